This is an optimization exercise on Yosys and OpenROAD, whose aim is small area, a short achievable clock period and few clock cycles per item, not a production implementation.
At most, simulation tests tie the RTL to the original design; equivalence was not proved.
Order is by start time. A run may have started before the one above it ended, and the first run may already hold edits.
Some runs may be left out. An edit can pass the tests and still lose a function that they never use.
No functional check of the RTL was part of runs 2 to 4.
Power and IR drop assume default switching activity.

[flow/run.sh]
#!/bin/bash
# synth_recipe.tcl (not shown) runs the flow's synth.tcl, then flattens the netlist and writes it again
# the make line also repeats each setting of config.mk as NAME=value (left out here)
make -C /OpenROAD-flow-scripts/flow DESIGN_CONFIG=/design/flow/config.mk WORK_HOME=/design/flow/orfs CLKGATE_MAP_FILE= SYNTH_SCRIPT=/design/flow/synth_recipe.tcl finish
[flow/design.v]
module sbox(
   input wire [4:0] in,
   output wire [4:0] out
);
reg [4:0] i_out;
always @* begin
   case (in)
      5'b00000: i_out = 5'b00000;
      5'b00001: i_out = 5'b00100;
      5'b00010: i_out = 5'b01110;
      5'b00011: i_out = 5'b01001;
      5'b00100: i_out = 5'b01101;
      5'b00101: i_out = 5'b01011;
      5'b00110: i_out = 5'b11110;
      5'b00111: i_out = 5'b11011;
      5'b01000: i_out = 5'b11100;
      5'b01001: i_out = 5'b10100;
      5'b01010: i_out = 5'b10011;
      5'b01011: i_out = 5'b11000;
      5'b01100: i_out = 5'b10111;
      5'b01101: i_out = 5'b11101;
      5'b01110: i_out = 5'b00101;
      5'b01111: i_out = 5'b01100;
      5'b10000: i_out = 5'b01111;
      5'b10001: i_out = 5'b10001;
      5'b10010: i_out = 5'b01000;
      5'b10011: i_out = 5'b10101;
      5'b10100: i_out = 5'b00011;
      5'b10101: i_out = 5'b11111;
      5'b10110: i_out = 5'b11001;
      5'b10111: i_out = 5'b00110;
      5'b11000: i_out = 5'b10000;
      5'b11001: i_out = 5'b00010;
      5'b11010: i_out = 5'b10110;
      5'b11011: i_out = 5'b00111;
      5'b11100: i_out = 5'b11010;
      5'b11101: i_out = 5'b01010;
      5'b11110: i_out = 5'b00001;
      5'b11111: i_out = 5'b10010;
      default: i_out = 5'b00000;
   endcase
end
assign out = i_out;
endmodule
module perm#(
   parameter integer PERM_SIZE = 40
) (
   input wire [PERM_SIZE-1:0] in,
   output wire [PERM_SIZE-1:0] out
);
generate
   if (PERM_SIZE == 30) begin
      assign out = {
         in[29-6]  ^ in[29-22],
         in[29-16] ^ in[29-8],
         in[29-0]  ^ in[29-18],
         in[29-15],
         in[29-1],
         in[29-7]  ^ in[29-27],
         in[29-20] ^ in[29-13],
         in[29-2]  ^ in[29-23],
         in[29-21],
         in[29-11],
         in[29-12] ^ in[29-17],
         in[29-26] ^ in[29-3],
         in[29-10] ^ in[29-28],
         in[29-25],
         in[29-5],
         in[29-2]  ^ in[29-27],
         in[29-21] ^ in[29-9],
         in[29-11] ^ in[29-24],
         in[29-16],
         in[29-0],
         in[29-7]  ^ in[29-17],
         in[29-15] ^ in[29-14],
         in[29-1]  ^ in[29-29],
         in[29-20],
         in[29-10],
         in[29-12] ^ in[29-25],
         in[29-22] ^ in[29-4],
         in[29-5]  ^ in[29-19],
         in[29-26],
         in[29-6]
      };
   end
   if (PERM_SIZE == 40) begin
      assign out = {
         in[39-22] ^ in[39-2],
         in[39-35] ^ in[39-8],
         in[39-16] ^ in[39-28],
         in[39-10],
         in[39-31],
         in[39-20] ^ in[39-7],
         in[39-27] ^ in[39-13],
         in[39-1]  ^ in[39-33],
         in[39-15],
         in[39-36],
         in[39-25] ^ in[39-12],
         in[39-32] ^ in[39-18],
         in[39-6]  ^ in[39-38],
         in[39-0],
         in[39-21],
         in[39-37] ^ in[39-17],
         in[39-26] ^ in[39-3],
         in[39-11] ^ in[39-23],
         in[39-5],
         in[39-30],
         in[39-27] ^ in[39-17],
         in[39-30] ^ in[39-9],
         in[39-0]  ^ in[39-24],
         in[39-11],
         in[39-35],
         in[39-32] ^ in[39-2],
         in[39-36] ^ in[39-14],
         in[39-5]  ^ in[39-29],
         in[39-16],
         in[39-20],
         in[39-37] ^ in[39-7],
         in[39-21] ^ in[39-19],
         in[39-10] ^ in[39-34],
         in[39-1],
         in[39-25],
         in[39-22] ^ in[39-12],
         in[39-31] ^ in[39-4],
         in[39-15] ^ in[39-39],
         in[39-6],
         in[39-26]
      };
   end
endgenerate
endmodule
module mix_groups#(
   parameter integer SIZE_STATE = 160
) (
   input wire [SIZE_STATE-1:0] in,
   output wire [SIZE_STATE-1:0] out
);
localparam integer GROUP_SIZE = SIZE_STATE/8;
assign out = {
   in[8*GROUP_SIZE-1:7*GROUP_SIZE],
   in[4*GROUP_SIZE-1:3*GROUP_SIZE],
   in[7*GROUP_SIZE-1:6*GROUP_SIZE],
   in[3*GROUP_SIZE-1:2*GROUP_SIZE],
   in[6*GROUP_SIZE-1:5*GROUP_SIZE],
   in[2*GROUP_SIZE-1:1*GROUP_SIZE],
   in[5*GROUP_SIZE-1:4*GROUP_SIZE],
   in[1*GROUP_SIZE-1:0*GROUP_SIZE]
};
endmodule
module round#(
   parameter integer SIZE_STATE = 160,
   parameter integer PERM_SIZE = 40
) (
   input wire [3:0] rnd_const,
   input wire [SIZE_STATE-1:0] in,
   output wire [SIZE_STATE-1:0] out
);
localparam integer N_GRPS_SBOX = SIZE_STATE/5;
localparam integer N_GRPS_PERM = SIZE_STATE/PERM_SIZE;
wire [SIZE_STATE-1:0] i_state [4:0];
assign i_state[0] = in;
wire [SIZE_STATE-1:0] rnd_const_ext = {N_GRPS_SBOX{1'b0, rnd_const}};
assign i_state[1] = i_state[0] ^ rnd_const_ext;
genvar I_SBOX;
generate
   for (I_SBOX=0; I_SBOX<N_GRPS_SBOX; I_SBOX=I_SBOX+1) begin: sbox
      sbox inst (
         .in (i_state[1][(I_SBOX+1)*5-1:I_SBOX*5]),
         .out(i_state[2][(I_SBOX+1)*5-1:I_SBOX*5])
      );
   end
endgenerate
genvar I_PERM;
generate
   for (I_PERM=0; I_PERM<N_GRPS_PERM; I_PERM=I_PERM+1) begin: perm
      perm #(
         .PERM_SIZE(PERM_SIZE)
      ) inst (
         .in (i_state[2][(I_PERM+1)*PERM_SIZE-1:I_PERM*PERM_SIZE]),
         .out(i_state[3][(I_PERM+1)*PERM_SIZE-1:I_PERM*PERM_SIZE])
      );
   end
endgenerate
mix_groups #(
   .SIZE_STATE(SIZE_STATE)
) inst (
   .in(i_state[3]),
   .out(i_state[4])
);
assign out = i_state[4];
endmodule
module key_ext#(
   parameter integer SIZE_STATE = 160,
   parameter integer SIZE_KEY = 128
) (
   input wire [SIZE_KEY-1:0] key,
   input wire [3:0] rnd_cnt,
   output wire [SIZE_STATE-1:0] key_ext
);
reg [SIZE_STATE-1:0] i_key_ext;
always @* begin
   if (rnd_cnt == 0) begin
      i_key_ext = {
         key[127:126], 3'd0,
         key[125:124], 3'd0,
         key[123:122], 3'd0,
         key[121:120], 3'd0,
         key[119:118], 3'd0,
         key[117:116], 3'd0,
         key[115:114], 3'd0,
         key[113:112], 3'd0,
         key[111:110], 3'd0,
         key[109:108], 3'd0,
         key[107:106], 3'd0,
         key[105:104], 3'd0,
         key[103:102], 3'd0,
         key[101:100], 3'd0,
         key[99:98], 3'd0,
         key[97:96], 3'd0,
         key[95:94], 3'd0,
         key[93:92], 3'd0,
         key[91:90], 3'd0,
         key[89:88], 3'd0,
         key[87:86], 3'd0,
         key[85:84], 3'd0,
         key[83:82], 3'd0,
         key[81:80], 3'd0,
         key[79:78], 3'd0,
         key[77:76], 3'd0,
         key[75:74], 3'd0,
         key[73:72], 3'd0,
         key[71:70], 3'd0,
         key[69:68], 3'd0,
         key[67:66], 3'd0,
         key[65:64], 3'd0
      };
   end else if (rnd_cnt == 1) begin
      i_key_ext = {
         key[63:62], 3'd0,
         key[61:60], 3'd0,
         key[59:58], 3'd0,
         key[57:56], 3'd0,
         key[55:54], 3'd0,
         key[53:52], 3'd0,
         key[51:50], 3'd0,
         key[49:48], 3'd0,
         key[47:46], 3'd0,
         key[45:44], 3'd0,
         key[43:42], 3'd0,
         key[41:40], 3'd0,
         key[39:38], 3'd0,
         key[37:36], 3'd0,
         key[35:34], 3'd0,
         key[33:32], 3'd0,
         key[31:30], 3'd0,
         key[29:28], 3'd0,
         key[27:26], 3'd0,
         key[25:24], 3'd0,
         key[23:22], 3'd0,
         key[21:20], 3'd0,
         key[19:18], 3'd0,
         key[17:16], 3'd0,
         key[15:14], 3'd0,
         key[13:12], 3'd0,
         key[11:10], 3'd0,
         key[9:8], 3'd0,
         key[7:6], 3'd0,
         key[5:4], 3'd0,
         key[3:2], 3'd0,
         key[1:0], 3'd0
      };
   end else begin
      i_key_ext = 0;
   end
end
assign key_ext = i_key_ext;
endmodule
module rounds_1#(
   parameter integer SIZE_STATE = 160,
   parameter integer SIZE_KEY = 128,
   parameter integer PERM_SIZE = 40
) (
   input wire clk,
   input wire load,
   input wire next,
   input wire [SIZE_KEY-1:0] key,  
   output wire busy,
   output wire [SIZE_STATE-1:0] state_out
);
reg [SIZE_STATE-1:0] state;
reg [3:0] rnd_const_lfsr;
wire final_round;
reg [3:0] rnd_cnt;
reg i_busy;
reg [3:0] rnd_const;
wire [SIZE_STATE-1:0] rnd_in_xor_value;
wire [SIZE_STATE-1:0] rnd_in;
wire [SIZE_STATE-1:0] rnd_out;
key_ext #(
   .SIZE_STATE(SIZE_STATE),
   .SIZE_KEY(SIZE_KEY)
) key_ext_inst (
   .key(key),
   .rnd_cnt(rnd_cnt),
   .key_ext(rnd_in_xor_value)
);
assign rnd_in = (load ? 0 : state) ^ rnd_in_xor_value;
always @(posedge clk) begin
   if (load || next || i_busy) begin
      rnd_const_lfsr <= {
         rnd_const_lfsr[2:0],
         rnd_const_lfsr[3]^rnd_const_lfsr[0]
      };
   end else begin
      rnd_const_lfsr <= 4'b1000;
   end
end
round #(
   .SIZE_STATE(SIZE_STATE),
   .PERM_SIZE(PERM_SIZE)
) rnd_inst (
   .rnd_const(rnd_const_lfsr),
   .in(rnd_in),
   .out(rnd_out)
);
always @(posedge clk) begin
   if (load || next) begin
      state <= rnd_out;
      rnd_cnt <= 1;
      i_busy <= 1;
   end else if (i_busy) begin
      state <= rnd_out;
      if (final_round) begin
         rnd_cnt <= 0;
         i_busy <= 0;
      end else begin
         rnd_cnt <= rnd_cnt + 1;
      end
   end else begin
      rnd_cnt <= 0;
   end
end
assign final_round = (rnd_cnt == 4'he);
assign busy = i_busy;
assign state_out = state;
endmodule
[flow/constraint.sdc]
create_clock -name core_clock -period 6.0 [get_ports {clk}]
set_input_delay 1.2000 -clock core_clock [delete_from_list [all_inputs] [get_ports {clk}]]
set_output_delay 1.2000 -clock core_clock [all_outputs]
set_load 0.01 [all_outputs]
[flow/config.mk]
export PLATFORM = sky130hd
export DESIGN_NAME = rounds_1
export DESIGN_NICKNAME = rounds_1
export VERILOG_FILES = /design/flow/design.v
export SDC_FILE = /design/flow/constraint.sdc
export NUM_CORES = 4
export LEC_CHECK = 0
export CAP_MARGIN = 20
export CORE_MARGIN = 2
export CORE_UTILIZATION = 40
export SLEW_MARGIN = 20
==> results of run 1 <==
[cells in the final DEF (no fill, tap or decap), drive strengths merged, types with 37 or more instances in the layout]
cell,count
xor2,86
a21oi,178
o211ai,45
nand3,58
edfxtp,160
nand2,225
nor3,51
clkdlybuf4s50,290
nor2,127
inv,107
nor2b,62
a211oi,37
nand2b,118
xnor2,344
mux2i,85
ha,164
nand3b,68
o21ai,116
a31oi,40
[layer usage]
layer  up-vias  track usage
li1       8749            -
met1      8840       0.3882
met2       673       0.4014
met3        72      0.03026
met4         0      0.07258
met5         -            0
[synth_stat cells, types with 8 or more instances]
| cell type | number |
|---|---|
| ha_1 | 164 |
| mux2i_1 | 84 |
| nor2b_1 | 62 |
| mux2_2 | 11 |
| nand2_1 | 225 |
| o31ai_1 | 16 |
| xor2_1 | 77 |
| a21oi_1 | 142 |
| o311ai_0 | 10 |
| buf_2 | 75 |
| o21ai_0 | 94 |
| nand3_1 | 58 |
| dfxtp_1 | 9 |
| buf_4 | 15 |
| nand2b_1 | 116 |
| inv_1 | 105 |
| clkbuf_1 | 18 |
| and2_1 | 8 |
| o211ai_1 | 42 |
| a21boi_0 | 8 |
| xor2_2 | 8 |
| and3_1 | 8 |
| edfxtp_1 | 160 |
| a21oi_2 | 30 |
| a211o_1 | 10 |
| a31oi_1 | 39 |
| nand3b_1 | 68 |
| a211oi_1 | 36 |
| o21ai_1 | 22 |
| xnor2_2 | 29 |
| nor2_1 | 127 |
| xnor2_1 | 315 |
| or3_1 | 16 |
| buf_6 | 10 |
| o22ai_1 | 11 |
| nor3_1 | 51 |
[worst max-delay path by stage]
stage               slack (ns)         to        from  cells after the start
CTS                       1.98  state[82]  rnd_cnt[1]                     10
global route              1.66  state[43]  rnd_cnt[0]                      9
detailed placement        1.47  state[29]        load                      9
finish                    1.94  state[82]  rnd_cnt[1]                     10
floorplan                 0.56   state[0]        load                      4
global placement          1.55  state[67]        load                     10
[through the flow]
step | hold WS (ns) | std cells | cell area (um2)
2_1_floorplan | 0.4863 | 2378 | 20530
3_3_place_gp | 0.5245 | 3264 | 23920
3_5_place_dp | 0.5230 | 3264 | 23920
4_1_cts | 0.5389 | 3296 | 24480
5_1_grt | 0.5540 | 3296 | 24560
6_report | 0.5353 | 3296 | 24560
[registers in the layout (all words and copies together), names as in the netlist]
signal and count:
rnd_const_lfsr 4, rnd_cnt 4, i_busy 1, state 160
[critical path, delay by kind of cell (launching register included)]
| family | cells | cell delay (ns) |
|---|---|---|
| buffers and inverters | 2 | 0.61 |
| XOR/XNOR | 3 | 0.76 |
| adder cells (fa/ha/maj) | 1 | 0.75 |
| flip-flops | 1 | 0.34 |
| AO/OA/AOI/OAI | 3 | 1.09 |
| AND/OR/NAND/NOR | 1 | 0.20 |
[kinds of logic (layout without fill, tap and decap cells)]
| logic type | count (synthesis) | count (layout) | share of synthesized area |
|---|---|---|---|
| compound gates | 538 | 538 | 0.1734 |
| flops | 169 | 169 | 0.2428 |
| mux | 96 | 96 | 0.04767 |
| simple gates | 757 | 757 | 0.1863 |
| buf+inv | 224 | 462 | 0.05193 |
| xor+xnor | 430 | 430 | 0.1979 |
| fa+ha+maj | 164 | 164 | 0.09996 |
[final cells by class]
| type | instances | area, um2 |
|---|---|---|
| well taps | 680 | 850.8 |
| inverters | 106 | 402.9 |
| multi-input cells | 1985 | 14580 |
| fillers | 4874 | 26430 |
| clock inverters | 14 | 131.4 |
| repair buffers | 324 | 3171 |
| clock buffers | 18 | 429.2 |
| flip-flops and latches | 169 | 4992 |
==> impl_results.md, run 1 <==
- Startpoint Class: register
- RSZ-0062 raised after global routing: false
- First-pass GRT wire length: about 110 mm
- M1 WL: about 34 mm
- Critical hold path startpoint: rnd_cnt[0]
- Number of hold buffers added after CTS: 0
- CTS tree: yes
- Site row count: 83
- Clock-pin slew on the worst setup and hold paths: 0.07 ns
- Critical path type: register to register
- Setup TNS: 0 ns
- Register area share after synthesis: 0.2428
- DR vias/cell: between 5 and 6
- Ranking of synthesized cells by area: edfxtp_1 23%, xnor2_1 13%, ha_1 10%, nand2_1 4.1%, mux2i_1 4.1%
- Fin util: 0.4817
- Max incr delay on CP: 0.75 ns
- Cell count after synthesis: 2378
- Nets: 2898
- Clock Path Buffers: 2
- I/O Buffers: 291
- H-tree levels: 4
- CTS buffer count: 17
- Iter 0 DRT Violations: 1588
- Tcrit/Tclk final: 0.6775
- Largest net degree at the start of global routing: 86
- Reg2reg end: state[82]
- Initial core utilization: 0.4026
- N_diodes: 0
- Slew Limit Headroom: 0.2457
- Syn nets: 2673
- Final setup skew: 0.01261 ns
- Worst R2R Start: rnd_cnt[1]
- Gr ovfl total: 0
- Die W: approximately 230 um
- Dpl ws: 1.467 ns
- Number of global-route vias before repair: 16995
- Setup slack after layout: 1.935 ns
- Top-area cell type share of the netlist area: 0.2341
- Reg2reg path depth: 10
- Critical Path AT: 4.24 ns
- Syn Area/Cell: approximately 8.6 um2
- Req. time, crit path: 6.17 ns
- Fmax: 246.0 MHz
- Ys flop type: edfxtp_1
- DRC: 0
- Share of cells above drive strength 1: 0.06995
- CTS root buffer: clkbuf_16
- Post-CTS resize count: 0
- Highest routed layer: met4
- Hold path depth: 1
- Number of flops mapped to enable cells by yosys: between 150 and 200
- IO Pins: 292
- Mapped cell area: 20530 um2
- Critical Path Slowest Stage Cell: ha_2
- Register bit count reported by yosys: 169
- Routed wire length: ~70 mm
- Post-synth top area cell: edfxtp_1
- Vias: between 15000 and 20000
- Post-DR wirelength/cell: 21.79 um
- Die area: 53150 um2
- Initial antenna violation count: 1
- Hold-critical path endpoint: rnd_cnt[0]
- CP Cell Sequence: inv_1 -> ha_2 -> buf_4 -> nand3b_1 -> a21oi_4 -> xor2_2 -> xnor2_1 -> a211oi_1 -> a21oi_1 -> xor2_1
- Core area: between 50000 and 60000 um2
- Async set-reset flop share out of synthesis: 0
- Routed length on met2: between 30 and 40 mm
- RePlAce Congestion: approximately 0.9
- R2R Setup Slk: 1.94 ns
- # setup viols final: 0
- Min-Delay Path Class: register to register
- Crit path max fanout: 33
- Clock Latency Late Sink: roughly 0.47 ns
- Slew Limit Fails: 0
- TritonRoute pass-1 iters: 5
- Gr usage total: 0.2626
- Post-DP HPWL: 55.01 mm
- Min cycle time layout: 4.065 ns
- Synthesis Warnings: 4
- CP Capture Type: register
- Setup Fix Bufs, Post-CTS: 0
- CTS Sinks: 169
- Status: finished clean
- Post-route ant nets: 0
- Tightest Pin Transition: around 1.1 ns
- Fin. Hold Viols: 0
- Area growth, synth to finish: 19.65%
- Die Y: 230.5 um
- Yosys cell types: 70
- Met3 wire length: ~4.6 mm
- Max-cap violations: 0
Testbench counts, summed over its fixed seeds: cycles 61,440, items 4,096.
Power of run 1 is left out: the tool's default activity adds up to more than one toggle a clock period on the data nets, which glitch-free logic cannot reach.
==> run 2: changes to the inputs <==
--- a/flow/design.v
+++ b/flow/design.v
@@ -4,41 +4,8 @@
 );
-reg [4:0] i_out;
-always @* begin
-   case (in)
-      5'b00000: i_out = 5'b00000;
-      5'b00001: i_out = 5'b00100;
-      5'b00010: i_out = 5'b01110;
-      5'b00011: i_out = 5'b01001;
-      5'b00100: i_out = 5'b01101;
-      5'b00101: i_out = 5'b01011;
-      5'b00110: i_out = 5'b11110;
-      5'b00111: i_out = 5'b11011;
-      5'b01000: i_out = 5'b11100;
-      5'b01001: i_out = 5'b10100;
-      5'b01010: i_out = 5'b10011;
-      5'b01011: i_out = 5'b11000;
-      5'b01100: i_out = 5'b10111;
-      5'b01101: i_out = 5'b11101;
-      5'b01110: i_out = 5'b00101;
-      5'b01111: i_out = 5'b01100;
-      5'b10000: i_out = 5'b01111;
-      5'b10001: i_out = 5'b10001;
-      5'b10010: i_out = 5'b01000;
-      5'b10011: i_out = 5'b10101;
-      5'b10100: i_out = 5'b00011;
-      5'b10101: i_out = 5'b11111;
-      5'b10110: i_out = 5'b11001;
-      5'b10111: i_out = 5'b00110;
-      5'b11000: i_out = 5'b10000;
-      5'b11001: i_out = 5'b00010;
-      5'b11010: i_out = 5'b10110;
-      5'b11011: i_out = 5'b00111;
-      5'b11100: i_out = 5'b11010;
-      5'b11101: i_out = 5'b01010;
-      5'b11110: i_out = 5'b00001;
-      5'b11111: i_out = 5'b10010;
-      default: i_out = 5'b00000;
-   endcase
-end
-assign out = i_out;
+wire x0 = in[0], x1 = in[1], x2 = in[2], x3 = in[3], x4 = in[4];
+assign out[0] = (x1 & (x0^x2^x3^x4)) ^ (x4 & ~(x2^x3)) ^ x2;
+assign out[1] = (x0 & (x1^x2^x4)) ^ (x3 & (x2^x4)) ^ x1 ^ x4;
+assign out[2] = (x1&x2) ^ (x3 & (x0^x2)) ^ x0^x1^x2^x3^x4;
+assign out[3] = (x1 & (x2^x4)) ^ (x0 & (x3^x4)) ^ x1^x2^x3^x4;
+assign out[4] = (x1&x2) ^ x3 ^ (x0&x4);
 endmodule
@@ -289,56 +256,66 @@
 );
+localparam integer K = 1;
+localparam integer NCYC = 15 / K;
+function [3:0] rc_of(input integer r);
+   integer i;
+   reg [3:0] c;
+   begin
+      c = 4'b1000;
+      for (i = 1; i < r; i = i + 1) c = {c[2:0], c[3] ^ c[0]};
+      rc_of = c;
+   end
+endfunction
+function [SIZE_STATE-1:0] kext(input [63:0] h);
+   integer i;
+   begin
+      kext = 0;
+      for (i = 0; i < 32; i = i + 1) begin
+         kext[159 - 5*i] = h[63 - 2*i];
+         kext[158 - 5*i] = h[62 - 2*i];
+      end
+   end
+endfunction
 reg [SIZE_STATE-1:0] state;
-reg [3:0] rnd_const_lfsr;
-wire final_round;
-reg [3:0] rnd_cnt;
 reg i_busy;
-reg [3:0] rnd_const;
-wire [SIZE_STATE-1:0] rnd_in_xor_value;
-wire [SIZE_STATE-1:0] rnd_in;
-wire [SIZE_STATE-1:0] rnd_out;
-key_ext #(
-   .SIZE_STATE(SIZE_STATE),
-   .SIZE_KEY(SIZE_KEY)
-) key_ext_inst (
-   .key(key),
-   .rnd_cnt(rnd_cnt),
-   .key_ext(rnd_in_xor_value)
-);
-assign rnd_in = (load ? 0 : state) ^ rnd_in_xor_value;
-always @(posedge clk) begin
-   if (load || next || i_busy) begin
-      rnd_const_lfsr <= {
-         rnd_const_lfsr[2:0],
-         rnd_const_lfsr[3]^rnd_const_lfsr[0]
-      };
-   end else begin
-      rnd_const_lfsr <= 4'b1000;
+reg [3:0] cyc;    
+wire start = load | next;
+wire [3:0] c = start ? 4'd0 : cyc;
+wire [SIZE_STATE-1:0] st_in [0:K];
+genvar J;
+generate
+   for (J = 0; J < K; J = J + 1) begin: stg
+      reg [3:0] rc;
+      reg [SIZE_STATE-1:0] kx;
+      integer q;
+      always @* begin
+         rc = 4'b0;
+         for (q = 0; q < NCYC; q = q + 1)
+            if (c == q) rc = rc_of(q*K + J + 1);
+      end
+      always @* begin
+         kx = 0;
+         if (J == 0) begin
+            if (start) kx = kext(key[127:64]);
+            if (K == 1 && !start && cyc == 1) kx = kext(key[63:0]);
+         end
+         if (J == 1 && start) kx = kext(key[63:0]);
+      end
+      round #(.SIZE_STATE(SIZE_STATE), .PERM_SIZE(PERM_SIZE)) rnd (
+         .rnd_const(rc),
+         .in(st_in[J] ^ kx),
+         .out(st_in[J+1])
+      );
    end
-end
-round #(
-   .SIZE_STATE(SIZE_STATE),
-   .PERM_SIZE(PERM_SIZE)
-) rnd_inst (
-   .rnd_const(rnd_const_lfsr),
-   .in(rnd_in),
-   .out(rnd_out)
-);
+endgenerate
+assign st_in[0] = load ? {SIZE_STATE{1'b0}} : state;
 always @(posedge clk) begin
-   if (load || next) begin
-      state <= rnd_out;
-      rnd_cnt <= 1;
-      i_busy <= 1;
+   if (start || i_busy) state <= st_in[K];
+   if (start) begin
+      i_busy <= (NCYC > 1);
+      cyc <= 1;
    end else if (i_busy) begin
-      state <= rnd_out;
-      if (final_round) begin
-         rnd_cnt <= 0;
-         i_busy <= 0;
-      end else begin
-         rnd_cnt <= rnd_cnt + 1;
-      end
-   end else begin
-      rnd_cnt <= 0;
+      if (cyc == NCYC - 1) i_busy <= 0;
+      cyc <= cyc + 1;
    end
 end
-assign final_round = (rnd_cnt == 4'he);
 assign busy = i_busy;
==> run 2 against run 1 <==
Net effect: still clean; first-iteration DRC count up 42%; fmax down 16%; critical path depth up 2; area after synthesis up 2.0%; synthesized cell count up 4.7%.
==> impl_results.md, run 2 <==
- Status: finished clean (unchanged)
- Slew Limit Headroom: 0.2558 (was 0.2457)
- Leakage: 9.417 nW
- Post-synth top area cell: edfxtp_1 (unchanged)
- RePlAce Congestion: 0.9348 (was 0.8990)
- Hold-critical path endpoint: i_busy (was rnd_cnt[0])
- Most frequent cell after synthesis: xnor2_1 (unchanged)
- Final setup skew: 0.008084 ns (was 0.01261 ns)
- Slew Limit Fails: 0 (unchanged)
- Largest register by flop count: state (unchanged)
- Clock-pin slew on the worst setup and hold paths: 0.07 ns (about the same)
- Syn Area/Cell: 8.416 um2 (was 8.632 um2)
- Most common cell after layout, fill and taps aside: xnor2_1 (unchanged)
- Max-cap violations: 0 (unchanged)
- Die W: 232.8 um (was 230.5 um)
- Initial core utilization: 0.4067 (was 0.4026)
- Setup Fix Bufs, Post-CTS: 0 (unchanged)
- Ranking of synthesized cells by area: edfxtp_1 23%, xnor2_1 16%, xor2_1 4.6%, ha_1 4.0%, a21oi_1 3.8% (was edfxtp_1 23%, xnor2_1 13%, ha_1 10%, nand2_1 4.1%, mux2i_1 4.1%)
- Worst R2R Start: cyc[2] (was rnd_cnt[1])
- Number of hold buffers added after CTS: 0 (unchanged)
- Nets: 2916 (was 2898)
- Vias: 20575 (was 18334)
- Cell count after synthesis: 2489 (was 2378)
- Min cycle time layout: 4.843 ns (was 4.065 ns)
- CTS buffer count: 17 (unchanged)
- Gr usage total: 0.3105 (was 0.2626)
- Max rail drop VDD: between 0.0002 and 0.0003 V
- Area of the multi-input gates: 15030 um2 (was 14580 um2)
- Critical path type: register to register (unchanged)
- Largest register FFs: 160 (unchanged)
- R2R Setup Slk: 1.16 ns (was 1.94 ns)
- Post-CTS resize count: 0 (unchanged)
- Startpoint Class: register (unchanged)
- Reg2reg end: state[128] (was state[82])
- Share of cells above drive strength 1: 0.07397 (was 0.06995)
- Post-route ant nets: 0 (unchanged)
- Commonest cells after routing, fill and taps aside: 371 x xnor2_1, 289 x clkdlybuf4s50_1, 199 x nand2_1, 195 x nor2_1, 160 x edfxtp_1 (was 303 x xnor2_1, 290 x clkdlybuf4s50_1, 225 x nand2_1, 162 x ha_1, 160 x edfxtp_1)
- DRC: 0 (unchanged)
- Setup TNS: 0 ns (unchanged)
- Clock Path Buffers: 2 (unchanged)
- RSZ-0062 raised after global routing: false (unchanged)
- First-pass GRT wire length: 123.1 mm (was 106.0 mm)
- Async set-reset flop share out of synthesis: 0 (unchanged)
- Number of global-route vias before repair: 18588 (was 16995)
- Tightest Pin Transition: 1.108 ns (was 1.123 ns)
- Req. time, crit path: 6.24 ns (was 6.17 ns)
- Fillers: 4911 (was 4874)
- Hold path depth: 2 (was 1)
- Die Y: 232.8 um (was 230.5 um)
- Storage cell area: 4905 um2 (was 4992 um2)
- Fin util: 0.4886 (was 0.4817)
- H-tree levels: 4 (unchanged)
- PwrDens: between 600 and 700 nW/um2
- Overall power: around 0.016 W
- Synthesis Warnings: 2 (was 4)
- Number of flops mapped to enable cells by yosys: 160 (unchanged)
- CTS Sinks: 165 (was 169)
- Site row count: 83 (unchanged)
- Clock Latency Late Sink: 0.50 ns (was 0.47 ns)
- I/O Buffers: 291 (unchanged)
- CTS root buffer: clkbuf_16 (unchanged)
- Yosys cell types: 97 (was 70)
- Register bit count reported by yosys: 165 (was 169)
- Crit path max fanout: 14 (was 33)
- Critical hold path startpoint: i_busy (was rnd_cnt[0])
- Register area share after synthesis: 0.2341 (was 0.2428)
- Fmax: 206.5 MHz (was 246.0 MHz)
- Iter 0 DRT Violations: 2255 (was 1588)
- Initial antenna violation count: 0 (was 1)
- Core area: 51510 um2 (was 50990 um2)
- # setup viols final: 0 (unchanged)
- Top-area cell type share of the netlist area: 0.2294 (was 0.2341)
- Post-DP HPWL: 66.38 mm (was 55.01 mm)
- Fin. Hold Viols: 0 (unchanged)
- Tcrit/Tclk final: 0.8072 (was 0.6775)
- Ys flop type: edfxtp_1 (unchanged)
- Syn nets: 2687 (was 2673)
- Post-synth top cells: 372 x xnor2_1, 199 x nand2_1, 196 x nor2_1, 160 x edfxtp_1, 157 x a21oi_1 (was 315 x xnor2_1, 225 x nand2_1, 164 x ha_1, 160 x edfxtp_1, 142 x a21oi_1)
- Area growth, synth to finish: 20.15% (was 19.65%)
- IO Pins: 292 (unchanged)
- Gr ovfl total: 0 (unchanged)
- TritonRoute pass-1 iters: 6 (was 5)
- CTS tree: yes (unchanged)
- Min-Delay Path Class: register to register (unchanged)
- DR vias/cell: 6.030 (was 5.563)
- Critical Path AT: 5.09 ns (was 4.24 ns)
- Largest net degree at the start of global routing: 94 (was 86)
- Routed wire length: 86.14 mm (was 71.81 mm)
- Largest regs: state: 160 flops, cyc: 4 flops, i_busy: 1 flops (was state: 160 flops, rnd_cnt: 4 flops, rnd_const_lfsr: 4 flops)
- Post-DR wirelength/cell: 25.25 um (was 21.79 um)
- Die area: 54210 um2 (was 53150 um2)
- CP Capture Type: register (unchanged)
- Reg2reg path depth: 12 (was 10)
- Mapped cell area: 20950 um2 (was 20530 um2)
## run 2: cell count changes after synthesis, moves of 29 or more
cell	delta
xor2_1	+34
xnor2_1	+57
clkbuf_1	+36
inv_1	-35
nand2b_1	-65
mux2i_1	-57
nand3b_1	-62
ha_1	-97
nor2_1	+69
nor2b_1	+35
a21oi_2	-29
## run 2: cell families after synthesis
kind of cell / after synthesis / synth area share
AOI/OAI and AO/OA: 629 / 0.2105
muxes: 38 / 0.01899
and+or+nand+nor: 844 / 0.2108
adders and majority gates: 67 / 0.04002
buffers and inverters: 227 / 0.05035
DFF: 165 / 0.2341
xor gates and xnor gates: 519 / 0.2352
## run 2: final cells by class
| class | instances | share of cell area |
|---|---|---|
| diodes | 1 | 0.00009942 |
| clock buffers | 18 | 0.01705 |
| clock inverters | 14 | 0.007258 |
| inverters | 80 | 0.01193 |
| multi-input cells | 2097 | 0.5970 |
| flip-flops and latches | 165 | 0.1949 |
| well taps | 680 | 0.03380 |
| repair buffers | 357 | 0.1380 |
## run 2: worst max-delay path by stage
stage	from	endpoint	slack, ns	cells after the start
after global routing	cyc[2]	state[128]	1.0	12
after detailed placement	next	state[28]	0.81	12
after global placement	next	state[28]	0.92	12
after CTS	cyc[2]	state[49]	1.34	10
final	cyc[2]	state[128]	1.16	12
after floorplan	load	state[0]	0.92	8
## run 2: through the flow
stage          cells  area [um2]  hold slack [ns]  worst slack, ns
2_1_floorplan   2489       20950           0.5465           0.9177
3_3_place_gp    3379       24550           0.6218           0.9151
3_5_place_dp    3379       24550           0.6240           0.8122
4_1_cts         3411       25160           0.6340            1.344
5_1_grt         3411       25170           0.6866           0.9959
6_report        3412       25170           0.6441            1.157
## run 2: power by group
part	internal [W]	switching (W)	leakage [nW]	total [W]
registers	0.00254	0.00105	1.74	0.00358
clock network	0.000692	0.000553	0.293	0.00125
logic	0.00490	0.00596	7.39	0.0109
## run 2: routing by layer
layer / vias to the layer above / track usage / share of wire
met5: - / 0 / 0
met4: 0 / 0.1125 / 0.034
met3: 119 / 0.04645 / 0.078
met2: 1027 / 0.4856 / 0.45
met1: 9982 / 0.4324 / 0.44
li1: 9447 / - / -
## run 2: critical path, cell delays in order (launching register included)
cell and delay, ns:
dfxtp_1 0.79, buf_4 0.33, nor4b_1 0.51, a211o_1 0.49, buf_4 0.31, mux2i_1 0.59, inv_1 0.21, ha_1 0.25
xnor2_1 0.31, xnor2_1 0.14, xnor2_1 0.35, xnor2_1 0.19, xnor2_1 0.10
==> run 3: changes to the inputs <==
--- a/flow/design.v
+++ b/flow/design.v
@@ -256,64 +256,37 @@
 );
-localparam integer K = 1;
-localparam integer NCYC = 15 / K;
-function [3:0] rc_of(input integer r);
-   integer i;
-   reg [3:0] c;
-   begin
-      c = 4'b1000;
-      for (i = 1; i < r; i = i + 1) c = {c[2:0], c[3] ^ c[0]};
-      rc_of = c;
-   end
-endfunction
-function [SIZE_STATE-1:0] kext(input [63:0] h);
-   integer i;
-   begin
-      kext = 0;
-      for (i = 0; i < 32; i = i + 1) begin
-         kext[159 - 5*i] = h[63 - 2*i];
-         kext[158 - 5*i] = h[62 - 2*i];
-      end
-   end
-endfunction
 reg [SIZE_STATE-1:0] state;
+reg [3:0] rc;       
 reg i_busy;
-reg [3:0] cyc;    
+reg rnd2;           
 wire start = load | next;
-wire [3:0] c = start ? 4'd0 : cyc;
-wire [SIZE_STATE-1:0] st_in [0:K];
-genvar J;
+wire last = (rc == 4'b0100) | (rc == 4'b0000);
+wire [63:0] kh = !i_busy ? key[127:64] : (rnd2 ? key[63:0] : 64'd0);
+wire [SIZE_STATE-1:0] kx;
+genvar I;
 generate
-   for (J = 0; J < K; J = J + 1) begin: stg
-      reg [3:0] rc;
-      reg [SIZE_STATE-1:0] kx;
-      integer q;
-      always @* begin
-         rc = 4'b0;
-         for (q = 0; q < NCYC; q = q + 1)
-            if (c == q) rc = rc_of(q*K + J + 1);
-      end
-      always @* begin
-         kx = 0;
-         if (J == 0) begin
-            if (start) kx = kext(key[127:64]);
-            if (K == 1 && !start && cyc == 1) kx = kext(key[63:0]);
-         end
-         if (J == 1 && start) kx = kext(key[63:0]);
-      end
-      round #(.SIZE_STATE(SIZE_STATE), .PERM_SIZE(PERM_SIZE)) rnd (
-         .rnd_const(rc),
-         .in(st_in[J] ^ kx),
-         .out(st_in[J+1])
-      );
+   for (I = 0; I < 32; I = I + 1) begin: kext
+      assign kx[159-5*I -: 5] = {kh[63-2*I], kh[62-2*I], 3'b000};
    end
 endgenerate
-assign st_in[0] = load ? {SIZE_STATE{1'b0}} : state;
+wire [SIZE_STATE-1:0] rnd_in = (load ? {SIZE_STATE{1'b0}} : state) ^ kx;
+wire [SIZE_STATE-1:0] rnd_out;
+round #(
+   .SIZE_STATE(SIZE_STATE),
+   .PERM_SIZE(PERM_SIZE)
+) rnd_inst (
+   .rnd_const(rc),
+   .in(rnd_in),
+   .out(rnd_out)
+);
 always @(posedge clk) begin
-   if (start || i_busy) state <= st_in[K];
+   if (start || i_busy) state <= rnd_out;
+   rnd2 <= start;
    if (start) begin
-      i_busy <= (NCYC > 1);
-      cyc <= 1;
-   end else if (i_busy) begin
-      if (cyc == NCYC - 1) i_busy <= 0;
-      cyc <= cyc + 1;
+      i_busy <= 1'b1;
+      rc <= {rc[2:0], rc[3] ^ rc[0]};
+   end else if (i_busy && !last) begin
+      rc <= {rc[2:0], rc[3] ^ rc[0]};
+   end else begin
+      i_busy <= 1'b0;
+      rc <= 4'b1000;
    end
==> run 3 against run 2 <==
Net effect: still clean on timing, DRC and antenna; via count decreased by 20%; synthesized cell count decreased by 15%; first-iteration DRC count decreased by 27%; area after synthesis decreased by 10%; sequential share of layout area increased by 2.1 points; register-to-register slack improved by 1.1 ns; critical path depth decreased by 2; clock-buffer cell count decreased by 1; cell count decreased by 12%; clock skew increased by 0.012 ns; core utilization increased by 0.20 points; sequential cell count increased by 1; critical path type is now input pin to register; largest cell class unchanged.
==> impl_results.md, run 3 <==
- Async set-reset flop share out of synthesis: 0 (unchanged)
- Clock Path Buffers: 2 (unchanged)
- Largest register by flop count: state (unchanged)
- Clock-pin slew on the worst setup and hold paths: 0.08 ns (was 0.07 ns)
- CTS buffer count: 17 (unchanged)
- Iter 0 DRT Violations: 1645 (was 2255)
- Dpl ws: 1.355 ns (was 0.8122 ns)
- Post-synth top area cell: edfxtp_1 (unchanged)
- Storage cell area: 4933 um2 (was 4905 um2)
- Number of hold buffers added after CTS: 0 (unchanged)
- First-pass GRT wire length: 96.08 mm (was 123.1 mm)
- Min cycle time layout: 4.191 ns (was 4.843 ns)
- Post-synth top cells: 420 x xnor2_1, 167 x nor2_1, 163 x a21oi_1, 160 x edfxtp_1, 157 x nand2_1 (was 372 x xnor2_1, 199 x nand2_1, 196 x nor2_1, 160 x edfxtp_1, 157 x a21oi_1)
- Clock Latency Late Sink: 0.48 ns (was 0.50 ns)
- Die W: 221.1 um (was 232.8 um)
- Post-DR wirelength/cell: 21.60 um (was 25.25 um)
- Max-cap violations: 0 (unchanged)
- Vias: 16525 (was 20575)
- Number of global-route vias before repair: 15527 (was 18588)
- Syn Area/Cell: 8.878 um2 (was 8.416 um2)
- Min-Delay Path Class: register to register (unchanged)
- Req. time, crit path: 6.22 ns (was 6.24 ns)
- CP Cell Sequence: buf_4 -> inv_2 -> buf_4 -> nand2_1 -> xnor2_1 -> ha_1 -> a22o_1 -> a222oi_1 -> xor2_1 -> xnor2_1 (was buf_4 -> nor4b_1 -> a211o_1 -> buf_4 -> mux2i_1 -> inv_1 -> ha_1 -> xnor2_1 -> xnor2_1 -> xnor2_1 -> xnor2_1 -> xnor2_1)
- Slew Limit Headroom: 0.3273 (was 0.2558)
- Ys flop type: edfxtp_1 (unchanged)
- Post-DP HPWL: 49.53 mm (was 66.38 mm)
- Setup slack after layout: 1.809 ns (was 1.157 ns)
- Setup TNS: 0 ns (unchanged)
- Yosys cell types: 82 (was 97)
- Number of flops mapped to enable cells by yosys: 160 (unchanged)
- Most frequent cell after synthesis: xnor2_1 (unchanged)
- TritonRoute pass-1 iters: 6 (unchanged)
- Mapped cell area: 18850 um2 (was 20950 um2)
- Die Y: 221.1 um (was 232.8 um)
- Tightest Pin Transition: 1.009 ns (was 1.108 ns)
- Routed wire length: 64.83 mm (was 86.14 mm)
- CTS root buffer: clkbuf_16 (unchanged)
- Register area share after synthesis: 0.2613 (was 0.2341)
- Post-CTS resize count: 0 (unchanged)
- Final setup skew: 0.02042 ns (was 0.008084 ns)
- CTS tree: yes (unchanged)
- Startpoint Class: input pin (was register)
- DR vias/cell: 5.506 (was 6.030)
- Largest net degree at the start of global routing: 73 (was 94)
- Setup Fix Bufs, Post-CTS: 0 (unchanged)
- Fin. Hold Viols: 0 (unchanged)
- RePlAce Congestion: 0.9249 (was 0.9348)
- # setup viols final: 0 (unchanged)
- Syn nets: 2318 (was 2687)
- Register bit count reported by yosys: 166 (was 165)
- Largest regs: state: 160 flops, rc: 4 flops (was state: 160 flops, cyc: 4 flops, i_busy: 1 flops)
- Initial core utilization: 0.4048 (was 0.4067)
- Gr ovfl total: 0 (unchanged)
- Largest register FFs: 160 (unchanged)
- Nets: 2575 (was 2916)
- Top-area cell type share of the netlist area: 0.2549 (was 0.2294)
- Cell count after synthesis: 2123 (was 2489)
- Synthesis Warnings: 2 (unchanged)
- Critical Path Slowest Stage Cell: inv_2 (was dfxtp_1)
- Crit path max fanout: 42 (was 14)
- Area of the multi-input gates: 13190 um2 (was 15030 um2)
- Post-route ant nets: 0 (unchanged)
- RSZ-0062 raised after global routing: false (unchanged)
- Worst R2R Start: rc[2] (was cyc[2])
- Share of cells above drive strength 1: 0.07898 (was 0.07397)
- I/O Buffers: 291 (unchanged)
- Slew Limit Fails: 0 (unchanged)
- Fillers: 4385 (was 4911)
- Critical Path Source: load (was cyc[2])
- H-tree levels: 4 (unchanged)
- Tcrit/Tclk final: 0.6985 (was 0.8072)
- Ranking of synthesized cells by area: edfxtp_1 25%, xnor2_1 20%, xor2_1 5.2%, nor2b_1 4.9%, xnor2_2 4.5% (was edfxtp_1 23%, xnor2_1 16%, xor2_1 4.6%, ha_1 4.0%, a21oi_1 3.8%)
- Max incr delay on CP: 0.64 ns (was 0.79 ns)
- Area growth, synth to finish: 21.19% (was 20.15%)
- Status: finished clean (unchanged)
- Site row count: 79 (was 83)
- Commonest cells after routing, fill and taps aside: 420 x xnor2_1, 290 x clkdlybuf4s50_1, 167 x nor2_1, 163 x a21oi_1, 160 x edfxtp_1 (was 371 x xnor2_1, 289 x clkdlybuf4s50_1, 199 x nand2_1, 195 x nor2_1, 160 x edfxtp_1)
- Initial antenna violation count: 0 (unchanged)
- Core area: 46560 um2 (was 51510 um2)
- DRC: 0 (unchanged)
- CP Capture Type: register (unchanged)
- Fmax: 238.6 MHz (was 206.5 MHz)
- Most common cell after layout, fill and taps aside: xnor2_1 (unchanged)
- WP buf/inv: 3 (unchanged)
- Critical Path AT: 4.41 ns (was 5.09 ns)
- Critical path type: input pin to register (was register to register)
- Critical hold path startpoint: rc[0] (was i_busy)
- Die area: 48870 um2 (was 54210 um2)
- Hold WS: 0.7115 ns (was 0.6441 ns)
- IO Pins: 292 (unchanged)
- Gr usage total: 0.2583 (was 0.3105)
- CTS Sinks: 166 (was 165)
- Family with the most delay on the worst path: buffers and inverters (was XOR/XNOR gates)
## run 3: cell types whose count changed after synthesis, moves of 29 or more
cell	before	now
clkbuf_1	54	4
nor3_1	60	28
xnor2_2	14	52
xnor2_1	372	420
nor2b_1	97	149
nand2_1	199	157
nor2_1	196	167
## run 3: through the flow
stage / utilization / cell area [um2] / cells
after global routing: 0.4906 / 22840 / 3000
final: 0.4906 / 22840 / 3001
after floorplan: - / 18850 / 2123
after global placement: 0.4775 / 22230 / 2968
after detailed placement: 0.4775 / 22230 / 2968
after CTS: 0.4906 / 22840 / 3000
## run 3: worst paths after layout
check / slack (ns) / endpoint / cells after the start
setup / recovery: 1.81 / state[127] / 10
hold / removal: 0.71 / rc[1] / 1
setup reg to reg: 2.21 / state[68] / 10
hold reg to reg: 0.71 / rc[1] / 1
## run 3: cells by family after synthesis
| family | after synthesis | synth area share |
|---|---|---|
| and+or+nand+nor | 647 | 0.1701 |
| xor gates and xnor gates | 608 | 0.3166 |
| AOI/OAI and AO/OA | 479 | 0.1618 |
| DFF | 166 | 0.2613 |
| buffers and inverters | 143 | 0.03897 |
| adders and majority gates | 64 | 0.04249 |
| muxes | 16 | 0.008630 |
## run 3: cell type report
cell class / instances / share of cell area
Antenna cell: 1 / 0.0001096
Clock buffer: 17 / 0.01862
Clock inverter: 15 / 0.008052
Inverter: 72 / 0.01205
Multi-Input combinational cell: 1814 / 0.5775
Sequential cell: 166 / 0.2160
Tap cell: 607 / 0.03325
Timing Repair Buffer: 309 / 0.1344
## run 3: metal layers
layer / track usage / share of wire
met1: 0.3444 / 0.44
met2: 0.4270 / 0.47
met3: 0.03227 / 0.059
met4: 0.09829 / 0.034
met5: 0 / 0
Power of run 3 is left out: the tool's default activity adds up to more than one toggle a clock period on the data nets, which glitch-free logic cannot reach.
==> run 4: changes to the inputs <==
--- a/flow/config.mk
+++ b/flow/config.mk
@@ -10,2 +10,3 @@
 export CORE_UTILIZATION = 40
+export SETUP_SLACK_MARGIN = 3.6
 export SLEW_MARGIN = 20
==> run 4 against run 3 <==
Net effect: still clean on timing, DRC and antenna; critical path depth up 2; via count up 29%; sequential cell count unchanged; register-to-register slack better by 0.74 ns; die area unchanged; design area up 66%; cell count up 24%; area after synthesis unchanged; core utilization up 32 points; critical endpoint is now state[157].
==> impl_results.md, run 4 <==
- Hold path depth: 1 (unchanged)
- Worst R2R Start: rc[2] (unchanged)
- Largest net degree at the start of global routing: 29 (was 73)
- Clock-pin slew on the worst setup and hold paths: 0.07 ns (was 0.08 ns)
- Status: finished clean (unchanged)
- Share of cells above drive strength 1: 0.5966 (was 0.07898)
- Storage cell area: 4943 um2 (was 4933 um2)
- Iter 0 DRT Violations: 2069 (was 1645)
- Hold-critical path endpoint: rc[3] (was rc[1])
- Post-synth top cells: 420 x xnor2_1, 167 x nor2_1, 163 x a21oi_1, 160 x edfxtp_1, 157 x nand2_1 (unchanged)
- CTS root buffer: clkbuf_16 (unchanged)
- Vias: 21315 (was 16525)
- Largest regs: state: 160 flops, rc: 4 flops (unchanged)
- Slew Limit Headroom: 0.4400 (was 0.3273)
- Min-Delay Path Class: register to register (unchanged)
- Number of flops mapped to enable cells by yosys: 160 (unchanged)
- Die Y: 221.1 um (unchanged)
- Fin. Hold Viols: 0 (unchanged)
- Post-DP HPWL: 51.07 mm (was 49.53 mm)
- Critical Path AT: 3.36 ns (was 4.41 ns)
- Async set-reset flop share out of synthesis: 0 (unchanged)
- Die W: 221.1 um (unchanged)
- CP Capture Type: register (unchanged)
- IO Pins: 292 (unchanged)
- Clock Path Buffers: 2 (unchanged)
- First-pass GRT wire length: 125.3 mm (was 96.08 mm)
- Synthesis Warnings: 2 (unchanged)
- Setup TNS: 0 ns (unchanged)
- Commonest cells after routing, fill and taps aside: 462 x buf_4, 175 x xnor2_2, 169 x buf_6, 160 x xnor2_1, 160 x edfxtp_1 (was 420 x xnor2_1, 290 x clkdlybuf4s50_1, 167 x nor2_1, 163 x a21oi_1, 160 x edfxtp_1)
- Gr usage total: 0.3420 (was 0.2583)
- Core area: 46560 um2 (unchanged)
- CTS tree: yes (unchanged)
- Post-DR wirelength/cell: 25.57 um (was 21.60 um)
- Critical Path Source: load (unchanged)
- Final setup skew: 0.01715 ns (was 0.02042 ns)
- CTS Sinks: 166 (unchanged)
- Reg2reg path depth: 12 (was 10)
- Reg2reg end: state[148] (was state[68])
- Initial core utilization: 0.4048 (unchanged)
- Grt met3 use: 0.05072 (was 0.03227)
- Critical Path Slowest Stage Cell: o221ai_1 (was inv_2)
- Routed wire length: 94.82 mm (was 64.83 mm)
- Most common cell after layout, fill and taps aside: buf_4 (was xnor2_1)
- Area of the multi-input gates: 21330 um2 (was 13190 um2)
- Syn nets: 2318 (unchanged)
- Max incr delay on CP: 0.32 ns (was 0.64 ns)
- Crit path max fanout: 10 (was 42)
- Register bit count reported by yosys: 166 (unchanged)
- TritonRoute pass-1 iters: 9 (was 6)
- Clock Latency Late Sink: 0.48 ns (about the same)
- Startpoint Class: input pin (unchanged)
- RSZ-0062 raised after global routing: true (was false)
- Area growth, synth to finish: 101.4% (was 21.19%)
- Gr ovfl total: 0 (unchanged)
- Gr busiest metal: met2 (unchanged)
- Tightest Pin Transition: 0.8400 ns (was 1.009 ns)
- Initial antenna violation count: 1 (was 0)
- Family with the most delay on the worst path: buffers and inverters (unchanged)
- H-tree levels: 4 (unchanged)
- Worst path depth: 12 (was 10)
- WP buf/inv: 4 (was 3)
- Post-route ant nets: 0 (unchanged)
- Number of global-route vias before repair: 19739 (was 15527)
- Worst path most repeated cell: xnor2_1
- Post-synth top area cell: edfxtp_1 (unchanged)
- CP Cell Sequence: clkbuf_16 -> buf_12 -> buf_16 -> nand2b_4 -> xnor2_4 -> buf_4 -> nor2_2 -> nand2_1 -> o221ai_1 -> a21oi_1 -> xnor2_1 -> xnor2_1 (was buf_4 -> inv_2 -> buf_4 -> nand2_1 -> xnor2_1 -> ha_1 -> a22o_1 -> a222oi_1 -> xor2_1 -> xnor2_1)
- R2R Setup Slk: 2.95 ns (was 2.21 ns)
- Register area share after synthesis: 0.2613 (unchanged)
- Most frequent cell after synthesis: xnor2_1 (unchanged)
- Tcrit/Tclk final: 0.5224 (was 0.6985)
- CTS buffer count: 17 (unchanged)
- Ys flop type: edfxtp_1 (unchanged)
- Ranking of synthesized cells by area: edfxtp_1 25%, xnor2_1 20%, xor2_1 5.2%, nor2b_1 4.9%, xnor2_2 4.5% (unchanged)
- Max-cap violations: 0 (unchanged)
- Fillers: 2566 (was 4385)
- Largest register FFs: 160 (unchanged)
- Fmax: 319.0 MHz (was 238.6 MHz)
- Syn Area/Cell: 8.878 um2 (unchanged)
- M1 GR Usage: 0.4466 (was 0.3444)
- Cell count after synthesis: 2123 (unchanged)
- Top-area cell type share of the netlist area: 0.2549 (unchanged)
- Nets: 3284 (was 2575)
- Slew Limit Fails: 0 (unchanged)
- Site row count: 79 (unchanged)
- Largest register by flop count: state (unchanged)
- I/O Buffers: 291 (unchanged)
- N_diodes: 0 (was 1)
- Req. time, crit path: 6.22 ns (about the same)
- Min cycle time layout: 3.134 ns (was 4.191 ns)
- DR vias/cell: 5.748 (was 5.506)
- Critical hold path startpoint: rc[2] (was rc[0])
- RePlAce Congestion: 0.8967 (was 0.9249)
- Die area: 48870 um2 (unchanged)
- DRC: 0 (unchanged)
- GR Layer Usage met2: 0.5604 (was 0.4270)
- Mapped cell area: 18850 um2 (unchanged)
- # setup viols final: 0 (unchanged)
- Critical path type: input pin to register (unchanged)
- Yosys cell types: 82 (unchanged)
[run 4: layout make-up]
class	instances	area share
Multi-Input combinational cell	1817	0.5618
Timing Repair Buffer	1009	0.2610
Timing Repair inverter	6	0.003625
Clock buffer	21	0.01160
Tap cell	607	0.02000
Inverter	72	0.008271
Sequential cell	166	0.1302
Clock inverter	10	0.003460
[run 4: worst max-delay path by stage]
stage	endpoint	slack [ns]
2_1_floorplan	state[0]	1.16
3_3_place_gp	state[68]	1.45
3_5_place_dp	state[68]	1.42
4_1_cts	state[104]	2.91
5_1_grt	state[128]	2.78
6_report	state[157]	2.87
[run 4: metal layers]
metal,vias up,routed length [um]
li1,9301,-
met1,10472,36450
met2,1244,44370
met3,298,8005
met4,0,5993
met5,-,0
[run 4: cells by family after synthesis]
family	Yosys count	share of synthesized area
adder cells (fa/ha/maj)	64	0.04249
flip-flops	166	0.2613
multiplexers	16	0.008630
XOR/XNOR	608	0.3166
AO/OA/AOI/OAI	479	0.1618
AND/OR/NAND/NOR	647	0.1701
buffers and inverters	143	0.03897
[run 4: worst register-to-register path, stage by stage (launching register included)]
cell and delay [ns]:
dfxtp_4 0.53, buf_8 0.47, xor2_4 0.26, inv_4 0.07, xnor2_4 0.14, ha_4 0.18
xor2_2 0.18, xnor2_2 0.15, xnor2_1 0.14, xnor2_1 0.24, xnor2_2 0.18, xnor2_1 0.18
xnor2_1 0.09
[run 4: timing repair]
action                                  4_1_cts  5_1_grt
pin swaps                                   340      353
setup buffers                               494      172
cloned                                       31        9
gates resized for setup                    1138      513
endpoints found under the setup margin      481      355
hold endpoints to repair                      0        0
hold buffers                                  0        0
[run 4: per-stage QoR]
stage	cells	worst slack, ns	util	cell area (um2)	hold slack (ns)
floorplan	2123	1.158	-	21970	0.9007
global placement	2971	1.453	0.5403	25150	0.6223
detailed placement	2971	1.424	0.5403	25150	0.6244
CTS	3527	2.911	0.7303	34000	0.6433
global route	3708	2.783	0.8156	37970	0.6757
finish	3708	2.866	0.8156	37970	0.6532
Power of run 4 is left out for the same reason.
==> run 5: changes to the inputs <==
--- a/flow/design.v
+++ b/flow/design.v
@@ -5,6 +5,6 @@
 wire x0 = in[0], x1 = in[1], x2 = in[2], x3 = in[3], x4 = in[4];
-assign out[0] = (x1 & (x0^x2^x3^x4)) ^ (x4 & ~(x2^x3)) ^ x2;
-assign out[1] = (x0 & (x1^x2^x4)) ^ (x3 & (x2^x4)) ^ x1 ^ x4;
-assign out[2] = (x1&x2) ^ (x3 & (x0^x2)) ^ x0^x1^x2^x3^x4;
-assign out[3] = (x1 & (x2^x4)) ^ (x0 & (x3^x4)) ^ x1^x2^x3^x4;
+assign out[0] = (x0&x1) ^ x2 ^ (x1&x2) ^ (x1&x3) ^ x4 ^ (x1&x4) ^ (x2&x4) ^ (x3&x4);
+assign out[1] = x1 ^ (x0&x1) ^ (x0&x2) ^ (x2&x3) ^ x4 ^ (x0&x4) ^ (x3&x4);
+assign out[2] = x0 ^ x1 ^ x2 ^ (x1&x2) ^ x3 ^ (x0&x3) ^ (x2&x3) ^ x4;
+assign out[3] = x1 ^ x2 ^ (x1&x2) ^ x3 ^ (x0&x3) ^ x4 ^ (x0&x4) ^ (x1&x4);
 assign out[4] = (x1&x2) ^ x3 ^ (x0&x4);
--- a/flow/config.mk
+++ b/flow/config.mk
@@ -10,3 +10,2 @@
 export CORE_UTILIZATION = 40
-export SETUP_SLACK_MARGIN = 3.6
 export SLEW_MARGIN = 20
==> run 5 against run 4 <==
Net effect: still clean on timing, DRC and antenna; via count decreased by 30%; register-to-register slack got worse by 0.69 ns; critical path depth decreased by 3; sequential cell count unchanged; cell count decreased by 29%; area after synthesis decreased by 9.0%; non-clock buffer count decreased by 699; sequential share of layout area increased by 11 points; critical path type unchanged; critical endpoint is now state[18].
==> impl_results.md, run 5 <==
- Status: finished clean (unchanged)
- Final setup skew: 0.01363 ns (was 0.01715 ns)
- Share of cells above drive strength 1: 0.08230 (was 0.5966)
- CTS root buffer: clkbuf_16 (unchanged)
- Ys flop type: edfxtp_1 (unchanged)
- Most frequent cell after synthesis: xnor2_1 (unchanged)
- Iter 0 DRT Violations: 1388 (was 2069)
- Cell count after synthesis: 1855 (was 2123)
- Slew Limit Fails: 0 (unchanged)
- Setup slack after layout: 1.931 ns (was 2.866 ns)
- CP Cell Sequence: buf_4 -> buf_12 -> nor2b_1 -> xnor2_1 -> xnor2_1 -> nor2_1 -> or3_1 -> a31oi_1 -> xor2_1 (was clkbuf_16 -> buf_12 -> buf_16 -> nand2b_4 -> xnor2_4 -> buf_4 -> nor2_2 -> nand2_1 -> o221ai_1 -> a21oi_1 -> xnor2_1 -> xnor2_1)
- R2R Setup Slk: 2.26 ns (was 2.95 ns)
- Fin. Hold Viols: 0 (unchanged)
- Site row count: 75 (was 79)
- Clock Path Buffers: 2 (unchanged)
- Reg2reg end: state[18] (was state[148])
- Die W: 211.1 um (was 221.1 um)
- Reg2reg path depth: 8 (was 12)
- Largest net degree at the start of global routing: 88 (was 29)
- Syn nets: 1986 (was 2318)
- Startpoint Class: input pin (unchanged)
- DRC: 0 (unchanged)
- Commonest cells after routing, fill and taps aside: 323 x xnor2_1, 290 x clkdlybuf4s50_1, 160 x edfxtp_1, 141 x nor2_1, 130 x xor2_1 (was 462 x buf_4, 175 x xnor2_2, 169 x buf_6, 160 x xnor2_1, 160 x edfxtp_1)
- Setup Fix Bufs, Post-CTS: 0 (was 494)
- CTS buffer count: 17 (unchanged)
- Worst R2R Start: i_busy (was rc[2])
- Ranking of synthesized cells by area: edfxtp_1 28%, xnor2_1 16%, xor2_1 6.6%, mux2i_1 3.8%, xnor2_2 3.5% (was edfxtp_1 25%, xnor2_1 20%, xor2_1 5.2%, nor2b_1 4.9%, xnor2_2 4.5%)
- Tightest Pin Transition: 1.090 ns (was 0.8400 ns)
- Register area share after synthesis: 0.2871 (was 0.2613)
- RePlAce Congestion: 0.9144 (was 0.8967)
- Post-route ant nets: 0 (unchanged)
- Slew Limit Headroom: 0.2683 (was 0.4400)
- Req. time, crit path: 6.19 ns (was 6.22 ns)
- RSZ-0062 raised after global routing: false (was true)
- Crit path to: state[18] (was state[157])
- N_diodes: 0 (unchanged)
- Most common cell after layout, fill and taps aside: xnor2_1 (was buf_4)
- # setup viols final: 0 (unchanged)
- Worst path most repeated cell: xnor2_1 (unchanged)
- Post-DP HPWL: 44.14 mm (was 51.07 mm)
- Core area: 42130 um2 (was 46560 um2)
- Routed wire length: 58.21 mm (was 94.82 mm)
- Non-Filler Instances: 2641 (was 3708)
- I/O Buffers: 291 (unchanged)
- Dpl ws: 1.534 ns (was 1.424 ns)
- Gr usage total: 0.2562 (was 0.3420)
- Die area: 44550 um2 (was 48870 um2)
- Number of global-route vias before repair: 13458 (was 19739)
- Area growth, synth to finish: 21.63% (was 101.4%)
- Largest register by flop count: state (unchanged)
- Async set-reset flop share out of synthesis: 0 (unchanged)
- Mapped cell area: 17150 um2 (was 18850 um2)
- Synthesis Warnings: 2 (unchanged)
- Post-DR wirelength/cell: 22.04 um (was 25.57 um)
- Post-CTS resize count: 0 (was 1138)
- CTS Sinks: 166 (unchanged)
- Critical Path AT: 4.26 ns (was 3.36 ns)
- IO Pins: 292 (unchanged)
- Clock-pin slew on the worst setup and hold paths: 0.07 ns (about the same)
- Min-Delay Path Class: register to register (unchanged)
- Min cycle time layout: 4.069 ns (was 3.134 ns)
- Critical Path Source: load (unchanged)
- Initial antenna violation count: 2 (was 1)
- Gr ovfl total: 0 (unchanged)
- Vias: 14949 (was 21315)
- Register bit count reported by yosys: 166 (unchanged)
- Die Y: 211.1 um (was 221.1 um)
- Largest register FFs: 160 (unchanged)
- Top-area cell type share of the netlist area: 0.2801 (was 0.2549)
- Fmax: 245.8 MHz (was 319.0 MHz)
- Critical path type: input pin to register (unchanged)
- Initial core utilization: 0.4071 (was 0.4048)
- H-tree levels: 4 (unchanged)
- DR vias/cell: 5.660 (was 5.748)
- Placed cells: 2607 (was 2971)
- Yosys cell types: 76 (was 82)
- CTS tree: yes (unchanged)
- Number of hold buffers added after CTS: 0 (unchanged)
- First-pass GRT wire length: 84.91 mm (was 125.3 mm)
- TritonRoute pass-1 iters: 5 (was 9)
- Tcrit/Tclk final: 0.6782 (was 0.5224)
- Largest regs: state: 160 flops, rc: 4 flops (unchanged)
- Syn Area/Cell: 9.246 um2 (was 8.878 um2)
- Clock Latency Late Sink: 0.46 ns (was 0.48 ns)
- CP Capture Type: register (unchanged)
- Setup TNS: 0 ns (unchanged)
- Post-synth top area cell: edfxtp_1 (unchanged)
- Post-synth top cells: 323 x xnor2_1, 160 x edfxtp_1, 141 x nor2_1, 130 x xor2_1, 111 x nand2_1 (was 420 x xnor2_1, 167 x nor2_1, 163 x a21oi_1, 160 x edfxtp_1, 157 x nand2_1)
- Critical Path Slowest Stage Cell: xnor2_1 (was o221ai_1)
- Number of flops mapped to enable cells by yosys: 160 (unchanged)
- Crit path max fanout: 86 (was 10)
- Max incr delay on CP: 0.81 ns (was 0.32 ns)
- Max-cap violations: 0 (unchanged)
- Nets: 2220 (was 3284)
==> run 5: changes by cell type after synthesis, sizes merged, moves of 51 or more <==
cell   change
nor2b     -57
a21oi    -113
xnor2    -113
mux2i     +51
ha        -64
a22oi     +65
inv       -52
==> run 5: logic make-up after synthesis <==
logic type                after synthesis  synth area share
AOI/OAI and AO/OA                     398            0.1692
muxes                                  83           0.05106
xor gates and xnor gates              502            0.2791
DFF                                   166            0.2871
buffers and inverters                 113           0.03852
and+or+nand+nor                       593            0.1749
==> run 5: how the worst min path moves through the flow <==
| stage | startpoint | endpoint | slack (ns) | cells past startpoint |
|---|---|---|---|---|
| 2_1_floorplan | i_busy | rc[0] | 0.67 | 2 |
| 3_3_place_gp | i_busy | rc[0] | 0.75 | 2 |
| 3_5_place_dp | i_busy | rc[0] | 0.78 | 2 |
| 4_1_cts | i_busy | rc[1] | 0.79 | 2 |
| 5_1_grt | i_busy | rc[0] | 0.86 | 2 |
| 6_report | i_busy | rc[2] | 0.79 | 2 |
==> run 5: critical path, delay by kind of cell <==
family	cells	cell delay [ns]
buffers and inverters	2	1.02
and+or+nand+nor	3	0.68
AOI/OAI and AO/OA	1	0.24
xor gates and xnor gates	3	1.04
==> run 5: layer usage <==
| metal | track usage | part of all wire | vias to the layer above | wire length [um] |
|---|---|---|---|---|
| met5 | 0 | 0 | - | 0 |
| met4 | 0.07188 | 0.023 | 0 | 1317 |
| met3 | 0.04490 | 0.073 | 68 | 4234 |
| met2 | 0.3854 | 0.44 | 562 | 25710 |
| met1 | 0.3754 | 0.46 | 7254 | 26960 |
| li1 | - | - | 7065 | - |
==> run 5: area by class of cell <==
| class | count | area (um2) |
|---|---|---|
| sequential | 166 | 4932 |
| tap | 539 | 674.4 |
| fill | 3927 | 21270 |
| clock buffer | 17 | 425.4 |
| timing repair buffer | 310 | 3060 |
| clock inverter | 15 | 128.9 |
| multi-input combinational | 1576 | 11570 |
| inverter | 18 | 73.82 |
==> run 5: metrics by stage <==
stage                       util  hold slack (ns)  cell area, um2
final                     0.4951           0.7901           20860
after global placement    0.4817           0.7473           20300
after CTS                 0.4949           0.7899           20850
after detailed placement  0.4817           0.7826           20300
after floorplan                -           0.6673           17150
after global routing      0.4951           0.8559           20860
Testbench counts for the RTL of run 5, summed over its fixed seeds: cycles 61,440, items 4,096.
Power of run 5 is left out for the same reason.
==> run 6: changes to the inputs <==
--- a/flow/config.mk
+++ b/flow/config.mk
@@ -10,2 +10,3 @@
 export CORE_UTILIZATION = 40
+export SETUP_SLACK_MARGIN = 3.3
 export SLEW_MARGIN = 20
==> run 6 against run 5 <==
Net effect: global-route usage is 6.2 points higher; first-iteration DRC count rose by 18%; cell count grew 15%; area after synthesis unchanged; clock-buffer cell count up 2; sequential cell count unchanged; fmax increased by 42%; via count grew 18%; core utilization up 22 points; wire length grew 29%; register-to-register slack gained 1.1 ns; critical path type unchanged; largest cell class unchanged.
==> impl_results.md, run 6 <==
- Cell count after synthesis: 1855 (unchanged)
- Max-cap violations: 0 (unchanged)
- Share of cells above drive strength 1: 0.4568 (was 0.08230)
- Max incr delay on CP: 0.44 ns (was 0.81 ns)
- Syn nets: 1986 (unchanged)
- Number of flops mapped to enable cells by yosys: 160 (unchanged)
- CTS root buffer: clkbuf_16 (unchanged)
- Top-area cell type share of the netlist area: 0.2801 (unchanged)
- Number of hold buffers added after CTS: 0 (unchanged)
- Hold-critical path endpoint: rc[2] (unchanged)
- WP buf/inv: 1 (was 2)
- Slew Limit Headroom: 0.5981 (was 0.2683)
- Die W: 211.1 um (unchanged)
- Core area: 42130 um2 (unchanged)
- RSZ-0062 raised after global routing: true (was false)
- CTS Sinks: 166 (unchanged)
- Gr ovfl total: 0 (unchanged)
- Most common cell after layout, fill and taps aside: buf_4 (was xnor2_1)
- Nets: 2627 (was 2220)
- Routed wire length: 75.00 mm (was 58.21 mm)
- Die Y: 211.1 um (unchanged)
- Min-Delay Path Class: register to register (unchanged)
- Number of global-route vias before repair: 16291 (was 13458)
- Syn Area/Cell: 9.246 um2 (unchanged)
- Hold WS: 0.7452 ns (was 0.7901 ns)
- Status: finished clean (unchanged)
- Mapped cell area: 17150 um2 (unchanged)
- Crit path max fanout: 4 (was 86)
- Dpl ws: 1.532 ns (was 1.534 ns)
- H-tree levels: 4 (unchanged)
- DRC: 0 (unchanged)
- I/O Buffers: 291 (unchanged)
- Post-DP HPWL: 45.59 mm (was 44.14 mm)
- Critical path type: input pin to register (unchanged)
- Critical Path Slowest Stage Cell: clkdlybuf4s50_1 (was xnor2_1)
- CTS tree: yes (unchanged)
- CP Capture Type: register (unchanged)
- Setup slack after layout: 3.136 ns (was 1.931 ns)
- Register bit count reported by yosys: 166 (unchanged)
- Reg2reg end: state[57] (was state[18])
- Hold path depth: 3 (was 2)
- Fin util: 0.7116 (was 0.4951)
- Critical hold path startpoint: i_busy (unchanged)
- Tcrit/Tclk final: 0.4774 (was 0.6782)
- Clock Path Buffers: 2 (unchanged)
- Initial core utilization: 0.4071 (unchanged)
- Family with the most delay on the worst path: compound AO/OA/AOI/OAI gates (was XOR/XNOR gates)
- Clock Latency Late Sink: 0.47 ns (was 0.46 ns)
- Area growth, synth to finish: 74.81% (was 21.63%)
- TritonRoute pass-1 iters: 5 (unchanged)
- Site row count: 75 (unchanged)
- Clock-pin slew on the worst setup and hold paths: 0.07 ns (about the same)
- Reg2reg path depth: 9 (was 8)
- Most frequent cell after synthesis: xnor2_1 (unchanged)
- Async set-reset flop share out of synthesis: 0 (unchanged)
- Gr usage total: 0.3186 (was 0.2562)
- Commonest cells after routing, fill and taps aside: 328 x buf_4, 194 x clkdlybuf4s50_1, 160 x edfxtp_1, 143 x xnor2_1, 135 x xnor2_2 (was 323 x xnor2_1, 290 x clkdlybuf4s50_1, 160 x edfxtp_1, 141 x nor2_1, 130 x xor2_1)
- IO Pins: 292 (unchanged)
- Final setup skew: 0.01250 ns (was 0.01363 ns)
- Yosys cell types: 76 (unchanged)
- Post-DR wirelength/cell: 24.60 um (was 22.04 um)
- Slew Limit Fails: 0 (unchanged)
- Tightest Pin Transition: 0.5986 ns (was 1.090 ns)
- Synthesis Warnings: 2 (unchanged)
- Iter 0 DRT Violations: 1643 (was 1388)
- Largest register by flop count: state (unchanged)
- CTS buffer count: 17 (unchanged)
- Min cycle time layout: 2.864 ns (was 4.069 ns)
- Die area: 44550 um2 (unchanged)
- Startpoint Class: input pin (unchanged)
- Post-route ant nets: 0 (unchanged)
- Critical Path AT: 3.07 ns (was 4.26 ns)
- Ys flop type: edfxtp_1 (unchanged)
- Post-synth top cells: 323 x xnor2_1, 160 x edfxtp_1, 141 x nor2_1, 130 x xor2_1, 111 x nand2_1 (unchanged)
- Ranking of synthesized cells by area: edfxtp_1 28%, xnor2_1 16%, xor2_1 6.6%, mux2i_1 3.8%, xnor2_2 3.5% (unchanged)
- First-pass GRT wire length: 104.2 mm (was 84.91 mm)
- Area of the multi-input gates: 16850 um2 (was 11570 um2)
- CP Cell Sequence: clkdlybuf4s50_1 -> a22oi_2 -> xor2_2 -> nor2_1 -> o32ai_1 -> a311o_1 -> xor2_1 (was buf_4 -> buf_12 -> nor2b_1 -> xnor2_1 -> xnor2_1 -> nor2_1 -> or3_1 -> a31oi_1 -> xor2_1)
- Vias: 17616 (was 14949)
- Fin. Hold Viols: 0 (unchanged)
- Post-synth top area cell: edfxtp_1 (unchanged)
- R2R Setup Slk: 3.34 ns (was 2.26 ns)
- RePlAce Congestion: 0.8829 (was 0.9144)
- Worst R2R Start: i_busy (unchanged)
- Setup TNS: 0 ns (unchanged)
- Fillers: 2908 (was 3927)
- Largest net degree at the start of global routing: 50 (was 88)
- N_diodes: 0 (unchanged)
- Largest regs: state: 160 flops, rc: 4 flops (unchanged)
- Storage cell area: 4945 um2 (was 4932 um2)
- Largest register FFs: 160 (unchanged)
- # setup viols final: 0 (unchanged)
- Initial antenna violation count: 1 (was 2)
- Req. time, crit path: 6.21 ns (was 6.19 ns)
- Fmax: 349.1 MHz (was 245.8 MHz)
- Register area share after synthesis: 0.2871 (unchanged)
- DR vias/cell: 5.780 (was 5.660)
[run 6: cell counts after synthesis]
No cell type changed its count.
[run 6: timing repair]
item,in CTS,in global routing
cloned,19,2
pin swaps,164,175
resized for setup,369,264
setup endpoints to repair,373,123
buffers inserted,264,118
[run 6: worst max path at each step]
stage / startpoint / end / depth (start not counted)
6_report: key[91] / state[122] / 7
5_1_grt: load / state[47] / 10
4_1_cts: load / state[122] / 7
3_5_place_dp: load / state[119] / 9
3_3_place_gp: load / state[153] / 9
2_1_floorplan: load / state[0] / 5
[run 6: area by class of cell]
type,count,share of cell area
repair inverters,2,0.0005425
clock buffers,19,0.01444
flip-flops and latches,166,0.1649
repair buffers,707,0.2264
inverters,18,0.003255
multi-input cells,1584,0.5620
clock inverters,13,0.005968
well taps,539,0.02249
[run 6: cell families after synthesis]
| group | after synthesis | share of synthesized area |
|---|---|---|
| buffers and inverters | 113 | 0.03852 |
| AOI/OAI and AO/OA | 398 | 0.1692 |
| xor gates and xnor gates | 502 | 0.2791 |
| and+or+nand+nor | 593 | 0.1749 |
| muxes | 83 | 0.05106 |
| DFF | 166 | 0.2871 |
[run 6: tightest hold or removal path: cells and delay by family, from the launching register on]
kind / cells / cell delay (ns)
AND/OR/NAND/NOR: 2 / 0.17
buffers and inverters: 1 / 0.15
flip-flops: 1 / 0.40
[run 6: routing by layer]
layer	vias to the layer above	global-route usage	share of wire
li1	7889	-	-
met1	8729	0.4326	0.41
met2	841	0.5082	0.47
met3	155	0.05843	0.080
met4	2	0.1151	0.040
met5	-	0	0.00019
[run 6: metrics by stage]
step	cells	instance area, um2
3_3_place_gp	2613	22480
2_1_floorplan	1855	19540
5_1_grt	3048	29980
3_5_place_dp	2613	22480
4_1_cts	2928	27510
6_report	3048	29980
Power of run 6 is left out for the same reason.
==> run 7: changes to the inputs <==
--- a/flow/config.mk
+++ b/flow/config.mk
@@ -10,3 +10,3 @@
 export CORE_UTILIZATION = 40
-export SETUP_SLACK_MARGIN = 3.3
+export SETUP_SLACK_MARGIN = 3.7
 export SLEW_MARGIN = 20
==> run 7 against run 6 <==
Net effect: still clean; die area unchanged; first-iteration DRC count is 40% higher; via count is 15% higher; worst setup slack got worse by 0.084 ns; clock-buffer cell count fell by 2; sequential cell count is the same; critical path type unchanged.
==> impl_results.md, run 7 <==
- Status: finished clean (unchanged)
- Post-DR wirelength/cell: 27.22 um (was 24.60 um)
- Largest net degree at the start of global routing: 31 (was 50)
- Number of hold buffers added after CTS: 0 (unchanged)
- Worst path most repeated cell: xnor2_4
- Routed wire length: 91.47 mm (was 75.00 mm)
- Core area: 42130 um2 (unchanged)
- Fmax: 339.1 MHz (was 349.1 MHz)
- Final setup skew: 0.01923 ns (was 0.01250 ns)
- Vias: 20209 (was 17616)
- Fin. Hold Viols: 0 (unchanged)
- Nets: 2939 (was 2627)
- Syn nets: 1986 (unchanged)
- Min cycle time layout: 2.949 ns (was 2.864 ns)
- Synthesis Warnings: 2 (unchanged)
- Fin util: 0.8315 (was 0.7116)
- Max-cap violations: 0 (unchanged)
- Post-synth top cells: 323 x xnor2_1, 160 x edfxtp_1, 141 x nor2_1, 130 x xor2_1, 111 x nand2_1 (unchanged)
- Critical Path Slowest Stage Cell: a311o_2 (was clkdlybuf4s50_1)
- Crit path max fanout: 10 (was 4)
- Share of cells above drive strength 1: 0.6515 (was 0.4568)
- # setup viols final: 0 (unchanged)
- Largest register FFs: 160 (unchanged)
- Min-Delay Path Class: register to register (unchanged)
- Slew Limit Fails: 0 (unchanged)
- Async set-reset flop share out of synthesis: 0 (unchanged)
- Post-route ant nets: 0 (unchanged)
- Tcrit/Tclk final: 0.4914 (was 0.4774)
- Clock Path Buffers: 2 (unchanged)
- Number of flops mapped to enable cells by yosys: 160 (unchanged)
- Area growth, synth to finish: 104.3% (was 74.81%)
- Family with the most delay on the worst path: XOR/XNOR gates (was compound AO/OA/AOI/OAI gates)
- Initial core utilization: 0.4071 (unchanged)
- CTS tree: yes (unchanged)
- CTS buffer count: 17 (unchanged)
- Top-area cell type share of the netlist area: 0.2801 (unchanged)
- CP Cell Sequence: clkbuf_16 -> buf_16 -> nor2b_4 -> xnor2_4 -> xnor2_4 -> mux2i_1 -> o22ai_1 -> a311o_2 -> xnor2_1 (was clkdlybuf4s50_1 -> a22oi_2 -> xor2_2 -> nor2_1 -> o32ai_1 -> a311o_1 -> xor2_1)
- Max incr delay on CP: 0.39 ns (was 0.44 ns)
- I/O Buffers: 291 (unchanged)
- Ys flop type: edfxtp_1 (unchanged)
- Gr ovfl total: 0 (unchanged)
- Most common cell after layout, fill and taps aside: buf_4 (unchanged)
- Clock Latency Late Sink: 0.48 ns (was 0.47 ns)
- H-tree levels: 4 (unchanged)
- Gr usage total: 0.3521 (was 0.3186)
- DR vias/cell: 6.015 (was 5.780)
- N_diodes: 0 (unchanged)
- Setup TNS: 0 ns (unchanged)
- Post-synth top area cell: edfxtp_1 (unchanged)
- Slew Limit Headroom: 0.4954 (was 0.5981)
- WP buf/inv: 2 (was 1)
- CTS root buffer: clkbuf_16 (unchanged)
- Register area share after synthesis: 0.2871 (unchanged)
- Iter 0 DRT Violations: 2301 (was 1643)
- Most frequent cell after synthesis: xnor2_1 (unchanged)
- Yosys cell types: 76 (unchanged)
- Cell count after synthesis: 1855 (unchanged)
- Site row count: 75 (unchanged)
- Mapped cell area: 17150 um2 (unchanged)
- Startpoint Class: input pin (unchanged)
- Register bit count reported by yosys: 166 (unchanged)
- Die Y: 211.1 um (unchanged)
- RePlAce Congestion: 0.8921 (was 0.8829)
- DRC: 0 (unchanged)
- First-pass GRT wire length: 115.1 mm (was 104.2 mm)
- CP Capture Type: register (unchanged)
- CTS Sinks: 166 (unchanged)
- Post-DP HPWL: 46.21 mm (was 45.59 mm)
- Syn Area/Cell: 9.246 um2 (unchanged)
- Initial antenna violation count: 1 (unchanged)
- Number of global-route vias before repair: 18433 (was 16291)
- RSZ-0062 raised after global routing: true (unchanged)
- Req. time, crit path: 6.28 ns (was 6.21 ns)
- Die area: 44550 um2 (unchanged)
- Tightest Pin Transition: 0.7515 ns (was 0.5986 ns)
- Critical path type: input pin to register (unchanged)
- Critical Path AT: 3.23 ns (was 3.07 ns)
- Commonest cells after routing, fill and taps aside: 449 x buf_4, 196 x buf_6, 160 x edfxtp_1, 152 x xnor2_4, 137 x buf_2 (was 328 x buf_4, 194 x clkdlybuf4s50_1, 160 x edfxtp_1, 143 x xnor2_1, 135 x xnor2_2)
- Die W: 211.1 um (unchanged)
- Clock-pin slew on the worst setup and hold paths: 0.08 ns (was 0.07 ns)
- Largest register by flop count: state (unchanged)
- Ranking of synthesized cells by area: edfxtp_1 28%, xnor2_1 16%, xor2_1 6.6%, mux2i_1 3.8%, xnor2_2 3.5% (unchanged)
- IO Pins: 292 (unchanged)
- Largest regs: state: 160 flops, rc: 4 flops (unchanged)
- TritonRoute pass-1 iters: 6 (was 5)
## run 7: through the flow
step / std cells / area (um2) / setup slack (ns) / hold WS, ns
floorplan: 1855 / 20120 / 1.396 / 0.6436
global placement: 2610 / 23010 / 1.683 / 0.7001
detailed placement: 2610 / 23010 / 1.620 / 0.7163
CTS: 3190 / 31610 / 3.188 / 0.6918
global route: 3360 / 35030 / 3.032 / 0.7490
finish: 3360 / 35030 / 3.051 / 0.7348
## run 7: tightest hold or removal path, cell delays in order, from the launching register on
cell and delay (ns):
dfxtp_4 0.41, buf_4 0.14, xnor2_1 0.11, nor2_1 0.05
## run 7: final timing paths
kind | start | to | slack (ns) | cells past startpoint
worst min-delay path | rc[3] | rc[0] | 0.73 | 3
worst min register to register | rc[3] | rc[0] | 0.73 | 3
worst max register to register | i_busy | state[33] | 3.22 | 11
worst max-delay path | load | state[33] | 3.05 | 9
## run 7: per-layer routing
| layer | track usage | up-vias | share of wire |
|---|---|---|---|
| met2 | 0.5512 | 1350 | 0.46 |
| met3 | 0.1075 | 345 | 0.10 |
| met1 | 0.4486 | 9976 | 0.37 |
| met5 | 0 | - | 0.00016 |
| met4 | 0.1564 | 2 | 0.061 |
| li1 | - | 8536 | - |
## run 7: cells by family after synthesis
family	share of synthesized area
xor gates and xnor gates	0.2791
muxes	0.05106
and+or+nand+nor	0.1749
AOI/OAI and AO/OA	0.1692
buffers and inverters	0.03852
DFF	0.2871
## run 7: repair_timing
action	CTS	global route
pin swaps	365	262
setup endpoints to repair	482	378
resized for setup	1429	374
setup buffers	510	155
gates cloned	38	15
## run 7: cell type report
cell class | instances | area, um2
clock inverter | 15 | 130.1
timing repair inverter | 5 | 38.79
fill | 2109 | 7101
clock buffer | 17 | 425.4
timing repair buffer | 1008 | 9447
multi-input combinational | 1592 | 19290
tap | 539 | 674.4
inverter | 18 | 83.83
sequential | 166 | 4945
Power of run 7 is left out for the same reason.
==> run 8: changes to the inputs <==
--- a/flow/config.mk
+++ b/flow/config.mk
@@ -10,3 +10,3 @@
 export CORE_UTILIZATION = 40
-export SETUP_SLACK_MARGIN = 3.7
+export SETUP_SLACK_MARGIN = 3.0
 export SLEW_MARGIN = 20
==> run 8 against run 7 <==
Net effect: area after synthesis unchanged; clock-buffer cell count grew 1; sequential share of layout area up 7.1 points; synthesized cell count is the same; clock skew decreased by 0.0047 ns.
==> impl_results.md, run 8 <==
- Status: finished clean (unchanged)
- Cell count after synthesis: 1855 (unchanged)
- IO Pins: 292 (unchanged)
- DRC: 0 (unchanged)
- CTS Sinks: 166 (unchanged)
- CP Cell Sequence: buf_16 -> buf_6 -> nor2b_1 -> xnor2_2 -> xnor2_1 -> nand3_1 -> o21ai_0 -> a2111oi_2 -> xnor2_1 (was clkbuf_16 -> buf_16 -> nor2b_4 -> xnor2_4 -> xnor2_4 -> mux2i_1 -> o22ai_1 -> a311o_2 -> xnor2_1)
- Iter 0 DRT Violations: 1520 (was 2301)
- Post-DP HPWL: 44.62 mm (was 46.21 mm)
- Setup TNS: 0 ns (unchanged)
- Tcrit/Tclk final: 0.5014 (was 0.4914)
- Share of cells above drive strength 1: 0.2041 (was 0.6515)
- Number of global-route vias before repair: 14023 (was 18433)
- Startpoint Class: input pin (unchanged)
- Critical path type: input pin to register (unchanged)
- Async set-reset flop share out of synthesis: 0 (unchanged)
- Req. time, crit path: 6.20 ns (was 6.28 ns)
- Max incr delay on CP: 0.52 ns (was 0.39 ns)
- Area growth, synth to finish: 36.08% (was 104.3%)
- Fmax: 332.4 MHz (was 339.1 MHz)
- Register bit count reported by yosys: 166 (unchanged)
- CTS tree: yes (unchanged)
- Clock Path Buffers: 2 (unchanged)
- Clock-pin slew on the worst setup and hold paths: 0.07 ns (was 0.08 ns)
- Critical hold path startpoint: rc[0] (was rc[3])
- Die area: 44550 um2 (unchanged)
- DR vias/cell: 5.729 (was 6.015)
- Synthesis Warnings: 2 (unchanged)
- WP buf/inv: 2 (unchanged)
- Vias: 15755 (was 20209)
- Fin. Hold Viols: 0 (unchanged)
- Hold-critical path endpoint: rc[1] (was rc[0])
- Yosys cell types: 76 (unchanged)
- Post-route ant nets: 0 (unchanged)
- Max-cap violations: 0 (unchanged)
- TritonRoute pass-1 iters: 5 (was 6)
- Slew Limit Headroom: 0.4175 (was 0.4954)
- Commonest cells after routing, fill and taps aside: 290 x clkdlybuf4s50_1, 236 x xnor2_1, 160 x edfxtp_1, 139 x nor2_1, 112 x xnor2_2 (was 449 x buf_4, 196 x buf_6, 160 x edfxtp_1, 152 x xnor2_4, 137 x buf_2)
- Initial core utilization: 0.4071 (unchanged)
- Largest register by flop count: state (unchanged)
- Core area: 42130 um2 (unchanged)
- Critical Path Slowest Stage Cell: a2111oi_2 (was a311o_2)
- Largest register FFs: 160 (unchanged)
- Crit path max fanout: 21 (was 10)
- Hold path depth: 1 (was 3)
- Critical Path AT: 3.21 ns (was 3.23 ns)
- Die W: 211.1 um (unchanged)
- Most common cell after layout, fill and taps aside: clkdlybuf4s50_1 (was buf_4)
- Reg2reg end: state[57] (was state[33])
- Family with the most delay on the worst path: XOR/XNOR gates (unchanged)
- Worst path most repeated cell: xnor2_1 (was xnor2_4)
- Reg2reg path depth: 7 (was 11)
- Tightest Pin Transition: 0.8676 ns (was 0.7515 ns)
- Min-Delay Path Class: register to register (unchanged)
- Site row count: 75 (unchanged)
- Slew Limit Fails: 0 (unchanged)
- Post-synth top cells: 323 x xnor2_1, 160 x edfxtp_1, 141 x nor2_1, 130 x xor2_1, 111 x nand2_1 (unchanged)
- Syn Area/Cell: 9.246 um2 (unchanged)
- RSZ-0062 raised after global routing: true (unchanged)
- Largest regs: state: 160 flops, rc: 4 flops (unchanged)
- Routed wire length: 64.26 mm (was 91.47 mm)
- Ys flop type: edfxtp_1 (unchanged)
- First-pass GRT wire length: 90.71 mm (was 115.1 mm)
- CTS root buffer: clkbuf_16 (unchanged)
- Largest net degree at the start of global routing: 104 (was 31)
- Gr usage total: 0.2749 (was 0.3521)
- Min cycle time layout: 3.008 ns (was 2.949 ns)
- Placed cells: 2614 (was 2610)
- Syn nets: 1986 (unchanged)
- Most frequent cell after synthesis: xnor2_1 (unchanged)
- Post-synth top area cell: edfxtp_1 (unchanged)
- Non-Filler Instances: 2750 (was 3360)
- Final setup skew: 0.01454 ns (was 0.01923 ns)
- Nets: 2328 (was 2939)
- Ranking of synthesized cells by area: edfxtp_1 28%, xnor2_1 16%, xor2_1 6.6%, mux2i_1 3.8%, xnor2_2 3.5% (unchanged)
- R2R Setup Slk: 3.06 ns (was 3.22 ns)
- # setup viols final: 0 (unchanged)
- Mapped cell area: 17150 um2 (unchanged)
- Post-DR wirelength/cell: 23.37 um (was 27.22 um)
- Gr ovfl total: 0 (unchanged)
- Initial antenna violation count: 2 (was 1)
- Number of hold buffers added after CTS: 0 (unchanged)
- Top-area cell type share of the netlist area: 0.2801 (unchanged)
- RePlAce Congestion: 0.9016 (was 0.8921)
- Worst R2R Start: rnd2 (was i_busy)
- H-tree levels: 4 (unchanged)
- Number of flops mapped to enable cells by yosys: 160 (unchanged)
- CP Capture Type: register (unchanged)
- CTS buffer count: 17 (unchanged)
- Die Y: 211.1 um (unchanged)
- Clock Latency Late Sink: 0.46 ns (was 0.48 ns)
- I/O Buffers: 291 (unchanged)
- Register area share after synthesis: 0.2871 (unchanged)
## run 8: changes by cell type in the layout (fill, tap and decap cells not counted), moves of 59 or more
cell	previous run	this run
nand2b_1	14	77
nand2b_4	63	4
buf_4	449	103
clkdlybuf4s50_1	26	290
buf_6	196	3
dlygate4sd2_1	83	0
xnor2_1	102	236
nor2b_1	11	85
xnor2_4	152	13
buf_2	137	0
nor2b_4	69	0
## run 8: how the worst max path moves through the flow
| stage | depth (start not counted) | start | endpoint | slack [ns] |
|---|---|---|---|---|
| 6_report | 9 | load | state[127] | 2.99 |
| 5_1_grt | 8 | load | state[104] | 2.93 |
| 4_1_cts | 7 | key[109] | state[38] | 2.94 |
| 3_5_place_dp | 9 | load | state[4] | 1.73 |
| 3_3_place_gp | 8 | load | state[38] | 1.70 |
| 2_1_floorplan | 5 | load | state[0] | 1.40 |
## run 8: final cells by class
cell class | count | area (um2)
Timing Repair inverter | 1 | 5.005
Clock inverter | 14 | 193.9
Tap cell | 539 | 674.4
Fill cell | 3740 | 18790
Inverter | 18 | 76.32
Antenna cell | 1 | 2.502
Timing Repair Buffer | 413 | 4066
Multi-Input combinational cell | 1580 | 12940
Clock buffer | 18 | 439.2
Sequential cell | 166 | 4941
## run 8: layer usage
layer	vias up	routed length, um	track usage
met2	695	28690	0.4158
met1	7715	29280	0.4181
li1	7278	-	-
met5	-	12	0
met3	65	5057	0.03241
met4	2	1212	0.05949
## run 8: cell families after synthesis
kind of cell | count (synthesis) | synth area share
muxes | 83 | 0.05106
buffers and inverters | 113 | 0.03852
and+or+nand+nor | 593 | 0.1749
DFF | 166 | 0.2871
AOI/OAI and AO/OA | 398 | 0.1692
xor gates and xnor gates | 502 | 0.2791
## run 8: repair_timing
item / 4_1_cts / 5_1_grt
pin swaps: 27 / 22
setup buffers: 55 / 38
setup endpoints to repair: 261 / 122
resized for setup: 106 / 86
cloned: 5 / 5
## run 8: worst reg2reg max path: stages, from the launching register on
cell      delay (ns)
dfxtp_1         0.56
and2_2          0.70
a22oi_2         0.22
xnor2_2         0.40
nor2_1          0.14
a221oi_1        0.32
o21ai_1         0.18
xnor2_1         0.17
## run 8: per-stage QoR
step	util	hold WS [ns]	setup slack (ns)	instance area [um2]
final	0.5539	0.7463	2.992	23340
after global routing	0.5539	0.7584	2.929	23340
after CTS	0.5313	0.7428	2.942	22380
after detailed placement	0.4872	0.6509	1.734	20530
after global placement	0.4872	0.6485	1.697	20530
after floorplan	-	0.6436	1.396	17380
Power of run 8 is left out for the same reason.
==> run 9: changes to the inputs <==
--- a/flow/config.mk
+++ b/flow/config.mk
@@ -10,3 +10,3 @@
 export CORE_UTILIZATION = 40
-export SETUP_SLACK_MARGIN = 3.0
+export SETUP_SLACK_MARGIN = 2.8
 export SLEW_MARGIN = 20
==> run 9 against run 8 <==
Net effect: hold slack better by 0.055 ns; design area is 6.3% lower; sequential cell count stayed put; clock-buffer cell count is 1 higher; critical path depth is 1 lower; cell count is 3.2% lower; sequential share of layout area is 1.4 points higher; highest routed layer is now met4; global-route usage is 1.4 points lower; die area stayed put.
==> impl_results.md, run 9 <==
- Status: finished clean (unchanged)
- M1 GR Usage: 0.3876 (was 0.4181)
- Die area: 44550 um2 (unchanged)
- Number of global-route vias before repair: 13608 (was 14023)
- CTS root buffer: clkbuf_16 (unchanged)
- Post-synth top area cell: edfxtp_1 (unchanged)
- DRC: 0 (unchanged)
- Post-route ant nets: 0 (unchanged)
- Register bit count reported by yosys: 166 (unchanged)
- Share of cells above drive strength 1: 0.1276 (was 0.2041)
- Largest regs: state: 160 flops, rc: 4 flops (unchanged)
- H-tree levels: 4 (unchanged)
- Number of flops mapped to enable cells by yosys: 160 (unchanged)
- DR vias/cell: 5.700 (was 5.729)
- Fillers: 3838 (was 3740)
- RSZ-0062 raised after global routing: true (unchanged)
- Post-DR wirelength/cell: 22.99 um (was 23.37 um)
- Area of the multi-input gates: 12280 um2 (was 12940 um2)
- CTS tree: yes (unchanged)
- Final setup skew: 0.008829 ns (was 0.01454 ns)
- Gr busiest metal: met2 (was met1)
- GR Layer Usage met2: 0.3987 (was 0.4158)
- Largest register FFs: 160 (unchanged)
- Most frequent cell after synthesis: xnor2_1 (unchanged)
- Req. time, crit path: 6.22 ns (was 6.20 ns)
- Routed wire length: 61.22 mm (was 64.26 mm)
- First-pass GRT wire length: 86.65 mm (was 90.71 mm)
- Post-synth top cells: 323 x xnor2_1, 160 x edfxtp_1, 141 x nor2_1, 130 x xor2_1, 111 x nand2_1 (unchanged)
- Clock Latency Late Sink: 0.45 ns (was 0.46 ns)
- Fin. Hold Viols: 0 (unchanged)
- Startpoint Class: register (was input pin)
- Commonest cells after routing, fill and taps aside: 290 x clkdlybuf4s50_1, 267 x xnor2_1, 160 x edfxtp_1, 140 x nor2_1, 118 x xor2_1 (was 290 x clkdlybuf4s50_1, 236 x xnor2_1, 160 x edfxtp_1, 139 x nor2_1, 112 x xnor2_2)
- Register area share after synthesis: 0.2871 (unchanged)
- Vias: 15179 (was 15755)
- Largest register by flop count: state (unchanged)
- Grt met3 use: 0.03420 (was 0.03241)
- Syn Area/Cell: 9.246 um2 (unchanged)
- Clock Path Buffers: 2 (unchanged)
- Site row count: 75 (unchanged)
- Min-Delay Path Class: register to register (unchanged)
- Slew Limit Headroom: 0.2733 (was 0.4175)
- Tightest Pin Transition: 1.082 ns (was 0.8676 ns)
- CP Capture Type: register (unchanged)
- Largest net degree at the start of global routing: 81 (was 104)
- Number of hold buffers added after CTS: 0 (unchanged)
- Post-DP HPWL: 44.55 mm (was 44.62 mm)
- Setup TNS: 0 ns (unchanged)
- Syn nets: 1986 (unchanged)
- Clock-pin slew on the worst setup and hold paths: 0.07 ns (about the same)
- Synthesis Warnings: 2 (unchanged)
- Tcrit/Tclk final: 0.5206 (was 0.5014)
- RePlAce Congestion: 0.9322 (was 0.9016)
- Core area: 42130 um2 (unchanged)
- Initial core utilization: 0.4071 (unchanged)
- Die Y: 211.1 um (unchanged)
- Critical Path AT: 3.34 ns (was 3.21 ns)
- Gr ovfl total: 0 (unchanged)
- Max-cap violations: 0 (unchanged)
- Nets: 2241 (was 2328)
- Fmax: 320.2 MHz (was 332.4 MHz)
- Storage cell area: 4936 um2 (was 4941 um2)
- TritonRoute pass-1 iters: 5 (unchanged)
- Min cycle time layout: 3.123 ns (was 3.008 ns)
- Top-area cell type share of the netlist area: 0.2801 (unchanged)
- Async set-reset flop share out of synthesis: 0 (unchanged)
- Iter 0 DRT Violations: 1559 (was 1520)
- Ranking of synthesized cells by area: edfxtp_1 28%, xnor2_1 16%, xor2_1 6.6%, mux2i_1 3.8%, xnor2_2 3.5% (unchanged)
- IO Pins: 292 (unchanged)
- Ys flop type: edfxtp_1 (unchanged)
- Initial antenna violation count: 1 (was 2)
- Gr usage total: 0.2608 (was 0.2749)
- Cell count after synthesis: 1855 (unchanged)
- Mapped cell area: 17150 um2 (unchanged)
- Die W: 211.1 um (unchanged)
- Slew Limit Fails: 0 (unchanged)
- Area growth, synth to finish: 27.57% (was 36.08%)
- # setup viols final: 0 (unchanged)
- Crit path max fanout: 41 (was 21)
- CTS buffer count: 17 (unchanged)
- I/O Buffers: 291 (unchanged)
- Critical path type: register to register (was input pin to register)
- Most common cell after layout, fill and taps aside: clkdlybuf4s50_1 (unchanged)
- Yosys cell types: 76 (unchanged)
- CTS Sinks: 166 (unchanged)
-- run 9: cell counts after synthesis --
No cell type changed its count.
-- run 9: cells by family (layout without fill, tap and decap cells) --
family	count (synthesis)	count (layout)	share of synthesized area
simple gates	593	595	0.1749
flops	166	166	0.2871
compound gates	398	398	0.1692
mux	83	83	0.05106
other cells	0	1	0
xor+xnor	502	502	0.2791
buf+inv	113	379	0.03852
-- run 9: area by class of cell --
cell class | count | area share
inverter | 18 | 0.003831
timing repair inverter | 1 | 0.0002287
sequential | 166 | 0.2256
clock buffer | 19 | 0.01979
timing repair buffer | 328 | 0.1503
multi-input combinational | 1578 | 0.5612
clock inverter | 13 | 0.008120
tap | 539 | 0.03082
antenna | 1 | 0.0001144
-- run 9: through the flow --
step	utilization	cell area, um2	worst slack [ns]	std cells	hold WS (ns)
2_1_floorplan	-	17190	1.396	1855	0.6436
3_3_place_gp	0.4822	20320	1.510	2605	0.6753
3_5_place_dp	0.4822	20320	1.450	2605	0.6802
4_1_cts	0.5064	21340	2.767	2648	0.7878
5_1_grt	0.5193	21880	2.753	2663	0.8215
6_report	0.5193	21880	2.877	2663	0.8011
-- run 9: routing by layer --
layer | part of all wire | routed length [um]
met3 | 0.074 | 4514
met5 | 0 | 0
met2 | 0.45 | 27420
met4 | 0.018 | 1126
met1 | 0.46 | 28160
-- run 9: worst max-delay path, cell delays in order, from the launching register on --
cell and delay, ns:
dfxtp_2 0.56, clkinv_8 0.30, buf_4 0.35, a22oi_2 0.35, xnor2_4 0.22, or4b_1 0.51
nand2_1 0.09, a221oi_2 0.10, xnor2_1 0.40
-- run 9: final timing paths --
| path | start | to | slack, ns | cells past startpoint |
|---|---|---|---|---|
| worst max-delay path | i_busy | state[108] | 2.88 | 8 |
| worst min-delay path | i_busy | rc[1] | 0.80 | 2 |
| worst max register to register | i_busy | state[108] | 2.88 | 8 |
| worst min register to register | i_busy | rc[1] | 0.80 | 2 |
-- run 9: timing repair --
| action | in CTS | in global routing |
|---|---|---|
| gates resized for setup | 50 | 53 |
| pin swaps | 6 | 6 |
| cloned | 2 | 2 |
| endpoints found under the setup margin | 280 | 85 |
| setup buffers | 9 | 11 |
Power of run 9 is left out for the same reason.

port drivers added, routing unchanged:
In the flow no input, the clock included, has a driving cell. The finished layouts below were timed again as built, in two steps. Step 1 (the two cells are an assumption about what drives the block):
set clk [get_ports {clk}]
set_driving_cell -lib_cell sky130_fd_sc_hd__clkbuf_16 $clk
set_driving_cell -lib_cell sky130_fd_sc_hd__buf_2 [delete_from_list [all_inputs] $clk]
Step 2 adds t to the input delays and takes it off the output delays; t is the mean of the earliest and latest rising clock arrival at the registers after step 1. Input paths then give back, and output paths get back, about the clock's delay inside the block. Slacks: no drivers / after step 1 / after step 2; pairs: no drivers / after step 1.
| run | t, ns | setup slack, ns | slew at the worst register clock pin (ns) |
|---|---|---|---|
| run 1 | 0.513 | 1.935 / 1.935 / 1.502 | 0.08 / 0.08 |
| run 2 | 0.556 | 1.157 / 1.157 / 0.685 | 0.07 / 0.07 |
| run 3 | 0.528 | 1.809 / 1.846 / 1.319 | 0.09 / 0.09 |
| run 4 | 0.535 | 2.866 / 2.517 / 1.982 | 0.08 / 0.08 |
| run 5 | 0.511 | 1.931 / 1.961 / 1.450 | 0.08 / 0.08 |
| run 6 | 0.514 | 3.136 / 2.914 / 2.400 | 0.08 / 0.08 |
| run 7 | 0.523 | 3.051 / 2.666 / 2.143 | 0.08 / 0.08 |
| run 8 | 0.512 | 2.992 / 2.799 / 2.286 | 0.08 / 0.08 |
| run 9 | 0.499 | 2.877 / 2.780 / 2.280 | 0.07 / 0.07 |
After both steps every run listed still meets setup and hold. The setup slack of run 7, which loses most, moves by -0.385 ns with the drivers and by -0.908 ns with both steps.
